Background: an optimization exercise with open tools, aiming at small area. Do not read the settings as production practice.
At most, simulation tests tie the RTL to the original design; equivalence was not proved.
Order is by start time. A run may have started before the one above it ended, and the first run may already hold edits.
Not every run is shown, and edits may drop behaviour that the tests do not exercise.
Only the layout flow was run in run 1; the RTL was not checked for function there.
Power figures rest on the tool's default switching activity, not on a simulated workload.

### flow/config.mk
export PLATFORM = sky130hd
export DESIGN_NAME = sync_fifo
export DESIGN_NICKNAME = sync_fifo
export VERILOG_FILES = /design/flow/design.v
export SDC_FILE = /design/flow/constraint.sdc
export NUM_CORES = 4
export LEC_CHECK = 0
export CAP_MARGIN = 20
export CORE_MARGIN = 2
export CORE_UTILIZATION = 40
export SLEW_MARGIN = 20
### flow/constraint.sdc
create_clock -name core_clock -period 5.0 [get_ports {clock}]
set_input_delay 1.0000 -clock core_clock [delete_from_list [all_inputs] [get_ports {clock}]]
set_output_delay 1.0000 -clock core_clock [all_outputs]
set_load 0.01 [all_outputs]
### flow/design.v
`timescale 1ns / 10ps
module sync_fifo
  #
  (
   parameter WIDTH = 32,
   parameter DEPTH = 8,
   parameter DLOG2 = 3,
   parameter AFULL = 3
   )
  (
   input  [WIDTH-1:0]     data,
   input                  wrreq,
   input                  rdreq,
   input                  clock,
   input                  aclr,
   output reg [WIDTH-1:0] q,
   output                 full,
   output                 empty,
   output reg [DLOG2-1:0] usedw,
   output                 almost_full
   );
  reg [WIDTH-1:0]         ram[DEPTH-1:0];
  reg [DLOG2-1:0]         wr_addr;
  reg [DLOG2-1:0]         rd_addr;
  always @(posedge clock, posedge aclr)
    if (aclr) begin
      usedw   <= 'b0;
      wr_addr <= 'b0;
      rd_addr <= 'b0;
      q       <= 'b0;
    end else begin
      case ({wrreq, rdreq})
        2'b10: usedw <= usedw + 8'h1;
        2'b01: usedw <= usedw - 8'h1;
      endcase  
      if (wrreq) ram[wr_addr] <= data;
      if (wrreq) wr_addr <= wr_addr + 8'h1;
      if (rdreq) begin
        rd_addr <= rd_addr + 8'h1;
        q       <= ram[rd_addr];
      end
    end  
  assign full = &usedw;
  assign empty = ~|usedw;
  assign almost_full = usedw > AFULL;
endmodule  
### flow/run.sh
#!/bin/bash
# synth_recipe.tcl (not shown) runs the flow's synth.tcl, then flattens the netlist and writes it again
# the make line also repeats each setting of config.mk as NAME=value (left out here)
make -C /OpenROAD-flow-scripts/flow DESIGN_CONFIG=/design/flow/config.mk WORK_HOME=/design/flow/orfs CLKGATE_MAP_FILE= SYNTH_SCRIPT=/design/flow/synth_recipe.tcl finish
==> results_dict.tcl, run 1 <==
set metrics [dict create \
    clk_latency_ns 0.55 \
    maxSlewViolCount 0 \
    cpPeakStageDelay_ns 0.61 \
    nFillCells 2455 \
    die_w_microns 174 \
    grt_max_degree 71 \
    antenna_found_initial 1 \
    grt_util_all_layers_pct 16.4 \
    first_pass_iters 5 \
    setup_viol 0 \
    cap_violations 0 \
    critical-path-top-delay-family "buffers and inverters" \
    max_slew_margin_pct 50.6 \
    rsz0062_at_grt "no" \
    powerDensity_nw_per_um2 570 \
    arrival_ns 3.43 \
    slowest_stage "ha_1" \
    path_cells "inv_1, ha_1, buf_4, nor4_2, nand2_2, buf_4, o211a_1, o22ai_1" \
    worst_pin_slew_ns 0.740 \
    ys_types 32 \
    clock_sinks 297 \
    synth_area_per_cell_sq_um 17.6 \
    final_common_cell "edfxtp_1" \
    rows 62 \
    worst_ep_required_time_ns 5.40 \
    hold_buffers 0 \
    syn-num-nets 706 \
    vias 6103 \
    grt.busiest_layer "met2" \
    met3_usage_pct 2.60 \
    fin_util_pct 47.8 \
    io_pins 74 \
    grt_pass1_wl_mm 38.2 \
    startpoint_type "flip-flop" \
    seqCellArea_sq_um 8710 \
    synth_seq_cells 297 \
    synthCells 656 \
    cts_buffers 30 \
    path_clk_slew_ns 0.06 \
    place_hpwl_mm 13.5 \
    cts_buffer_depth 3 \
    area_growth_pct 18.1 \
    cpMostUsedCell "buf_4" \
    min_period_over_period_pct 60.5 \
    async_reset_ff_share_pct 13.8 \
    fmax_mhz 330 \
    drt_iter0_drc 490 \
    placement.io_buffers 73 \
    period_needed_ns 3.03 \
    finish.net_count 784 \
    start_util_pct 40.5 \
    skew_ns 0.0219 \
    multi_input_area_sq_um 2470 \
    first_global_vias 6546 \
    worst-path-buf-inv 3 \
    hold_class "reg -> reg" \
    use_met2_pct 28.3 \
    final_cell_mix "256 x edfxtp_1, 72 x clkdlybuf4s50_1, 42 x inv_1" \
    worstSetupEndpointType "flip-flop" \
    hold_viol 0 \
    critPathKind "reg -> reg" \
    cts-resized-gates 0 \
    via_per_inst 5.34 \
    leakage_nw 4.90 \
    post_drt_wl_per_cell_microns 21.6 \
    cts_tree "done" \
    drive_gt1_share_pct 16.8 \
    irDropWorstVdd_mv 0.370 \
    ys_seq_area_share_pct 75.4 \
    grt_overflow 0 \
    path_max_fanout 36 \
    totalWireLength_mm 24.7 \
    place.gp.congestion 0.744 \
    h-tree-depth 1 \
    post_cts_buffers 0 \
    cts-root-buf "clkbuf_16" \
    syn_area_sq_um 11600 \
    drc 0 \
    status "finished clean" \
    fin_tns_setup_ns 0 \
    core_sq_um 28500 \
    die_h_microns 174 \
    grt.met1_usage_pct 21.4 \
    design.die.area_sq_um 30300 \
    synth_enable_flop_cells 256 \
    ys.flop_type "edfxtp_1" \
    yosys_warnings 2 \
    final_antenna_net_count 0 \
]
where the power goes:
group | internal [mW] | switching, mW
clock | 1.27 | 0.887
sequential | 3.03 | 0.191
combinational | 1.10 | 1.31
total | 5.39 | 2.39
worst paths after layout:
| kind | from | endpoint | slack, ns | cells after the start |
|---|---|---|---|---|
| worst max register to register | rd_addr[0]$_DFFE_PP0P_ | q[1]$_DFFE_PP0P_ | 1.97 | 8 |
| max in group asynchronous | aclr | rd_addr[2]$_DFFE_PP0P_ | 3.51 | 3 |
| worst max-delay path | rd_addr[0]$_DFFE_PP0P_ | q[1]$_DFFE_PP0P_ | 1.97 | 8 |
| worst min-delay path | ram[0][25]$_DFFE_PP_ | q[25]$_DFFE_PP0P_ | 0.52 | 2 |
| worst min register to register | ram[0][25]$_DFFE_PP_ | q[25]$_DFFE_PP0P_ | 0.52 | 2 |
| min in group asynchronous | aclr | usedw[0]$_DFFE_PP0P_ | 1.00 | 3 |
sequential cells by signal, summed over array words and instances (netlist names):
name / count
wr_addr: 3
usedw: 3
rd_addr: 3
ram: 256
q: 32
worst min-delay path, stage by stage, from the launching register on:
cell,delay [ns]
edfxtp_1,0.31
o21ai_0,0.08
o22ai_1,0.10
cell families (layout without fill, tap and decap cells):
| family | count (synthesis) | in the layout | synth area share (%) |
|---|---|---|---|
| AO/OA/AOI/OAI | 197 | 197 | 14.4 |
| XOR/XNOR | 5 | 5 | 0.379 |
| adder cells (fa/ha/maj) | 14 | 14 | 1.58 |
| buffers and inverters | 89 | 191 | 3.36 |
| flip-flops | 297 | 297 | 75.4 |
| multiplexers | 31 | 31 | 3.83 |
| other | 0 | 1 | 0 |
| AND/OR/NAND/NOR | 23 | 23 | 1.06 |
metal layers:
metal / up-vias / part of all wire, % / wire [microns]
met2: 172 / 50 / 12200
met4: 0 / 2.7 / 663
met3: 48 / 4.5 / 1120
met1: 3097 / 43 / 10700
met5: - / 0 / 0
li1: 2786 / - / -
cells in the mapped netlist (5+ instances only):
| master | count | area share, % |
|---|---|---|
| mux2_4 | 25 | 3.2 |
| edfxtp_1 | 256 | 67 |
| buf_2 | 9 | 0.39 |
| o22ai_1 | 32 | 1.7 |
| ha_1 | 13 | 1.4 |
| a22o_1 | 31 | 2.3 |
| inv_1 | 43 | 1.4 |
| clkbuf_1 | 29 | 0.94 |
| nand2_1 | 5 | 0.16 |
| and3_1 | 7 | 0.38 |
| a221oi_2 | 25 | 3.2 |
| nor2_1 | 6 | 0.19 |
| mux2_2 | 6 | 0.58 |
| o211a_1 | 31 | 2.7 |
| o21ai_0 | 32 | 1.4 |
| a221oi_1 | 8 | 0.61 |
| dfrtp_1 | 41 | 8.9 |
| a22oi_1 | 32 | 2.1 |
through the flow:
step / hold WS, ns / total power, mW / cell area [sq um] / setup WS, ns / std cells
2_1_floorplan: 0.491 / 4.83 / 11600 / 1.66 / 656
3_3_place_gp: 0.511 / 5.61 / 12700 / 2.02 / 1086
3_5_place_dp: 0.518 / 5.70 / 12700 / 1.96 / 1086
4_1_cts: 0.523 / 7.86 / 13600 / 1.97 / 1142
5_1_grt: 0.556 / 8.16 / 13700 / 1.76 / 1143
6_report: 0.522 / 7.78 / 13700 / 1.97 / 1143
final cells by class:
cell class	instances	area share, %
clock buffer	42	6.13
timing repair buffer	92	6.36
multi-input combinational	270	18.1
antenna	1	0.0183
sequential	297	63.8
tap	384	3.52
inverter	43	1.18
clock inverter	14	0.871
==> run 2, diff against run 1 <==
==> flow/design.v (replaced) <==
`timescale 1ns / 10ps
module sync_fifo
  #
  (
   parameter WIDTH = 32,
   parameter DEPTH = 8,
   parameter DLOG2 = 3,
   parameter AFULL = 3
   )
  (
   input  [WIDTH-1:0]     data,
   input                  wrreq,
   input                  rdreq,
   input                  clock,
   input                  aclr,
   output [WIDTH-1:0]     q,
   output                 full,
   output                 empty,
   output reg [DLOG2-1:0] usedw,
   output                 almost_full
   );
  reg [WIDTH-1:0]         mem [DEPTH-1:0];
  reg                     q_vld;
  integer                 k;
  always @(posedge clock)
    if (wrreq) begin
      mem[0] <= data;
      for (k = 1; k < DEPTH; k = k + 1)
        mem[k] <= mem[k-1];
    end
  always @(posedge clock, posedge aclr)
    if (aclr) begin
      usedw <= 'b0;
      q_vld <= 1'b0;
    end else begin
      case ({wrreq, rdreq})
        2'b10: usedw <= usedw + 1'b1;
        2'b01: usedw <= usedw - 1'b1;
        default: ;
      endcase
      if (rdreq) q_vld <= 1'b1;
    end
  reg [WIDTH-1:0] q_r;
  always @* begin
    q_r = {WIDTH{1'b0}};
    for (k = 0; k < DEPTH; k = k + 1)
      q_r = q_r | (mem[k] & {WIDTH{q_vld && (usedw == k)}});
  end
  assign q = q_r;
  assign full = &usedw;
  assign empty = ~|usedw;
  assign almost_full = usedw > AFULL;
endmodule  
==> run 2 against run 1 <==
First-iteration DRC count rose by 32%. Die area fell by 14%. Clock-buffer cell count fell by 8. Register-to-register slack improved by 1.3 ns. Still clean. Critical endpoint is now q[8]. Global-route usage fell by 1.0 points. Utilization rose by 0.98 points. Sequential share of layout area rose by 1.8 points. Largest power group unchanged.
==> results_dict.tcl, run 2 <==
set metrics [dict create \
    min_period_over_period_pct 87.6 \
    worst-path-buf-inv 3 \
    design.die.area_sq_um 26000 \
    synth_enable_flop_cells 256 \
    via_per_inst 5.64 \
    fmax_mhz 228 \
    rsz0062_at_grt "no" \
    fin_cells 935 \
    die_w_microns 161 \
    core_sq_um 24300 \
    post_drt_wl_per_cell_microns 21.7 \
    worst_ep_required_time_ns 4.00 \
    path_cells "inv_1, ha_2, buf_4, a222oi_1, a21boi_0, clkdlybuf4s50_1" \
    critical-path-top-delay-family "buffers and inverters" \
    worstSetupEndpointType "output pin" \
    clk_latency_ns 0.53 \
    max_slew_margin_pct 48.7 \
    final_common_cell "edfxtp_1" \
    first_global_vias 5415 \
    drt_iter0_drc 645 \
    power.net_switching_mw 2.00 \
    met2_length_mm 9.76 \
    synth_most_common_cell "edfxtp_1" \
    path_max_fanout 33 \
    io_pins 74 \
    startpoint_type "flip-flop" \
    seq_power_share_pct 39.2 \
    syn-num-nets 560 \
    finish.net_count 637 \
    ys_types 26 \
    leakage_nw 4.03 \
    final_antenna_net_count 0 \
    cts-resized-gates 0 \
    seqCellArea_sq_um 7790 \
    cts_tree "done" \
    synth.top_cell.area_share_pct 77.8 \
    syn_area_sq_um 9890 \
    powerDensity_nw_per_um2 580 \
    status "finished clean" \
    critPathKind "reg -> out" \
    grt_overflow 0 \
    slowest_stage "dfrtp_4" \
    wl_met3_mm 1.37 \
    grt_pass1_wl_mm 31.4 \
    met1_length_mm 8.68 \
    path_clk_slew_ns 0.06 \
    hold_buffers 0 \
    cts_buffer_depth 3 \
    fin_tns_setup_ns 0 \
    ys_seq_area_share_pct 78.8 \
    largest_reg_flops 256 \
    cap_violations 0 \
    drive_gt1_share_pct 15.2 \
    yosys_warnings 2 \
    swShare_pct 29.1 \
    nFillCells 2022 \
    maxSlewViolCount 0 \
    vias 5275 \
    place.gp.congestion 0.718 \
    ys.flop_type "edfxtp_1" \
    hold_class "reg -> reg" \
    final_cell_mix "256 x edfxtp_1, 72 x clkdlybuf4s50_1, 32 x a222oi_1" \
    grt_max_degree 121 \
    rows 57 \
    cts_buffers 28 \
    arrival_ns 3.38 \
    first_pass_iters 7 \
    async_reset_ff_share_pct 1.54 \
    antenna_found_initial 0 \
    start_util_pct 40.7 \
    skew_ns 0.00620 \
    drc 0 \
    place_hpwl_mm 11.2 \
    antennaDiodeCount 0 \
    multi_input_area_sq_um 1890 \
    synth_area_per_cell_sq_um 19.2 \
    area_growth_pct 20.0 \
    period_needed_ns 4.38 \
    cpPeakStageDelay_ns 0.66 \
    top_regs "mem: 256 flops, usedw: 3 flops, q_vld: 1 flops" \
    post_cts_buffers 0 \
    cts-root-buf "clkbuf_16" \
    setup_viol 0 \
    dpl.cell_count 887 \
    die_h_microns 161 \
    ys_top_cells_by_count "256 x edfxtp_1, 32 x a222oi_1, 31 x mux2_2, 31 x o21ai_0" \
    placement.io_buffers 73 \
    synth.area.top_cells "edfxtp_1 78%, mux2_2 3.5%, a222oi_1 3.2%, a221o_1 3.0%, a22o_1 2.7%" \
    h-tree-depth 1 \
    comb_power_share_pct 30.8 \
    clock_sinks 260 \
    grt_util_all_layers_pct 15.4 \
    power.internal_mw 4.88 \
    worst_pin_slew_ns 0.769 \
    irDropWorstVdd_mv 0.307 \
    power.share.clock_pct 29.9 \
    synth_largest_area_cell "edfxtp_1" \
    routed.top_layer "met4" \
    totalWireLength_mm 20.3 \
    hold_viol 0 \
    synth_seq_cells 260 \
    largest-register "mem" \
    synthCells 516 \
]
==> run 2: area by class of cell <==
class | count | area share (%)
timing repair buffer | 85 | 7.06
clock buffer | 34 | 6.27
sequential | 260 | 65.7
inverter | 6 | 0.190
clock inverter | 14 | 1.44
tap | 324 | 3.42
multi-input combinational | 212 | 16.0
==> run 2: cell families (layout without fill, tap and decap cells) <==
kind of cell,Yosys count,after routing,share of synthesized area (%)
xor gates and xnor gates,2,2,0.177
buffers and inverters,44,139,2.20
muxes,36,36,4.29
and+or+nand+nor,5,5,0.241
adders and majority gates,8,8,1.01
DFF,260,260,78.8
AOI/OAI and AO/OA,161,161,13.3
==> run 2: metrics by stage <==
stage	power [mW]	util [%]	cell area (sq um)	setup slack (ns)	hold WS (ns)
finish	6.88	48.8	11900	0.618	0.442
floorplan	3.88	-	9890	2.01	0.420
CTS	6.97	48.8	11900	0.569	0.442
global placement	4.86	45.0	11000	1.19	0.424
detailed placement	4.88	45.0	11000	1.16	0.430
global route	7.20	48.8	11900	0.455	0.447
==> run 2: path summary, 6_finish.rpt <==
kind	from	end	slack, ns	cells past startpoint
min	mem[1][5]$_DFFE_PP_	mem[2][5]$_DFFE_PP_	0.44	0
min in group asynchronous	aclr	usedw[1]$_DFFE_PP0P_	0.65	2
max in group asynchronous	aclr	usedw[2]$_DFFE_PP0P_	4.17	2
min reg2reg	mem[1][5]$_DFFE_PP_	mem[2][5]$_DFFE_PP_	0.44	0
max	usedw[2]$_DFFE_PP0P_	q[8]	0.62	6
max reg2reg	usedw[2]$_DFFE_PP0P_	usedw[2]$_DFFE_PP0P_	3.31	4
==> run 2: power groups by stage <==
stage / sequential [mW] / clock, mW / combinational (mW)
floorplan: 2.67 / 0 / 1.21
global placement: 2.73 / 0 / 2.12
detailed placement: 2.74 / 0 / 2.14
CTS: 2.70 / 2.12 / 2.15
global route: 2.72 / 2.20 / 2.28
finish: 2.70 / 2.06 / 2.12
==> run 2: per-layer routing <==
metal  up-vias  global-route usage (%)
li1       2335                       -
met4         0                    4.79
met2       214                    24.8
met5         -                       0
met3        41                    3.08
met1      2685                    21.1
==> run 3, diff against run 2 <==
--- a/flow/design.v
+++ b/flow/design.v
@@ -29,4 +29,12 @@
         mem[k] <= mem[k-1];
     end
+  wire            cnt_en = wrreq ^ rdreq;
+  wire            cnt_dn = rdreq;
+  wire [DLOG2-1:0] tgl;
+  genvar g;
+  assign tgl[0] = cnt_en;
+  generate for (g = 1; g < DLOG2; g = g + 1) begin : g_tgl
+    assign tgl[g] = tgl[g-1] & (usedw[g-1] ^ cnt_dn);
+  end endgenerate
   always @(posedge clock, posedge aclr)
     if (aclr) begin
@@ -34,18 +42,15 @@
       q_vld <= 1'b0;
     end else begin
-      case ({wrreq, rdreq})
-        2'b10: usedw <= usedw + 1'b1;
-        2'b01: usedw <= usedw - 1'b1;
-        default: ;
-      endcase
+      usedw <= usedw ^ tgl;
       if (rdreq) q_vld <= 1'b1;
     end
-  reg [WIDTH-1:0] q_r;
-  always @* begin
-    q_r = {WIDTH{1'b0}};
-    for (k = 0; k < DEPTH; k = k + 1)
-      q_r = q_r | (mem[k] & {WIDTH{q_vld && (usedw == k)}});
-  end
-  assign q = q_r;
+  wire [DEPTH-1:0] sel;
+  generate for (g = 0; g < DEPTH; g = g + 1) begin : g_sel
+    assign sel[g] = q_vld & (usedw == g);
+  end endgenerate
+  wire [WIDTH-1:0] t0 = ~((mem[0] & {WIDTH{sel[0]}}) | (mem[1] & {WIDTH{sel[1]}}) | (mem[2] & {WIDTH{sel[2]}}));
+  wire [WIDTH-1:0] t1 = ~((mem[3] & {WIDTH{sel[3]}}) | (mem[4] & {WIDTH{sel[4]}}) | (mem[5] & {WIDTH{sel[5]}}));
+  wire [WIDTH-1:0] t2 = ~((mem[6] & {WIDTH{sel[6]}}) | (mem[7] & {WIDTH{sel[7]}}));
+  assign q = ~(t0 & t1 & t2);
   assign full = &usedw;
   assign empty = ~|usedw;
==> flow/flow/run.sh (new file) <==
#!/bin/bash
# Layout flow: the standard ORFS layout (standard.sh) with these changes:
#  - synthesis maps the combinational logic with an area-only ABC script
#    (flow/abc_area.script, via flow/synth_area.tcl); registers are mapped
#    by the standard synthesis steps, before ABC, so they are unchanged;
#  - ports are buffered with the smallest buffer (buf_1);
#  - the clock tree is built from clkbuf_4/clkbuf_8 without dummy loads.
# Each make run writes its output to a log of its own here; ORFS keeps its
# per-step logs under orfs/logs.
set -euo pipefail
work=$(pwd)
export FLOW_ABC_SCRIPT=$work/flow/abc_area.script
export FLOW_STD_SYNTH=$work/synth_recipe.tcl
vars=(
  "SYNTH_SCRIPT=$work/flow/synth_area.tcl"
  "BUFFER_PORTS_ARGS=-buffer_cell sky130_fd_sc_hd__buf_1"
  "CTS_ARGS=-sink_clustering_enable -repair_clock_nets -dont_use_dummy_load -buf_list {sky130_fd_sc_hd__clkbuf_4 sky130_fd_sc_hd__clkbuf_8} -sink_clustering_size 16 -sink_clustering_max_diameter 50"
)
bash standard.sh "${vars[@]}" synth > "$work/synth.log" 2>&1
bash standard.sh "${vars[@]}" finish > "$work/layout.log" 2>&1
==> flow/flow/abc_area.script (new file) <==
&get -n
&st
&synch2
&nf -a
&put
==> flow/flow/synth_area.tcl (new file) <==
# The standard flow's synthesis (synth_recipe.tcl) with one change: the ABC call that maps
# the combinational logic uses an area-only script (flow/abc_area.script)
# instead of ORFS's delay-driven one. Registers are mapped before ABC runs,
# so they come out as in the standard synthesis.
proc abc {args} {
  set i [lsearch -exact $args -script]
  if { $i >= 0 && ![string match *retime* [lindex $args [expr {$i + 1}]]] } {
    lset args [expr {$i + 1}] $::env(FLOW_ABC_SCRIPT)
  }
  foreach opt {-D -constr} {
    set j [lsearch -exact $args $opt]
    if { $j >= 0 } { set args [lreplace $args $j [expr {$j + 1}]] }
  }
  yosys abc {*}$args
}
source $::env(FLOW_STD_SYNTH)
==> flow/standard.sh (new file) <==
#!/bin/bash
# synth_recipe.tcl (not shown) runs the flow's synth.tcl, then flattens the netlist and writes it again
# the make line also repeats each setting of config.mk as NAME=value (left out here)
make -C /OpenROAD-flow-scripts/flow DESIGN_CONFIG=/design/flow/config.mk WORK_HOME=/design/flow/orfs CLKGATE_MAP_FILE= SYNTH_SCRIPT=/design/flow/synth_recipe.tcl "${@:-finish}"
removed: flow/run.sh
==> run 3 against run 2 <==
Still clean on timing, DRC and antenna. Cell count down 15%. Synthesized area down 9.0%. Utilization is 2.9 points lower. Clock-buffer cell count is 10 lower. Global-route usage fell by 0.15 points. Power decreased by 26%. Routed wire length shrank 12%. Synthesized cell count decreased by 21%. Clock power shrank 48%. Maximum frequency rose by 17%. Die area is 8.8% lower. Hold slack got worse by 0.16 ns. Critical path type unchanged. Critical endpoint is now q[0].
==> results_dict.tcl, run 3 <==
set metrics [dict create \
    grt_util_all_layers_pct 15.2 \
    maxSlewViolCount 0 \
    place.gp.congestion 0.713 \
    arrival_ns 2.74 \
    io_pins 74 \
    final_common_cell "edfxtp_1" \
    finish.net_count 551 \
    worst-path-buf-inv 1 \
    hold_viol 0 \
    irDropWorstVdd_mv 0.266 \
    synth_most_common_cell "edfxtp_1" \
    worst_slack_ns 1.26 \
    worst_r2r_endpoint "usedw[2]$_DFF_PP0_" \
    drive_gt1_share_pct 7.99 \
    ys_types 17 \
    synth.area.top_cells "edfxtp_1 85%, a222oi_1 7.1%, a22oi_1 2.7%, nand3_1 1.8%, dfrtp_1 1.1%" \
    max_slew_margin_pct 39.3 \
    status "finished clean" \
    fmax_mhz 267 \
    synth_area_per_cell_sq_um 22.0 \
    leakage_nw 3.24 \
    grt_max_degree 83 \
    synth_largest_area_cell "edfxtp_1" \
    grt_pass1_wl_mm 28.4 \
    largest-register "mem" \
    core_sq_um 22000 \
    post_drt_wl_per_cell_microns 22.6 \
    clock_sinks 260 \
    first_global_vias 4866 \
    drc 0 \
    skew_ns 0.0483 \
    post-place-ws_ns 1.77 \
    synth_seq_cells 260 \
    rsz0062_at_grt "no" \
    cts-root-buf "clkbuf_8" \
    largest_reg_flops 256 \
    drt_iter0_drc 493 \
    rows 54 \
    worstSetupEndpointType "output pin" \
    async_reset_ff_share_pct 1.54 \
    grt_overflow 0 \
    syn_area_sq_um 8990 \
    syn-num-nets 445 \
    start_util_pct 41.0 \
    fin_tns_setup_ns 0 \
    yosys_warnings 2 \
    cts_tree "done" \
    hold_buffers 0 \
    path_clk_slew_ns 0.08 \
    die_w_microns 154 \
    fin_util_pct 45.9 \
    final_antenna_net_count 0 \
    hold_class "in -> async" \
    synthCells 409 \
    first_pass_iters 7 \
    fin_cells 793 \
    antenna_found_initial 0 \
    vias 4682 \
    cts-resized-gates 0 \
    ys_top_cells_by_count "256 x edfxtp_1, 64 x a222oi_1, 32 x a22oi_1, 32 x nand3_1" \
    cap_violations 0 \
    cts_buffers 24 \
    min_period_over_period_pct 74.8 \
    area_growth_pct 12.0 \
    critical-path-top-delay-family "simple AND/OR/NAND/NOR gates" \
    dpl.cell_count 769 \
    slowest_stage "and4b_2" \
    die_h_microns 154 \
    placement.io_buffers 73 \
    path_max_fanout 32 \
    synth_enable_flop_cells 256 \
    period_needed_ns 3.74 \
    synth.top_cell.area_share_pct 85.5 \
    path_cells "and4b_2, a222oi_1, nand3_1, buf_1" \
    clk_latency_ns 0.55 \
    cp.depth 4 \
    worst_ep_required_time_ns 4.00 \
    worst_pin_slew_ns 0.911 \
    reg2regPathDepth 3 \
    cpPeakStageDelay_ns 0.91 \
    powerDensity_nw_per_um2 508 \
    ys.flop_type "edfxtp_1" \
    ys_seq_area_share_pct 86.6 \
    r2r_setup_slack_ns 3.67 \
    startpoint_type "flip-flop" \
    place_hpwl_mm 9.56 \
    totalWireLength_mm 17.9 \
    cts_buffer_depth 3 \
    h-tree-depth 1 \
    design.die.area_sq_um 23700 \
    final_cell_mix "256 x edfxtp_1, 72 x buf_1, 64 x a222oi_1" \
    via_per_inst 5.90 \
    setup_viol 0 \
    critPathKind "reg -> out" \
    post_cts_buffers 0 \
    r2r_start "usedw[0]$_DFF_PP0_" \
    top_regs "mem: 256 flops, usedw: 3 flops, q_vld: 1 flops" \
    antennaDiodeCount 0 \
]
## run 3: metal layers
layer	track usage, %	share of wire [%]	up-vias
met5	0	0	-
met4	3.56	1.7	0
met3	3.18	6.7	19
met2	23.9	48	183
met1	22.0	43	2410
li1	-	-	2070
## run 3: cells by family (layout without fill, tap and decap cells)
family,count (synthesis),in the layout,synth area share [%]
and+or+nand+nor,45,45,2.94
buffers and inverters,2,106,0.0834
AOI/OAI and AO/OA,96,96,9.80
DFF,260,260,86.6
xor gates and xnor gates,6,6,0.584
## run 3: stage by stage
stage / power (mW) / cell area [sq um] / hold WS (ns)
after CTS: 5.21 / 10100 / 0.246
final: 5.12 / 10100 / 0.277
after global placement: 4.12 / 9750 / 0.428
after floorplan: 3.46 / 8990 / 0.425
after global routing: 5.40 / 10100 / 0.261
after detailed placement: 4.14 / 9750 / 0.433
## run 3: how the worst max path moves through the flow
stage | start | endpoint
after floorplan | usedw[0]$_DFF_PP0_ | q[0]
after global placement | usedw[0]$_DFF_PP0_ | q[14]
after detailed placement | usedw[0]$_DFF_PP0_ | q[14]
after CTS | usedw[0]$_DFF_PP0_ | q[14]
after global routing | usedw[0]$_DFF_PP0_ | q[14]
final | usedw[0]$_DFF_PP0_ | q[0]
## run 3: report_power, final
part	leakage (nW)	internal [mW]	total (mW)	switching, mW
logic	0.520	0.481	1.37	0.888
clock network	0.173	0.428	1.07	0.643
registers	2.55	2.56	2.68	0.121
## run 3: cell type report
type                            count  area, sq um
Sequential cell                   260         7790
Inverter                            1         3.75
Tap cell                          280          350
Timing Repair Buffer               81          350
Fill cell                        1843        11900
Clock buffer                       24          330
Multi-Input combinational cell    147         1250
==> run 4, diff against run 3 <==
--- a/flow/flow/run.sh
+++ b/flow/flow/run.sh
@@ -5,5 +5,5 @@
 #    by the standard synthesis steps, before ABC, so they are unchanged;
 #  - ports are buffered with the smallest buffer (buf_1);
-#  - the clock tree is built from clkbuf_4/clkbuf_8 without dummy loads.
+#  - the clock tree is built from clkbuf_4 without dummy loads.
 # Each make run writes its output to a log of its own here; ORFS keeps its
 # per-step logs under orfs/logs.
@@ -15,5 +15,5 @@
   "SYNTH_SCRIPT=$work/flow/synth_area.tcl"
   "BUFFER_PORTS_ARGS=-buffer_cell sky130_fd_sc_hd__buf_1"
-  "CTS_ARGS=-sink_clustering_enable -repair_clock_nets -dont_use_dummy_load -buf_list {sky130_fd_sc_hd__clkbuf_4 sky130_fd_sc_hd__clkbuf_8} -sink_clustering_size 16 -sink_clustering_max_diameter 50"
+  "CTS_ARGS=-sink_clustering_enable -repair_clock_nets -dont_use_dummy_load -buf_list {sky130_fd_sc_hd__clkbuf_4} -sink_clustering_size 10 -sink_clustering_max_diameter 40"
 )
 bash standard.sh "${vars[@]}" synth > "$work/synth.log" 2>&1
==> run 4 against run 3 <==
Cell area shrank 0.52%. Sequential share of layout area grew 0.40 points. Combinational power is essentially flat. Hold slack lost 0.030 ns. Synthesized area is the same. First-iteration DRC count grew 14%. Via count grew 1.2%. Clock skew grew 0.0066 ns. Power shrank 1.5%. Clock power shrank 7%. Routed wire length grew 1.3%. Cell count grew 1.6%. Critical path type unchanged. Largest cell class unchanged.
==> results_dict.tcl, run 4 <==
set metrics [dict create \
    status "finished clean" \
    worstSetupEndpointType "output pin" \
    final_common_cell "edfxtp_1" \
    synth_top_family_by_area "compound AO/OA/AOI/OAI gates" \
    h-tree-depth 2 \
    rsz0062_at_grt "no" \
    area_growth_pct 11.5 \
    cap_violations 0 \
    grt_overflow 0 \
    die_h_microns 154 \
    postPlaceCellArea_sq_um 9750 \
    grt_max_degree 83 \
    cts-root-buf "clkbuf_4" \
    cts-resized-gates 0 \
    startpoint_type "flip-flop" \
    io_pins 74 \
    hold_class "in -> async" \
    path_max_fanout 32 \
    largest_reg_flops 256 \
    antenna_found_initial 0 \
    placement.io_buffers 73 \
    largest-register "mem" \
    cts_buffers 37 \
    dpl.cell_count 769 \
    die_w_microns 154 \
    p_total_mw 5.04 \
    antennaDiodeCount 0 \
    syn_area_sq_um 8990 \
    yosys_warnings 2 \
    first_pass_iters 5 \
    place.gp.congestion 0.713 \
    nFillCells 1869 \
    synth_seq_cells 260 \
    muxShareOfSynthArea_pct 0 \
    fmax_mhz 266 \
    maxSlewViolCount 0 \
    core_sq_um 22000 \
    final_cell_mix "256 x edfxtp_1, 72 x buf_1, 64 x a222oi_1" \
    setup_viol 0 \
    finish.net_count 564 \
    synth_most_common_cell "edfxtp_1" \
    totalWireLength_mm 18.1 \
    worst_ep_required_time_ns 4.00 \
    critPathKind "reg -> out" \
    via_per_inst 5.88 \
    design.die.area_sq_um 23700 \
    synthSimpleGateAreaFrac_pct 2.94 \
    max_slew_margin_pct 39.8 \
    synth_area_per_cell_sq_um 22.0 \
    path_clk_slew_ns 0.06 \
    synthCells 409 \
    syn-num-nets 445 \
    grt_pass1_wl_mm 28.8 \
    leakage_nw 3.24 \
    irDropWorstVdd_mv 0.266 \
    synth_enable_flop_cells 256 \
    design_area_sq_um 10000 \
    start_util_pct 41.0 \
    hold_viol 0 \
    period_needed_ns 3.77 \
    skew_ns 0.0549 \
    holdWs_ns 0.246 \
    post_cts_buffers 0 \
    synth.area.top_cells "edfxtp_1 85%, a222oi_1 7.1%, a22oi_1 2.7%, nand3_1 1.8%, dfrtp_1 1.1%" \
    cts_tree "done" \
    min_period_over_period_pct 75.3 \
    final_antenna_net_count 0 \
    powerDensity_nw_per_um2 503 \
    synthAdderAreaFrac_pct 0 \
    worst_pin_slew_ns 0.903 \
    hold_buffers 0 \
    post_drt_wl_per_cell_microns 22.5 \
    place_hpwl_mm 9.56 \
    fin_tns_setup_ns 0 \
    fin_cells 806 \
    clock_sinks 260 \
    drt_iter0_drc 561 \
    synth.top_cell.area_share_pct 85.5 \
    drive_gt1_share_pct 10.3 \
    clk_latency_ns 0.63 \
    grt_util_all_layers_pct 15.5 \
    drc 0 \
    cts_buffer_depth 3 \
    synth_compound_area_share_pct 9.80 \
    ys_seq_area_share_pct 86.6 \
    ys_types 17 \
    rows 54 \
    ys.flop_type "edfxtp_1" \
    synthXorXnorAreaFrac_pct 0.584 \
    async_reset_ff_share_pct 1.54 \
    top_regs "mem: 256 flops, usedw: 3 flops, q_vld: 1 flops" \
    vias 4739 \
    synth_largest_area_cell "edfxtp_1" \
    arrival_ns 2.77 \
    first_global_vias 4985 \
    ys_top_cells_by_count "256 x edfxtp_1, 64 x a222oi_1, 32 x a22oi_1, 32 x nand3_1" \
]
==> run 4: cell counts after synthesis <==
No cell type changed its count.
==> run 4: cells by family after synthesis <==
kind of cell	Yosys count
DFF	260
AOI/OAI and AO/OA	96
and+or+nand+nor	45
xor gates and xnor gates	6
buffers and inverters	2
==> run 4: metrics by stage <==
step	setup WS (ns)	util, %
floorplan	0.431	-
global placement	1.82	44.4
detailed placement	1.77	44.4
CTS	1.14	45.6
global route	1.00	45.6
finish	1.23	45.6
==> run 4: cell type report <==
cell class	count	area [sq um]	share of cell area (%)
Clock buffer	37	278	2.77
Inverter	1	3.75	0.0374
Multi-Input combinational cell	147	1250	12.5
Sequential cell	260	7790	77.7
Tap cell	280	350	3.50
Timing Repair Buffer	81	350	3.50
==> run 4: final timing paths <==
| check | from | end | slack, ns | depth (start not counted) |
|---|---|---|---|---|
| min in group core_clock | mem[1][16]$_DFFE_PP_ | mem[2][16]$_DFFE_PP_ | 0.41 | 0 |
| hold / removal | aclr | usedw[0]$_DFF_PP0_ | 0.25 | 2 |
| hold reg to reg | mem[1][16]$_DFFE_PP_ | mem[2][16]$_DFFE_PP_ | 0.41 | 0 |
| max in group asynchronous | aclr | usedw[1]$_DFF_PP0_ | 4.61 | 2 |
| setup / recovery | usedw[1]$_DFF_PP0_ | q[2] | 1.23 | 4 |
| setup reg to reg | usedw[0]$_DFF_PP0_ | usedw[2]$_DFF_PP0_ | 3.66 | 3 |
==> run 4: critical path, cell delays in order, from the launching register on <==
cell and delay, ns:
dfrtp_1 0.68, and4_2 0.93, a22oi_1 0.24, nand3_1 0.16
buf_1 0.18
==> run 4: per-layer routing <==
layer,global-route usage [%],wire (microns)
met1,21.9,7770
met2,24.2,8690
met3,3.75,1340
met4,4.49,347
met5,0,0
==> run 4: where the power goes <==
| part | internal, mW | switching, mW |
|---|---|---|
| Sequential | 2.56 | 0.121 |
| Clock | 0.342 | 0.652 |
| Combinational | 0.481 | 0.886 |
==> run 5, diff against run 4 <==
==> flow/design.v (replaced) <==
`timescale 1ns / 10ps
module sync_fifo
  #
  (
   parameter WIDTH = 32,
   parameter DEPTH = 8,
   parameter DLOG2 = 3,
   parameter AFULL = 3
   )
  (
   input  [WIDTH-1:0]     data,
   input                  wrreq,
   input                  rdreq,
   input                  clock,
   input                  aclr,
   output reg [WIDTH-1:0] q,
   output                 full,
   output                 empty,
   output reg [DLOG2-1:0] usedw,
   output                 almost_full
   );
  localparam NWORDS = DEPTH - 1;
  reg [WIDTH-1:0]         mem [NWORDS-1:0];
  integer                 k;
  always @(posedge clock)
    if (wrreq) begin
      mem[0] <= data;
      for (k = 1; k < NWORDS; k = k + 1)
        mem[k] <= mem[k-1];
    end
  wire            cnt_en = wrreq ^ rdreq;
  wire            cnt_dn = rdreq;
  wire [DLOG2-1:0] tgl;
  genvar g;
  assign tgl[0] = cnt_en;
  generate for (g = 1; g < DLOG2; g = g + 1) begin : g_tgl
    assign tgl[g] = tgl[g-1] & (usedw[g-1] ^ cnt_dn);
  end endgenerate
  wire [NWORDS-1:0] sel;
  generate for (g = 0; g < NWORDS; g = g + 1) begin : g_sel
    assign sel[g] = rdreq & (usedw == g + 1);
  end endgenerate
  wire hold = ~rdreq;
  wire [WIDTH-1:0] t0 = ~((mem[0] & {WIDTH{sel[0]}}) | (mem[1] & {WIDTH{sel[1]}}) | (mem[2] & {WIDTH{sel[2]}}));
  wire [WIDTH-1:0] t1 = ~((mem[3] & {WIDTH{sel[3]}}) | (mem[4] & {WIDTH{sel[4]}}) | (mem[5] & {WIDTH{sel[5]}}));
  wire [WIDTH-1:0] t2 = ~((mem[6] & {WIDTH{sel[6]}}) | (q & {WIDTH{hold}}));
  wire [WIDTH-1:0] q_nxt = ~(t0 & t1 & t2);
  always @(posedge clock, posedge aclr)
    if (aclr) begin
      usedw <= 'b0;
      q     <= 'b0;
    end else begin
      usedw <= usedw ^ tgl;
      q     <= q_nxt;
    end
  assign full = &usedw;
  assign empty = ~|usedw;
  assign almost_full = usedw > AFULL;
endmodule  
--- a/flow/flow/run.sh
+++ b/flow/flow/run.sh
@@ -5,5 +5,5 @@
 #    by the standard synthesis steps, before ABC, so they are unchanged;
 #  - ports are buffered with the smallest buffer (buf_1);
-#  - the clock tree is built from clkbuf_4 without dummy loads.
+#  - the clock tree is built from clkbuf_4/clkbuf_8 without dummy loads.
 # Each make run writes its output to a log of its own here; ORFS keeps its
 # per-step logs under orfs/logs.
@@ -15,5 +15,5 @@
   "SYNTH_SCRIPT=$work/flow/synth_area.tcl"
   "BUFFER_PORTS_ARGS=-buffer_cell sky130_fd_sc_hd__buf_1"
-  "CTS_ARGS=-sink_clustering_enable -repair_clock_nets -dont_use_dummy_load -buf_list {sky130_fd_sc_hd__clkbuf_4} -sink_clustering_size 10 -sink_clustering_max_diameter 40"
+  "CTS_ARGS=-sink_clustering_enable -repair_clock_nets -dont_use_dummy_load -buf_list {sky130_fd_sc_hd__clkbuf_4 sky130_fd_sc_hd__clkbuf_8} -sink_clustering_size 16 -sink_clustering_max_diameter 50"
 )
 bash standard.sh "${vars[@]}" synth > "$work/synth.log" 2>&1
==> flow/flow/abc_area.script (replaced) <==
&get -n
&st
&dch
&nf -a
&put
==> run 5 against run 4 <==
Utilization fell by 0.15 points. Non-clock buffer count down 1. Clock-buffer cell count down 13. Synthesized cell count decreased by 0.49%. Synthesized area is 2.2% lower. Maximum frequency up 47%. First-iteration DRC count rose by 29%. Combinational power is 45% lower. Clock skew shrank 0.028 ns. Register-to-register slack got worse by 0.78 ns. Via count fell by 3.4%. Die area fell by 2.1%.
==> results_dict.tcl, run 5 <==
set metrics [dict create \
    cap_violations 0 \
    min_period_over_period_pct 51.1 \
    use_met2_pct 23.6 \
    grt.met1_usage_pct 22.1 \
    worst_pin_slew_ns 0.951 \
    synth_largest_area_cell "edfxtp_1" \
    design.die.area_sq_um 23200 \
    arrival_ns 2.96 \
    antennaDiodeCount 0 \
    largest_reg_flops 224 \
    rsz0062_at_grt "no" \
    area_growth_pct 12.2 \
    rows 54 \
    final_cell_mix "224 x edfxtp_1, 72 x buf_1, 64 x a222oi_1" \
    largest-register "mem" \
    seq_power_share_pct 60.8 \
    ys_top_cells_by_count "224 x edfxtp_1, 64 x a222oi_1, 35 x dfrtp_1" \
    grt_pass1_wl_mm 27.3 \
    die_h_microns 152 \
    grt_max_degree 75 \
    die_w_microns 152 \
    grt_overflow 0 \
    comb_power_share_pct 16.3 \
    synth_area_per_cell_sq_um 21.6 \
    cts_buffers 24 \
    power.share.clock_pct 22.8 \
    design_area_sq_um 9870 \
    holdWs_ns 0.428 \
    hold_buffers 0 \
    path_max_fanout 18 \
    status "finished clean" \
    cts_buffer_depth 3 \
    h-tree-depth 1 \
    synth_seq_cells 259 \
    first_pass_iters 6 \
    period_needed_ns 2.55 \
    totalWireLength_mm 17.8 \
    p_total_mw 4.64 \
    dpl.cell_count 766 \
    syn-num-nets 443 \
    synth_most_common_cell "edfxtp_1" \
    final_antenna_net_count 0 \
    fmax_mhz 392 \
    post_cts_buffers 0 \
    async_reset_ff_share_pct 13.5 \
    start_util_pct 40.6 \
    io_pins 74 \
    powerDensity_nw_per_um2 470 \
    final_common_cell "edfxtp_1" \
    place.gp.congestion 0.650 \
    ys_seq_area_share_pct 86.4 \
    max_slew_margin_pct 36.6 \
    power.internal_mw 3.35 \
    ys_types 16 \
    path_clk_slew_ns 0.09 \
    critPathKind "in -> reg" \
    worst_ep_required_time_ns 5.41 \
    hold_viol 0 \
    maxSlewViolCount 0 \
    core_sq_um 21700 \
    place_hpwl_mm 9.39 \
    power.net_switching_mw 1.28 \
    leakage_nw 3.29 \
    antenna_found_initial 0 \
    nFillCells 1814 \
    worst_slack_ns 2.45 \
    grt.busiest_layer "met2" \
    fin_util_pct 45.5 \
    multi_input_area_sq_um 1230 \
    synth.top_cell.area_share_pct 76.5 \
    synthCells 407 \
    clock_sinks 259 \
    postPlaceCellArea_sq_um 9540 \
    clk_latency_ns 0.53 \
    irDropWorstVdd_mv 0.176 \
    finish.net_count 548 \
    ys.flop_type "edfxtp_1" \
    vias 4577 \
    skew_ns 0.0265 \
    synth.area.top_cells "edfxtp_1 76%, dfrtp_1 10%, a222oi_1 7.3%, a22oi_1 2.7%, nand3_1 1.8%" \
    swShare_pct 27.7 \
    met3_usage_pct 2.62 \
    yosys_warnings 2 \
    startpoint_type "input pin" \
    via_per_inst 5.79 \
    cts-root-buf "clkbuf_8" \
    drive_gt1_share_pct 7.84 \
    fin_cells 790 \
    syn_area_sq_um 8800 \
    post-place-ws_ns 1.93 \
    synth_enable_flop_cells 224 \
    placement.io_buffers 73 \
    setup_viol 0 \
    hold_class "reg -> reg" \
    grt_util_all_layers_pct 14.9 \
    drt_iter0_drc 721 \
    worstSetupEndpointType "flip-flop" \
    first_global_vias 4617 \
    top_regs "mem: 224 flops, q: 32 flops, usedw: 3 flops" \
    cts_tree "done" \
    drc 0 \
    fin_tns_setup_ns 0 \
    cts-resized-gates 0 \
    post_drt_wl_per_cell_microns 22.5 \
    seqCellArea_sq_um 7600 \
]
-- run 5: layer usage --
metal / routed length [microns] / part of all wire [%]
met3: 1390 / 7.8
met5: 0 / 0
met4: 258 / 1.5
met1: 7600 / 43
met2: 8530 / 48
-- run 5: final cells by class --
| type | instances | area share (%) |
|---|---|---|
| flip-flops and latches | 259 | 77.0 |
| multi-input cells | 145 | 12.5 |
| well taps | 280 | 3.55 |
| repair buffers | 80 | 3.47 |
| clock buffers | 24 | 3.35 |
| inverters | 2 | 0.0761 |
-- run 5: final timing paths --
kind	from	to	cells past startpoint	slack [ns]
worst max-delay path	rdreq	q[22]$_DFF_PP0_	5	2.45
worst min-delay path	mem[3][10]$_DFFE_PP_	mem[4][10]$_DFFE_PP_	0	0.43
worst max register to register	usedw[0]$_DFF_PP0_	q[19]$_DFF_PP0_	3	2.88
worst min register to register	mem[3][10]$_DFFE_PP_	mem[4][10]$_DFFE_PP_	0	0.43
max in group asynchronous	aclr	q[19]$_DFF_PP0_	2	3.76
min in group asynchronous	aclr	q[20]$_DFF_PP0_	2	0.64
-- run 5: critical path, stage by stage --
cell      delay (ns)
buf_1           0.38
clkinv_1        0.65
buf_4           0.45
a222oi_1        0.36
nand3_1         0.11
-- run 5: kinds of logic after synthesis --
logic type                count (synthesis)  synth area share [%]
AOI/OAI and AO/OA                        96                  10.0
DFF                                     259                  86.4
buffers and inverters                     3                 0.128
and+or+nand+nor                          43                  2.84
xor gates and xnor gates                  6                 0.597
-- run 5: power by group through the flow --
stage / registers, mW / clock network, mW / logic [mW]
detailed placement: 2.87 / 0 / 0.770
CTS: 2.82 / 1.10 / 0.771
floorplan: 2.85 / 0 / 0.382
global route: 2.85 / 1.19 / 0.829
global placement: 2.85 / 0 / 0.740
finish: 2.82 / 1.06 / 0.757
==> run 6, diff against run 5 <==
--- a/flow/flow/run.sh
+++ b/flow/flow/run.sh
@@ -5,5 +5,5 @@
 #    by the standard synthesis steps, before ABC, so they are unchanged;
 #  - ports are buffered with the smallest buffer (buf_1);
-#  - the clock tree is built from clkbuf_4/clkbuf_8 without dummy loads.
+#  - the clock tree is built from clkbuf_4 without dummy loads.
 # Each make run writes its output to a log of its own here; ORFS keeps its
 # per-step logs under orfs/logs.
@@ -15,5 +15,5 @@
   "SYNTH_SCRIPT=$work/flow/synth_area.tcl"
   "BUFFER_PORTS_ARGS=-buffer_cell sky130_fd_sc_hd__buf_1"
-  "CTS_ARGS=-sink_clustering_enable -repair_clock_nets -dont_use_dummy_load -buf_list {sky130_fd_sc_hd__clkbuf_4 sky130_fd_sc_hd__clkbuf_8} -sink_clustering_size 16 -sink_clustering_max_diameter 50"
+  "CTS_ARGS=-sink_clustering_enable -repair_clock_nets -dont_use_dummy_load -buf_list {sky130_fd_sc_hd__clkbuf_4} -sink_clustering_size 10 -sink_clustering_max_diameter 40"
 )
 bash standard.sh "${vars[@]}" synth > "$work/synth.log" 2>&1
==> run 6 against run 5 <==
Still clean on timing, DRC and antenna. Power is 1.9% lower. Register-to-register slack worse by 0.03 ns. Global-route usage is 0.20 points higher. Hold slack worse by 0.029 ns. Synthesized area stayed put. Utilization is 0.28 points lower. Die area stayed put. Flip-flop and latch count stayed put. Maximum frequency is 3.0% lower. Setup slack worse by 0.079 ns. Sequential power hardly changed. Critical path type is now reg -> out. Critical endpoint is now full. Largest power group unchanged.
==> results_dict.tcl, run 6 <==
set metrics [dict create \
    status "finished clean" \
    min_period_over_period_pct 52.7 \
    final_cell_mix "224 x edfxtp_1, 72 x buf_1, 64 x a222oi_1" \
    synth_area_per_cell_sq_um 21.6 \
    synth.area.top_cells "edfxtp_1 76%, dfrtp_1 10%, a222oi_1 7.3%, a22oi_1 2.7%, nand3_1 1.8%" \
    totalWireLength_mm 18.0 \
    post_cts_buffers 0 \
    cts-root-buf "clkbuf_4" \
    clk_latency_ns 0.61 \
    rows 54 \
    grt.met1_usage_pct 21.7 \
    grt_overflow 0 \
    path_clk_slew_ns 0.11 \
    critPathKind "reg -> out" \
    largest-register "mem" \
    synth_seq_cells 259 \
    grt_pass1_wl_mm 27.4 \
    grt.busiest_layer "met2" \
    worst_ep_required_time_ns 4.00 \
    maxSlewViolCount 0 \
    die_h_microns 152 \
    place.gp.congestion 0.650 \
    fmax_mhz 380 \
    irDropWorstVdd_mv 0.169 \
    placement.io_buffers 73 \
    powerDensity_nw_per_um2 464 \
    design.die.area_sq_um 23200 \
    start_util_pct 40.6 \
    period_needed_ns 2.63 \
    max_slew_margin_pct 37.4 \
    die_w_microns 152 \
    grt_util_all_layers_pct 15.1 \
    fin_tns_setup_ns 0 \
    syn_area_sq_um 8800 \
    largest_reg_flops 224 \
    post-place-ws_ns 1.93 \
    ys_types 16 \
    syn-num-nets 443 \
    ys.flop_type "edfxtp_1" \
    area_growth_pct 11.5 \
    use_met2_pct 23.3 \
    leakage_nw 3.29 \
    hold_buffers 0 \
    drc 0 \
    path_max_fanout 12 \
    met3_usage_pct 3.64 \
    synth_most_common_cell "edfxtp_1" \
    h-tree-depth 2 \
    synth_enable_flop_cells 224 \
    drive_gt1_share_pct 9.96 \
    design_area_sq_um 9810 \
    fin_util_pct 45.2 \
    rsz0062_at_grt "no" \
    worst_pin_slew_ns 0.938 \
    grt_max_degree 75 \
    synth.top_cell.area_share_pct 76.5 \
    first_pass_iters 9 \
    via_per_inst 5.89 \
    yosys_warnings 2 \
    synthCells 407 \
    first_global_vias 4759 \
    arrival_ns 1.63 \
    cap_violations 0 \
    core_sq_um 21700 \
    hold_viol 0 \
    nFillCells 1829 \
    drt_iter0_drc 726 \
    ys_seq_area_share_pct 86.4 \
    cts-resized-gates 0 \
    synth_largest_area_cell "edfxtp_1" \
    ys_top_cells_by_count "224 x edfxtp_1, 64 x a222oi_1, 35 x dfrtp_1" \
    clock_sinks 259 \
    skew_ns 0.0491 \
    cts_tree "done" \
    worst_slack_ns 2.37 \
    async_reset_ff_share_pct 13.5 \
    worstSetupEndpointType "output pin" \
    place_hpwl_mm 9.39 \
    vias 4727 \
    p_total_mw 4.55 \
    cts_buffer_depth 3 \
    antenna_found_initial 0 \
    post_drt_wl_per_cell_microns 22.4 \
    setup_viol 0 \
    final_antenna_net_count 0 \
    hold_class "reg -> reg" \
    top_regs "mem: 224 flops, q: 32 flops, usedw: 3 flops" \
    antennaDiodeCount 0 \
    final_common_cell "edfxtp_1" \
    finish.net_count 560 \
    postPlaceCellArea_sq_um 9540 \
    startpoint_type "flip-flop" \
    cts_buffers 36 \
    io_pins 74 \
]
==> run 6: cell count changes in the layout (fill, tap and decap cells not counted) <==
cell / delta
clkbuf_4: +36
clkbuf_8: -24
==> run 6: worst paths after layout <==
| kind | start | to | slack [ns] | depth (start not counted) |
|---|---|---|---|---|
| max | usedw[0]$_DFF_PP0_ | full | 2.37 | 2 |
| min | mem[1][8]$_DFFE_PP_ | mem[2][8]$_DFFE_PP_ | 0.40 | 0 |
| max reg2reg | usedw[0]$_DFF_PP0_ | q[15]$_DFF_PP0_ | 2.85 | 3 |
| min reg2reg | mem[1][8]$_DFFE_PP_ | mem[2][8]$_DFFE_PP_ | 0.40 | 0 |
| max in group asynchronous | aclr | q[25]$_DFF_PP0_ | 3.84 | 2 |
| min in group asynchronous | aclr | q[20]$_DFF_PP0_ | 0.56 | 2 |
==> run 6: logic make-up (layout without fill, tap and decap cells) <==
logic type             Yosys count  in the layout  share of synthesized area, %
flip-flops                     259            259                          86.4
AND/OR/NAND/NOR                 43             43                          2.84
AO/OA/AOI/OAI                   96             96                          10.0
XOR/XNOR                         6              6                         0.597
buffers and inverters            3            118                         0.128
==> run 6: layout make-up <==
| cell class | instances | area, sq um | share of cell area, % |
|---|---|---|---|
| clock buffers | 36 | 270 | 2.76 |
| repair buffers | 80 | 343 | 3.50 |
| well taps | 280 | 350 | 3.57 |
| multi-input cells | 145 | 1230 | 12.6 |
| inverters | 2 | 7.51 | 0.0766 |
| flip-flops and latches | 259 | 7600 | 77.5 |
==> run 6: power by group <==
part,switching (mW),internal [mW]
Sequential,0.197,2.62
Combinational,0.457,0.301
Clock,0.636,0.333
==> run 6: routing by layer <==
metal  routed length [microns]  share of wire [%]
met4                       317                1.8
met1                      7670                 43
met5                         0                  0
met3                      1430                8.0
met2                      8570                 48
==> run 6: worst max-delay path, cell delays in order, from the launching register on <==
cell and delay [ns]:
dfrtp_1 0.65, and3_1 0.22, buf_1 0.14
==> run 6: through the flow <==
step                      hold WS (ns)  instances
final                            0.400        802
after global routing             0.400        802
after CTS                        0.396        802
after detailed placement         0.434        766
after global placement           0.432        766
after floorplan                  0.425        407
==> run 7, diff against run 6 <==
--- a/flow/flow/run.sh
+++ b/flow/flow/run.sh
@@ -16,4 +16,8 @@
   "BUFFER_PORTS_ARGS=-buffer_cell sky130_fd_sc_hd__buf_1"
   "CTS_ARGS=-sink_clustering_enable -repair_clock_nets -dont_use_dummy_load -buf_list {sky130_fd_sc_hd__clkbuf_4} -sink_clustering_size 10 -sink_clustering_max_diameter 40"
+  "CORE_UTILIZATION=60"
+  "PLACE_DENSITY=0.75"
+  "CAP_MARGIN=5"
+  "SLEW_MARGIN=5"
 )
 bash standard.sh "${vars[@]}" synth > "$work/synth.log" 2>&1
==> run 7 against run 6 <==
Combinational power about the same. Clock-buffer cell count down 6. Critical endpoint unchanged. Sequential share of layout area up 1.2 points. Die area shrank 33%. Highest routed layer unchanged.
==> results_dict.tcl, run 7 <==
set metrics [dict create \
    ys.flop_type "edfxtp_1" \
    synth_most_common_cell "edfxtp_1" \
    fin_tns_setup_ns 0 \
    clk_latency_ns 0.65 \
    skew_ns 0.0183 \
    drc 0 \
    arrival_ns 1.66 \
    r2r_setup_slack_ns 2.98 \
    io_pins 74 \
    placement.io_buffers 73 \
    worst_slack_ns 2.34 \
    fin_util_pct 66.9 \
    synth.top_cell.area_share_pct 76.5 \
    totalWireLength_mm 16.8 \
    cts_buffer_depth 3 \
    yosys_warnings 2 \
    ys_types 16 \
    worstHoldEndpoint "mem[6][15]$_DFFE_PP_" \
    reg2regPathDepth 3 \
    synthXorXnorAreaFrac_pct 0.597 \
    synthCells 407 \
    worst_pin_slew_ns 0.895 \
    place.gp.congestion 0.715 \
    grt_pass1_wl_mm 26.3 \
    post_drt_wl_per_cell_microns 24.0 \
    die_h_microns 125 \
    synth_enable_flop_cells 224 \
    hold_path_depth 0 \
    antenna_found_initial 0 \
    worstSetupEndpointType "output pin" \
    syn-num-nets 443 \
    largest-register "mem" \
    synth_largest_area_cell "edfxtp_1" \
    leakage_nw 3.26 \
    fmax_mhz 375 \
    hold_buffers 0 \
    multi_input_area_sq_um 1230 \
    ys_seq_area_share_pct 86.4 \
    r2r_start "usedw[0]$_DFF_PP0_" \
    synth_top_family_by_area "compound AO/OA/AOI/OAI gates" \
    final_common_cell "edfxtp_1" \
    top_regs "mem: 224 flops, q: 32 flops, usedw: 3 flops" \
    synth_compound_area_share_pct 10.0 \
    synthSimpleGateAreaFrac_pct 2.84 \
    cts_buffers 30 \
    cts-root-buf "clkbuf_4" \
    grt_max_degree 76 \
    nFillCells 972 \
    min_period_over_period_pct 53.3 \
    drt_iter0_drc 719 \
    place_hpwl_mm 9.15 \
    final_cell_mix "224 x edfxtp_1, 72 x buf_1, 64 x a222oi_1" \
    worst_ep_required_time_ns 4.00 \
    h-tree-depth 1 \
    area_growth_pct 9.74 \
    start_util_pct 61.0 \
    rsz0062_at_grt "no" \
    powerDensity_nw_per_um2 460 \
    grt.met1_usage_pct 30.3 \
    first_pass_iters 9 \
    grt.busiest_layer "met2" \
    maxSlewViolCount 0 \
    hold_start "mem[5][15]$_DFFE_PP_" \
    syn_area_sq_um 8800 \
    rows 44 \
    hold_viol 0 \
    cap_violations 0 \
    worst_r2r_endpoint "q[20]$_DFF_PP0_" \
    max_slew_margin_pct 40.3 \
    via_per_inst 6.75 \
    post-place-ws_ns 2.09 \
    seqCellArea_sq_um 7600 \
    critPathKind "reg -> out" \
    synth_seq_cells 259 \
    synthAdderAreaFrac_pct 0 \
    use_met2_pct 34.3 \
    path_max_fanout 12 \
    hold_class "reg -> reg" \
    finish.net_count 554 \
    cts-resized-gates 0 \
    post_cts_buffers 0 \
    irDropWorstVdd_mv 0.189 \
    grt_util_all_layers_pct 21.3 \
    status "finished clean" \
    final_antenna_net_count 0 \
    grt_overflow 0 \
    first_global_vias 4905 \
    ys_top_cells_by_count "224 x edfxtp_1, 64 x a222oi_1, 35 x dfrtp_1" \
    synth.area.top_cells "edfxtp_1 76%, dfrtp_1 10%, a222oi_1 7.3%, a22oi_1 2.7%, nand3_1 1.8%" \
    setup_viol 0 \
    antennaDiodeCount 0 \
    period_needed_ns 2.66 \
    cts_tree "done" \
    vias 4725 \
    die_w_microns 125 \
    drive_gt1_share_pct 8.91 \
    startpoint_type "flip-flop" \
    largest_reg_flops 224 \
    async_reset_ff_share_pct 13.5 \
    core_sq_um 14400 \
    met3_usage_pct 4.02 \
    design.die.area_sq_um 15600 \
    synth_area_per_cell_sq_um 21.6 \
    muxShareOfSynthArea_pct 0 \
    clock_sinks 259 \
    path_clk_slew_ns 0.10 \
]
run 7: cell types whose count changed in the layout (fill, tap and decap cells not counted):
cell      before  now
clkbuf_4      37   31
buf_12         1    2
buf_4          6    5
run 7: power breakdown:
group | internal, mW | total, mW | switching (mW) | leakage, nW
clock | 0.275 | 0.878 | 0.603 | 0.138
combinational | 0.302 | 0.757 | 0.455 | 0.496
sequential | 2.62 | 2.81 | 0.189 | 2.63
total | 3.20 | 4.44 | 1.25 | 3.26
run 7: metrics by stage:
step,total power [mW],area [sq um],cells,hold WS (ns)
after global placement,3.57,9430,670,0.431
after CTS,4.48,9650,700,0.448
after detailed placement,3.62,9430,670,0.431
after global routing,4.65,9650,700,0.446
after floorplan,3.23,8800,407,0.425
final,4.44,9650,700,0.447
run 7: area by class of cell:
cell class / instances / share of cell area [%]
inverters: 2 / 0.0778
multi-input cells: 145 / 12.8
repair buffers: 80 / 3.68
well taps: 184 / 2.38
clock buffers: 30 / 2.33
flip-flops and latches: 259 / 78.7
run 7: cells by family after synthesis:
group,Yosys count
buffers and inverters,3
DFF,259
AOI/OAI and AO/OA,96
xor gates and xnor gates,6
and+or+nand+nor,43
run 7: how the worst max path moves through the flow:
stage | from | endpoint | slack, ns | cells past startpoint
6_report | usedw[1]$_DFF_PP0_ | full | 2.34 | 2
5_1_grt | usedw[1]$_DFF_PP0_ | full | 2.22 | 2
4_1_cts | usedw[1]$_DFF_PP0_ | full | 2.30 | 2
3_3_place_gp | rdreq | q[8]$_DFF_PP0_ | 2.26 | 5
2_1_floorplan | rdreq | q[0]$_DFF_PP0_ | 1.04 | 3
3_5_place_dp | rdreq | q[0]$_DFF_PP0_ | 2.09 | 5
run 7: layer usage:
layer / part of all wire [%] / vias to the layer above
met1: 41 / 2420
met3: 7.9 / 33
met5: 0 / -
li1: - / 2050
met4: 2.1 / 0
met2: 49 / 222
run 7: critical path, cell delays in order, from the launching register on:
cell and delay [ns]:
dfrtp_1 0.65, and3_1 0.22, buf_1 0.15
==> run 8, diff against run 7 <==
--- a/flow/flow/run.sh
+++ b/flow/flow/run.sh
@@ -16,8 +16,6 @@
   "BUFFER_PORTS_ARGS=-buffer_cell sky130_fd_sc_hd__buf_1"
   "CTS_ARGS=-sink_clustering_enable -repair_clock_nets -dont_use_dummy_load -buf_list {sky130_fd_sc_hd__clkbuf_4} -sink_clustering_size 10 -sink_clustering_max_diameter 40"
-  "CORE_UTILIZATION=60"
-  "PLACE_DENSITY=0.75"
-  "CAP_MARGIN=5"
-  "SLEW_MARGIN=5"
+  "CORE_UTILIZATION=75"
+  "PLACE_DENSITY=0.88"
 )
 bash standard.sh "${vars[@]}" synth > "$work/synth.log" 2>&1
==> run 8 against run 7 <==
Largest cell class unchanged. Non-clock buffer count increased by 4. Still clean. Critical endpoint is now q[11]$_DFF_PP0_. Combinational power increased by 3.0%. Highest routed layer unchanged. Largest power group unchanged. Cell count decreased by 5.1%.
==> results_dict.tcl, run 8 <==
set metrics [dict create \
    totalWireLength_mm 16.8 \
    worst-path-buf-inv 2 \
    path_clk_slew_ns 0.10 \
    max_slew_margin_pct 22.4 \
    ys_top_cells_by_count "224 x edfxtp_1, 64 x a222oi_1, 35 x dfrtp_1" \
    antenna_found_initial 0 \
    dpl.cell_count 633 \
    setup_viol 0 \
    final_antenna_net_count 0 \
    io_pins 74 \
    critical-path-top-delay-family "simple AND/OR/NAND/NOR gates" \
    synth_area_per_cell_sq_um 21.6 \
    syn_area_sq_um 8800 \
    first_global_vias 4980 \
    worst_pin_slew_ns 1.16 \
    swShare_pct 28.0 \
    rsz0062_at_grt "no" \
    fin_tns_setup_ns 0 \
    ys.flop_type "edfxtp_1" \
    final_cell_mix "224 x edfxtp_1, 72 x buf_1, 64 x a222oi_1" \
    start_util_pct 77.0 \
    final_common_cell "edfxtp_1" \
    cts-resized-gates 0 \
    yosys_warnings 2 \
    hold_buffers 0 \
    clock_sinks 259 \
    cts_tree "done" \
    grt_util_all_layers_pct 26.7 \
    place.gp.congestion 0.752 \
    top_regs "mem: 224 flops, q: 32 flops, usedw: 3 flops" \
    period_needed_ns 2.74 \
    grt_max_degree 115 \
    core_sq_um 11400 \
    synth.top_cell.area_share_pct 76.5 \
    hold_viol 0 \
    r2r_setup_slack_ns 2.49 \
    clk_latency_ns 0.61 \
    fin_util_pct 84.4 \
    design.die.area_sq_um 12600 \
    powerDensity_nw_per_um2 464 \
    finish.net_count 559 \
    post_drt_wl_per_cell_microns 25.3 \
    critPathKind "in -> reg" \
    largest-register "mem" \
    drc 0 \
    arrival_ns 3.28 \
    place_hpwl_mm 10.2 \
    synth_largest_area_cell "edfxtp_1" \
    placement.io_buffers 73 \
    h-tree-depth 1 \
    power.share.clock_pct 19.5 \
    synth_seq_cells 259 \
    synth.area.top_cells "edfxtp_1 76%, dfrtp_1 10%, a222oi_1 7.3%, a22oi_1 2.7%, nand3_1 1.8%" \
    cts_buffers 31 \
    die_w_microns 112 \
    area_growth_pct 9.54 \
    path_max_fanout 18 \
    status "finished clean" \
    holdWs_ns 0.391 \
    power.net_switching_mw 1.25 \
    cts-root-buf "clkbuf_4" \
    first_pass_iters 9 \
    leakage_nw 3.29 \
    drive_gt1_share_pct 9.40 \
    grt_overflow 0 \
    synthCells 407 \
    cts_buffer_depth 3 \
    syn-num-nets 443 \
    ys_seq_area_share_pct 86.4 \
    maxSlewViolCount 0 \
    synth_enable_flop_cells 224 \
    async_reset_ff_share_pct 13.5 \
    drt_iter0_drc 773 \
    fmax_mhz 365 \
    ys_types 16 \
    synth_most_common_cell "edfxtp_1" \
    comb_power_share_pct 17.4 \
    power.internal_mw 3.22 \
    grt_pass1_wl_mm 26.0 \
    largest_reg_flops 224 \
    rows 39 \
    min_period_over_period_pct 54.9 \
    vias 4875 \
    via_per_inst 7.34 \
    worstSetupEndpointType "flip-flop" \
    fin_cells 664 \
    path_cells "buf_1, nor4bb_4, buf_4, a22oi_1, nand3_1" \
    worst_ep_required_time_ns 5.54 \
    slowest_stage "nor4bb_4" \
    cpPeakStageDelay_ns 1.11 \
    die_h_microns 112 \
    hold_class "reg -> reg" \
    antennaDiodeCount 0 \
    skew_ns 0.0595 \
    seq_power_share_pct 63.1 \
    irDropWorstVdd_mv 0.349 \
    startpoint_type "input pin" \
    cap_violations 0 \
    post_cts_buffers 0 \
]
==> run 8: cell count changes in the layout (fill, tap and decap cells not counted) <==
cell,delta
inv_2,+1
and4b_1,+2
and4_1,+1
clkbuf_4,+1
and4_2,-1
buf_4,+4
clkinv_1,-1
and4b_2,-2
==> run 8: kinds of logic (layout without fill, tap and decap cells) <==
| group | after synthesis | in the layout | share of synthesized area (%) |
|---|---|---|---|
| xor+xnor | 6 | 6 | 0.597 |
| flops | 259 | 259 | 86.4 |
| compound gates | 96 | 96 | 10.0 |
| buf+inv | 3 | 117 | 0.128 |
| simple gates | 43 | 43 | 2.84 |
==> run 8: worst reg2reg max path, delay by kind of cell, from the launching register on <==
family / cells / cell delay (ns)
compound gates: 1 / 0.16
buf+inv: 1 / 0.45
flops: 1 / 0.65
simple gates: 2 / 1.17
==> run 8: final timing paths <==
check | start | end | cells after the start
max | rdreq | q[11]$_DFF_PP0_ | 5
min | mem[0][7]$_DFFE_PP_ | mem[1][7]$_DFFE_PP_ | 0
max reg2reg | usedw[2]$_DFF_PP0_ | q[11]$_DFF_PP0_ | 4
min reg2reg | mem[0][7]$_DFFE_PP_ | mem[1][7]$_DFFE_PP_ | 0
max in group asynchronous | aclr | q[10]$_DFF_PP0_ | 2
min in group asynchronous | aclr | q[17]$_DFF_PP0_ | 2
==> run 8: cell type report <==
| cell class | count | area [sq um] |
|---|---|---|
| Clock buffer | 31 | 233 |
| Tap cell | 143 | 179 |
| Fill cell | 520 | 1780 |
| Multi-Input combinational cell | 145 | 1230 |
| Sequential cell | 259 | 7600 |
| Inverter | 2 | 7.51 |
| Timing Repair Buffer | 84 | 385 |
==> run 8: stage by stage <==
step	area [sq um]	power, mW	setup WS [ns]
2_1_floorplan	8800	3.23	1.04
3_3_place_gp	9400	3.56	1.78
3_5_place_dp	9400	3.64	1.59
4_1_cts	9640	4.48	2.25
5_1_grt	9640	4.64	2.22
6_report	9640	4.47	2.26
==> run 8: power groups by stage <==
stage | logic, mW | registers [mW] | clock network (mW)
2_1_floorplan | 0.382 | 2.85 | 0
3_3_place_gp | 0.730 | 2.83 | 0
3_5_place_dp | 0.777 | 2.86 | 0
4_1_cts | 0.778 | 2.82 | 0.884
5_1_grt | 0.840 | 2.84 | 0.957
6_report | 0.780 | 2.82 | 0.870
==> run 8: metal layers <==
layer	vias to the layer above	global-route usage (%)	part of all wire, %
met5	-	0	0
met4	0	9.76	1.8
met3	28	5.13	11
met2	333	42.3	50
met1	2456	38.8	37
li1	2058	-	-
==> run 9, diff against run 8 <==
--- a/flow/flow/run.sh
+++ b/flow/flow/run.sh
@@ -16,6 +16,7 @@
   "BUFFER_PORTS_ARGS=-buffer_cell sky130_fd_sc_hd__buf_1"
   "CTS_ARGS=-sink_clustering_enable -repair_clock_nets -dont_use_dummy_load -buf_list {sky130_fd_sc_hd__clkbuf_4} -sink_clustering_size 10 -sink_clustering_max_diameter 40"
-  "CORE_UTILIZATION=75"
-  "PLACE_DENSITY=0.88"
+  "CORE_UTILIZATION=60"
+  "PLACE_DENSITY=0.75"
+  "GPL_TIMING_DRIVEN=0"
 )
 bash standard.sh "${vars[@]}" synth > "$work/synth.log" 2>&1
==> run 9 against run 8 <==
Hold slack got worse by 0.15 ns. Largest power group unchanged. Cell count rose by 7.7%. Sequential power barely moved. Critical path type is now reg -> out. Clock-buffer cell count fell by 1. Power rose by 0.49%. Via count fell by 3.0%. Register-to-register slack improved by 0.24 ns. Combinational power rose by 4.9%. Critical path depth fell by 3. Clock skew fell by 0.026 ns.
==> results_dict.tcl, run 9 <==
set metrics [dict create \
    powerDensity_nw_per_um2 454 \
    cts-resized-gates 0 \
    cts_buffers 30 \
    place_hpwl_mm 9.96 \
    cts_tree "done" \
    power.share.clock_pct 19.4 \
    via_per_inst 6.62 \
    place.gp.congestion 0.705 \
    cpPeakStageDelay_ns 0.68 \
    fmax_mhz 374 \
    post_drt_wl_per_cell_microns 23.1 \
    drt_iter0_drc 681 \
    yosys_warnings 2 \
    seqCellArea_sq_um 7600 \
    worst_ep_required_time_ns 4.00 \
    vias 4730 \
    hold_class "in -> async" \
    worstSetupEndpointType "output pin" \
    syn-num-nets 443 \
    synth_top_family_by_area "compound AO/OA/AOI/OAI gates" \
    synth_area_per_cell_sq_um 21.6 \
    rsz0062_at_grt "no" \
    hold_buffers 0 \
    skew_ns 0.0334 \
    grt_util_all_layers_pct 21.3 \
    clk_latency_ns 0.62 \
    die_h_microns 125 \
    area_growth_pct 12.5 \
    startpoint_type "flip-flop" \
    power.net_switching_mw 1.24 \
    irDropWorstVdd_mv 0.235 \
    finish.net_count 568 \
    leakage_nw 3.38 \
    synthSimpleGateAreaFrac_pct 2.84 \
    top_regs "mem: 224 flops, q: 32 flops, usedw: 3 flops" \
    cap_violations 0 \
    ys_types 16 \
    first_pass_iters 8 \
    slowest_stage "dfrtp_1" \
    core_sq_um 14400 \
    largest-register "mem" \
    grt_overflow 0 \
    maxSlewViolCount 0 \
    synth_largest_area_cell "edfxtp_1" \
    dpl.cell_count 684 \
    muxShareOfSynthArea_pct 0 \
    post_cts_buffers 0 \
    path_clk_slew_ns 0.10 \
    power.internal_mw 3.25 \
    drc 0 \
    synthAdderAreaFrac_pct 0 \
    nFillCells 917 \
    async_reset_ff_share_pct 13.5 \
    final_common_cell "edfxtp_1" \
    fin_cells 715 \
    largest_reg_flops 224 \
    synth_most_common_cell "edfxtp_1" \
    grt_pass1_wl_mm 26.4 \
    synthCells 407 \
    synth_seq_cells 259 \
    ys_top_cells_by_count "224 x edfxtp_1, 64 x a222oi_1, 35 x dfrtp_1" \
    holdWs_ns 0.245 \
    cts-root-buf "clkbuf_4" \
    h-tree-depth 1 \
    drive_gt1_share_pct 11.3 \
    first_global_vias 4938 \
    rows 44 \
    critPathKind "reg -> out" \
    syn_area_sq_um 8800 \
    ys.flop_type "edfxtp_1" \
    grt_max_degree 39 \
    cts_buffer_depth 3 \
    design.die.area_sq_um 15600 \
    multi_input_area_sq_um 1230 \
    comb_power_share_pct 18.2 \
    final_cell_mix "224 x edfxtp_1, 73 x buf_1, 64 x a222oi_1" \
    hold_viol 0 \
    io_pins 74 \
    setup_viol 0 \
    seq_power_share_pct 62.3 \
    status "finished clean" \
    synth_enable_flop_cells 224 \
    final_antenna_net_count 0 \
    period_needed_ns 2.67 \
    synth.area.top_cells "edfxtp_1 76%, dfrtp_1 10%, a222oi_1 7.3%, a22oi_1 2.7%, nand3_1 1.8%" \
    path_max_fanout 12 \
    synth.top_cell.area_share_pct 76.5 \
    synth_compound_area_share_pct 10.0 \
    clock_sinks 259 \
    min_period_over_period_pct 53.4 \
    totalWireLength_mm 16.5 \
    antenna_found_initial 1 \
    swShare_pct 27.7 \
    die_w_microns 125 \
    ys_seq_area_share_pct 86.4 \
    start_util_pct 61.0 \
    synthXorXnorAreaFrac_pct 0.597 \
    worst_pin_slew_ns 0.790 \
    arrival_ns 1.67 \
    placement.io_buffers 73 \
    max_slew_margin_pct 47.3 \
    path_cells "and3_1, buf_1" \
]
-- run 9: logic make-up (layout without fill, tap and decap cells) --
kind of cell / count (synthesis) / count (layout)
AO/OA/AOI/OAI: 96 / 96
XOR/XNOR: 6 / 6
buffers and inverters: 3 / 126
flip-flops: 259 / 259
other: 0 / 1
AND/OR/NAND/NOR: 43 / 43
-- run 9: worst paths after layout --
| kind | startpoint | end | slack, ns | cells after the start |
|---|---|---|---|---|
| worst min register to register | mem[2][7]$_DFFE_PP_ | mem[3][7]$_DFFE_PP_ | 0.41 | 0 |
| worst max-delay path | usedw[0]$_DFF_PP0_ | full | 2.33 | 2 |
| worst max register to register | usedw[2]$_DFF_PP0_ | q[21]$_DFF_PP0_ | 2.73 | 6 |
| max in group asynchronous | aclr | q[22]$_DFF_PP0_ | 4.31 | 3 |
| min in group core_clock | mem[2][7]$_DFFE_PP_ | mem[3][7]$_DFFE_PP_ | 0.41 | 0 |
| worst min-delay path | aclr | q[19]$_DFF_PP0_ | 0.25 | 2 |
-- run 9: final cells by class --
cell class	count	area share, %
Sequential cell	259	76.8
Multi-Input combinational cell	145	12.5
Timing Repair Buffer	93	5.99
Tap cell	184	2.33
Clock buffer	30	2.27
Inverter	2	0.101
Buffer	1	0.0379
Antenna cell	1	0.0253
-- run 9: critical path, delay by kind of cell, from the launching register on --
| kind | cells | cell delay [ns] |
|---|---|---|
| flip-flops | 1 | 0.68 |
| AND/OR/NAND/NOR | 1 | 0.23 |
| buffers and inverters | 1 | 0.15 |
-- run 9: stage by stage --
| stage | worst slack [ns] | utilization (%) | area [sq um] | TNS, ns | total power [mW] |
|---|---|---|---|---|---|
| after floorplan | 1.04 | - | 8800 | 0 | 3.23 |
| after global placement | -5.28 | 64.5 | 9300 | -1042.36 | 3.56 |
| after detailed placement | 1.77 | 67.1 | 9670 | 0 | 3.67 |
| after CTS | 2.28 | 68.6 | 9900 | 0 | 4.53 |
| after global routing | 2.19 | 68.6 | 9900 | 0 | 4.72 |
| final | 2.33 | 68.6 | 9900 | 0 | 4.49 |
-- run 9: layer usage --
metal | wire length (microns) | track usage [%]
met2 | 8480 | 35.8
met5 | 0 | 0
met4 | 326 | 7.45
met1 | 6470 | 29.0
met3 | 1250 | 3.59
-- run 9: power by group through the flow --
stage	Sequential [mW]	Combinational, mW	Clock, mW
CTS	2.80	0.826	0.902
finish	2.80	0.818	0.873
global route	2.83	0.893	0.990
detailed placement	2.85	0.822	0
floorplan	2.85	0.382	0
global placement	2.83	0.726	0
==> run 10, diff against run 9 <==
--- a/flow/flow/run.sh
+++ b/flow/flow/run.sh
@@ -18,5 +18,4 @@
   "CORE_UTILIZATION=60"
   "PLACE_DENSITY=0.75"
-  "GPL_TIMING_DRIVEN=0"
 )
 bash standard.sh "${vars[@]}" synth > "$work/synth.log" 2>&1
==> run 10 against run 9 <==
Critical path type unchanged. Register-to-register slack gained 0.25 ns. Routed wire length increased by 1.9%. Sequential power hardly changed. Via count is 0.11% lower. Highest routed layer unchanged. Cell area decreased by 2.5%. Power shrank 1.0%. Synthesized cell count did not move. Sequential share of layout area increased by 2.0 points.
==> results_dict.tcl, run 10 <==
set metrics [dict create \
    min_period_over_period_pct 53.3 \
    syn_area_sq_um 8800 \
    h-tree-depth 1 \
    worst_pin_slew_ns 0.895 \
    largest_reg_flops 224 \
    drt_iter0_drc 719 \
    path_max_fanout 12 \
    syn-num-nets 443 \
    totalWireLength_mm 16.8 \
    largest-register "mem" \
    hold_class "reg -> reg" \
    post-place-ws_ns 2.09 \
    drive_gt1_share_pct 8.91 \
    clock_sinks 259 \
    max_slew_margin_pct 40.3 \
    place.gp.congestion 0.715 \
    irDropWorstVdd_mv 0.189 \
    design.die.area_sq_um 15600 \
    ys_types 16 \
    grt_overflow 0 \
    ys_seq_area_share_pct 86.4 \
    hold_viol 0 \
    fmax_mhz 375 \
    p_total_mw 4.44 \
    start_util_pct 61.0 \
    grt_max_degree 76 \
    startpoint_type "flip-flop" \
    cap_violations 0 \
    period_needed_ns 2.66 \
    first_global_vias 4905 \
    antenna_found_initial 0 \
    synthCells 407 \
    cts-resized-gates 0 \
    place_hpwl_mm 9.15 \
    status "finished clean" \
    finish.net_count 554 \
    synth_enable_flop_cells 224 \
    synth_area_per_cell_sq_um 21.6 \
    grt_util_all_layers_pct 21.3 \
    ys_top_cells_by_count "224 x edfxtp_1, 64 x a222oi_1, 35 x dfrtp_1" \
    via_per_inst 6.75 \
    post_cts_buffers 0 \
    setup_viol 0 \
    synth_largest_area_cell "edfxtp_1" \
    arrival_ns 1.66 \
    clk_latency_ns 0.65 \
    path_clk_slew_ns 0.10 \
    synth.top_cell.area_share_pct 76.5 \
    maxSlewViolCount 0 \
    critPathKind "reg -> out" \
    rows 44 \
    final_common_cell "edfxtp_1" \
    worstSetupEndpointType "output pin" \
    cts-root-buf "clkbuf_4" \
    powerDensity_nw_per_um2 460 \
    cts_tree "done" \
    cts_buffers 30 \
    core_sq_um 14400 \
    area_growth_pct 9.74 \
    antennaDiodeCount 0 \
    io_pins 74 \
    worst_ep_required_time_ns 4.00 \
    worst_slack_ns 2.34 \
    fin_tns_setup_ns 0 \
    synth_seq_cells 259 \
    final_cell_mix "224 x edfxtp_1, 72 x buf_1, 64 x a222oi_1" \
    skew_ns 0.0183 \
    async_reset_ff_share_pct 13.5 \
    ys.flop_type "edfxtp_1" \
    synth_most_common_cell "edfxtp_1" \
    leakage_nw 3.26 \
    die_h_microns 125 \
    grt_pass1_wl_mm 26.3 \
    first_pass_iters 9 \
    hold_buffers 0 \
    synth.area.top_cells "edfxtp_1 76%, dfrtp_1 10%, a222oi_1 7.3%, a22oi_1 2.7%, nand3_1 1.8%" \
    cts_buffer_depth 3 \
    yosys_warnings 2 \
    rsz0062_at_grt "no" \
    top_regs "mem: 224 flops, q: 32 flops, usedw: 3 flops" \
    final_antenna_net_count 0 \
    placement.io_buffers 73 \
    post_drt_wl_per_cell_microns 24.0 \
    vias 4725 \
    die_w_microns 125 \
    drc 0 \
]
[run 10: metal layers]
metal  wire [microns]  vias up  GRT usage [%]
met2             8290      222           34.3
met5                0        -              0
met4              352        0           7.12
li1                 -     2050              -
met3             1330       33           4.02
met1             6860     2420           30.3
[run 10: final cells by class]
class	instances	area, sq um
Sequential cell	259	7600
Fill cell	972	4770
Multi-Input combinational cell	145	1230
Timing Repair Buffer	80	355
Tap cell	184	230
Clock buffer	30	225
Inverter	2	7.51
[run 10: kinds of logic after synthesis]
group / synth area share (%)
AO/OA/AOI/OAI: 10.0
XOR/XNOR: 0.597
AND/OR/NAND/NOR: 2.84
flip-flops: 86.4
buffers and inverters: 0.128
[run 10: worst paths after layout]
check | start | to | slack [ns] | cells after the start
setup / recovery | usedw[1]$_DFF_PP0_ | full | 2.34 | 2
hold / removal | mem[5][15]$_DFFE_PP_ | mem[6][15]$_DFFE_PP_ | 0.45 | 0
setup reg to reg | usedw[0]$_DFF_PP0_ | q[20]$_DFF_PP0_ | 2.98 | 3
hold reg to reg | mem[5][15]$_DFFE_PP_ | mem[6][15]$_DFFE_PP_ | 0.45 | 0
max in group asynchronous | aclr | q[29]$_DFF_PP0_ | 3.92 | 2
min in group asynchronous | aclr | q[13]$_DFF_PP0_ | 0.49 | 2
[run 10: metrics by stage]
step	instance area (sq um)	hold WS (ns)	std cells	util [%]
2_1_floorplan	8800	0.425	407	-
3_3_place_gp	9430	0.431	670	65.4
3_5_place_dp	9430	0.431	670	65.4
4_1_cts	9650	0.448	700	66.9
5_1_grt	9650	0.446	700	66.9
6_report	9650	0.447	700	66.9
[run 10: worst max-delay path: stages (launching register included)]
cell and delay, ns:
dfrtp_1 0.65, and3_1 0.22, buf_1 0.15
[run 10: power breakdown]
| part | switching [mW] | internal (mW) |
|---|---|---|
| registers | 0.189 | 2.62 |
| clock network | 0.603 | 0.275 |
| logic | 0.455 | 0.302 |
==> run 11, diff against run 10 <==
--- a/flow/flow/run.sh
+++ b/flow/flow/run.sh
@@ -16,6 +16,6 @@
   "BUFFER_PORTS_ARGS=-buffer_cell sky130_fd_sc_hd__buf_1"
   "CTS_ARGS=-sink_clustering_enable -repair_clock_nets -dont_use_dummy_load -buf_list {sky130_fd_sc_hd__clkbuf_4} -sink_clustering_size 10 -sink_clustering_max_diameter 40"
-  "CORE_UTILIZATION=60"
-  "PLACE_DENSITY=0.75"
+  "CORE_UTILIZATION=50"
+  "PLACE_DENSITY=0.65"
 )
 bash standard.sh "${vars[@]}" synth > "$work/synth.log" 2>&1
==> run 11 against run 10 <==
Flip-flop and latch count unchanged. Cell area up 0.79%. First-iteration DRC count up 7.0%. Critical path depth unchanged. Die area up 19%.
==> results_dict.tcl, run 11 <==
set metrics [dict create \
    swShare_pct 28.1 \
    grt_pass1_wl_mm 26.5 \
    period_needed_ns 2.59 \
    synthCells 407 \
    final_antenna_net_count 0 \
    slowest_stage "dfrtp_1" \
    cts_tree "done" \
    synth_seq_cells 259 \
    syn_area_sq_um 8800 \
    hold_class "reg -> reg" \
    synth_area_per_cell_sq_um 21.6 \
    final_common_cell "edfxtp_1" \
    design.die.area_sq_um 18700 \
    core_sq_um 17200 \
    post_cts_buffers 0 \
    synth_enable_flop_cells 224 \
    synth_most_common_cell "edfxtp_1" \
    start_util_pct 51.0 \
    rsz0062_at_grt "no" \
    drive_gt1_share_pct 9.79 \
    largest_reg_flops 224 \
    maxSlewViolCount 0 \
    final_cell_mix "224 x edfxtp_1, 72 x buf_1, 64 x a222oi_1" \
    fmax_mhz 386 \
    synth.top_cell.area_share_pct 76.5 \
    ys_types 16 \
    startpoint_type "flip-flop" \
    arrival_ns 1.59 \
    status "finished clean" \
    cap_violations 0 \
    fin_tns_setup_ns 0 \
    drt_iter0_drc 769 \
    comb_power_share_pct 16.7 \
    async_reset_ff_share_pct 13.5 \
    holdWs_ns 0.416 \
    skew_ns 0.0704 \
    post-place-ws_ns 1.94 \
    leakage_nw 3.28 \
    ys.flop_type "edfxtp_1" \
    first_global_vias 4669 \
    setup_viol 0 \
    place_hpwl_mm 8.93 \
    syn-num-nets 443 \
    worstSetupEndpointType "output pin" \
    drc 0 \
    die_h_microns 137 \
    power.internal_mw 3.25 \
    seq_power_share_pct 62.2 \
    placement.io_buffers 73 \
    vias 4707 \
    design_area_sq_um 9730 \
    path_clk_slew_ns 0.10 \
    totalWireLength_mm 17.1 \
    yosys_warnings 2 \
    grt_overflow 0 \
    worst-path-buf-inv 1 \
    postPlaceCellArea_sq_um 9470 \
    antenna_found_initial 0 \
    max_slew_margin_pct 38.8 \
    cts-root-buf "clkbuf_4" \
    irDropWorstVdd_mv 0.284 \
    grt_max_degree 143 \
    die_w_microns 137 \
    ys_top_cells_by_count "224 x edfxtp_1, 64 x a222oi_1, 35 x dfrtp_1" \
    post_drt_wl_per_cell_microns 22.9 \
    min_period_over_period_pct 51.9 \
    io_pins 74 \
    path_max_fanout 12 \
    worst_pin_slew_ns 0.916 \
    hold_viol 0 \
    antennaDiodeCount 0 \
    r2r_setup_slack_ns 2.80 \
    top_regs "mem: 224 flops, q: 32 flops, usedw: 3 flops" \
    powerDensity_nw_per_um2 464 \
    cts_buffer_depth 3 \
    place.gp.congestion 0.734 \
    power.net_switching_mw 1.27 \
    synth_largest_area_cell "edfxtp_1" \
    grt_util_all_layers_pct 18.9 \
    path_cells "and3_1, buf_1" \
    worst_ep_required_time_ns 4.00 \
    hold_buffers 0 \
    synth.area.top_cells "edfxtp_1 76%, dfrtp_1 10%, a222oi_1 7.3%, a22oi_1 2.7%, nand3_1 1.8%" \
    fin_util_pct 56.5 \
    rows 48 \
    cts-resized-gates 0 \
    fin_cells 746 \
    first_pass_iters 7 \
    p_total_mw 4.52 \
    cpPeakStageDelay_ns 0.65 \
    largest-register "mem" \
    clock_sinks 259 \
    power.share.clock_pct 21.1 \
    h-tree-depth 2 \
    cts_buffers 35 \
    clk_latency_ns 0.63 \
    dpl.cell_count 711 \
    area_growth_pct 10.6 \
    critical-path-top-delay-family "flip-flops" \
    finish.net_count 559 \
    worst_slack_ns 2.41 \
    ys_seq_area_share_pct 86.4 \
    critPathKind "reg -> out" \
    via_per_inst 6.31 \
]
-- run 11: final cells by class --
class	count	area, sq um
clock buffers	35	263
well taps	225	282
inverters	2	7.51
repair buffers	80	343
flip-flops and latches	259	7600
multi-input cells	145	1230
fillers	1318	7510
-- run 11: kinds of logic (layout without fill, tap and decap cells) --
kind of cell,count (synthesis),after routing,synth area share (%)
and+or+nand+nor,43,43,2.84
AOI/OAI and AO/OA,96,96,10.0
buffers and inverters,3,117,0.128
xor gates and xnor gates,6,6,0.597
DFF,259,259,86.4
-- run 11: worst paths after layout --
kind / start / cells after the start / end
hold reg to reg: mem[1][12]$_DFFE_PP_ / 0 / mem[2][12]$_DFFE_PP_
setup / recovery: usedw[0]$_DFF_PP0_ / 2 / full
max in group asynchronous: aclr / 2 / usedw[2]$_DFF_PP0_
hold / removal: mem[1][12]$_DFFE_PP_ / 0 / mem[2][12]$_DFFE_PP_
min in group asynchronous: aclr / 2 / q[12]$_DFF_PP0_
setup reg to reg: usedw[1]$_DFF_PP0_ / 4 / q[20]$_DFF_PP0_
-- run 11: layer usage --
metal,GRT usage (%),wire (microns),vias up
li1,-,-,2063
met1,27.6,7200,2405
met2,28.5,8010,211
met3,4.81,1600,28
met4,5.61,276,0
met5,0,0,-
-- run 11: power groups by stage --
stage / sequential (mW) / combinational [mW] / clock [mW]
finish: 2.81 / 0.755 / 0.955
global route: 2.84 / 0.832 / 1.08
CTS: 2.81 / 0.768 / 0.990
detailed placement: 2.86 / 0.765 / 0
global placement: 2.84 / 0.743 / 0
floorplan: 2.85 / 0.382 / 0
==> run 12, diff against run 11 <==
--- a/flow/flow/run.sh
+++ b/flow/flow/run.sh
@@ -15,7 +15,7 @@
   "SYNTH_SCRIPT=$work/flow/synth_area.tcl"
   "BUFFER_PORTS_ARGS=-buffer_cell sky130_fd_sc_hd__buf_1"
-  "CTS_ARGS=-sink_clustering_enable -repair_clock_nets -dont_use_dummy_load -buf_list {sky130_fd_sc_hd__clkbuf_4} -sink_clustering_size 10 -sink_clustering_max_diameter 40"
-  "CORE_UTILIZATION=50"
-  "PLACE_DENSITY=0.65"
+  "CTS_ARGS=-sink_clustering_enable -repair_clock_nets -dont_use_dummy_load -buf_list {sky130_fd_sc_hd__clkbuf_4} -sink_clustering_size 11 -sink_clustering_max_diameter 45"
+  "CORE_UTILIZATION=60"
+  "PLACE_DENSITY=0.75"
 )
 bash standard.sh "${vars[@]}" synth > "$work/synth.log" 2>&1
==> run 12 against run 11 <==
Die area decreased by 16%. Synthesized area unchanged. Routed wire length shrank 1.7%. Maximum frequency down 1.9%. Critical endpoint unchanged. Setup slack worse by 0.051 ns. Via count up 0.30%. Global-route usage increased by 2.3 points.
==> results_dict.tcl, run 12 <==
set metrics [dict create \
    status "finished clean" \
    path_clk_slew_ns 0.11 \
    skew_ns 0.0357 \
    hold_viol 0 \
    synth_most_common_cell "edfxtp_1" \
    final_cell_mix "224 x edfxtp_1, 72 x buf_1, 64 x a222oi_1" \
    hold_class "reg -> reg" \
    grt_util_all_layers_pct 21.2 \
    grt_overflow 0 \
    worst_pin_slew_ns 0.891 \
    totalWireLength_mm 16.8 \
    die_w_microns 125 \
    top_regs "mem: 224 flops, q: 32 flops, usedw: 3 flops" \
    ys_seq_area_share_pct 86.4 \
    cap_violations 0 \
    critPathKind "reg -> out" \
    hold_path_depth 0 \
    first_global_vias 4885 \
    ys.flop_type "edfxtp_1" \
    start_util_pct 61.0 \
    place.gp.congestion 0.715 \
    synthCells 407 \
    max_slew_margin_pct 40.5 \
    cts-root-buf "clkbuf_4" \
    finish.net_count 552 \
    synth_area_per_cell_sq_um 21.6 \
    postPlaceCellArea_sq_um 9430 \
    drc 0 \
    worst_r2r_endpoint "q[12]$_DFF_PP0_" \
    post_drt_wl_per_cell_microns 24.0 \
    area_growth_pct 9.60 \
    swShare_pct 28.0 \
    period_needed_ns 2.64 \
    placement.io_buffers 73 \
    synth_largest_area_cell "edfxtp_1" \
    synth.top_cell.area_share_pct 76.5 \
    yosys_warnings 2 \
    clock_sinks 259 \
    r2r_setup_slack_ns 2.99 \
    arrival_ns 1.64 \
    power.share.clock_pct 19.3 \
    fin_tns_setup_ns 0 \
    drive_gt1_share_pct 8.56 \
    final_antenna_net_count 0 \
    cts_buffers 28 \
    seq_power_share_pct 63.6 \
    min_period_over_period_pct 52.9 \
    power.net_switching_mw 1.24 \
    holdWs_ns 0.420 \
    irDropWorstVdd_mv 0.217 \
    cts-resized-gates 0 \
    h-tree-depth 1 \
    post_cts_buffers 0 \
    comb_power_share_pct 17.1 \
    die_h_microns 125 \
    first_pass_iters 6 \
    hold_buffers 0 \
    antenna_found_initial 1 \
    rows 44 \
    via_per_inst 6.75 \
    worstHoldEndpoint "mem[5][9]$_DFFE_PP_" \
    synth.area.top_cells "edfxtp_1 76%, dfrtp_1 10%, a222oi_1 7.3%, a22oi_1 2.7%, nand3_1 1.8%" \
    power.internal_mw 3.18 \
    startpoint_type "flip-flop" \
    grt_pass1_wl_mm 26.2 \
    core_sq_um 14400 \
    design_area_sq_um 9640 \
    worst_ep_required_time_ns 4.00 \
    rsz0062_at_grt "no" \
    largest_reg_flops 224 \
    clk_latency_ns 0.65 \
    reg2regPathDepth 3 \
    powerDensity_nw_per_um2 458 \
    ys_top_cells_by_count "224 x edfxtp_1, 64 x a222oi_1, 35 x dfrtp_1" \
    leakage_nw 3.25 \
    cts_buffer_depth 3 \
    fmax_mhz 378 \
    drt_iter0_drc 793 \
    cts_tree "done" \
    setup_viol 0 \
    p_total_mw 4.42 \
    async_reset_ff_share_pct 13.5 \
    final_common_cell "edfxtp_1" \
    r2r_start "usedw[0]$_DFF_PP0_" \
    ys_types 16 \
    path_max_fanout 12 \
    largest-register "mem" \
    syn_area_sq_um 8800 \
    grt_max_degree 76 \
    synth_seq_cells 259 \
    vias 4721 \
    place_hpwl_mm 9.15 \
    synth_enable_flop_cells 224 \
    worstSetupEndpointType "output pin" \
    syn-num-nets 443 \
    design.die.area_sq_um 15600 \
    maxSlewViolCount 0 \
    hold_start "mem[4][9]$_DFFE_PP_" \
    io_pins 74 \
]
-- run 12: cell counts after synthesis --
No cell type changed its count.
-- run 12: how the worst max path moves through the flow --
| stage | from | cells after the start | slack [ns] | endpoint |
|---|---|---|---|---|
| 2_1_floorplan | rdreq | 3 | 1.04 | q[0]$_DFF_PP0_ |
| 3_3_place_gp | rdreq | 5 | 2.26 | q[8]$_DFF_PP0_ |
| 3_5_place_dp | rdreq | 5 | 2.09 | q[0]$_DFF_PP0_ |
| 4_1_cts | usedw[1]$_DFF_PP0_ | 2 | 2.31 | full |
| 5_1_grt | usedw[1]$_DFF_PP0_ | 2 | 2.24 | full |
| 6_report | usedw[1]$_DFF_PP0_ | 2 | 2.36 | full |
-- run 12: area by class of cell --
| type | instances | area (sq um) |
|---|---|---|
| Multi-Input combinational cell | 145 | 1230 |
| Inverter | 2 | 7.51 |
| Fill cell | 974 | 4780 |
| Sequential cell | 259 | 7600 |
| Tap cell | 184 | 230 |
| Antenna cell | 1 | 2.50 |
| Timing Repair Buffer | 80 | 355 |
| Clock buffer | 28 | 210 |
-- run 12: stage by stage --
step,instances,setup WS [ns],utilization (%)
floorplan,407,1.04,-
global placement,670,2.26,65.4
detailed placement,670,2.09,65.4
CTS,698,2.31,66.8
global route,699,2.24,66.8
finish,699,2.36,66.8
-- run 12: kinds of logic after synthesis --
family	synth area share, %
flops	86.4
compound gates	10.0
simple gates	2.84
xor+xnor	0.597
buf+inv	0.128
-- run 12: critical path, stage by stage (launching register included) --
cell	delay, ns
dfrtp_1	0.65
and3_1	0.22
buf_1	0.15
-- run 12: power by group through the flow --
stage	combinational [mW]	clock (mW)	sequential, mW
after global routing	0.827	0.946	2.84
after CTS	0.766	0.878	2.81
final	0.757	0.853	2.81
after floorplan	0.382	0	2.85
after global placement	0.733	0	2.84
after detailed placement	0.764	0	2.86
-- run 12: layer usage --
layer | wire length (microns) | vias to the layer above | GRT usage [%]
met3 | 1390 | 27 | 3.77
met4 | 290 | 0 | 6.73
met2 | 8410 | 247 | 34.1
met5 | 0 | - | 0
li1 | - | 2051 | -
met1 | 6700 | 2396 | 30.3

## separate check: timing with driven ports
Ports are ideal in the flow. The routed layouts listed here were re-timed in OpenROAD. Step 1 (the two cells are an assumption about what drives the block):
set clk [get_ports {clock}]
set_driving_cell -lib_cell sky130_fd_sc_hd__clkbuf_16 $clk
set_driving_cell -lib_cell sky130_fd_sc_hd__buf_2 [delete_from_list [all_inputs] $clk]
Step 2 adds t to the input delays and takes it off the output delays; t is the mean of the earliest and latest rising clock arrival at the registers after step 1. Input paths then give back, and output paths get back, about the clock's delay inside the block. Slacks: ideal ports / drivers / drivers and shift; pairs: ideal ports / drivers.
run	t (ns)	setup slack, ns	worst setup path after step 2	clock arrival spread, ns	pins driven straight from the clock port
run 1	0.589	1.974 / 1.974 / 1.950	input to register	0.024 / 0.023	1
run 2	0.571	0.618 / 0.575 / 1.145	register to output	0.010 / 0.011	1
run 3	0.562	1.258 / 1.218 / 1.780	register to output	0.069 / 0.070	1
run 4	0.629	1.234 / 1.201 / 1.831	register to output	0.073 / 0.073	1
run 5	0.555	2.446 / 2.434 / 1.892	input to register	0.032 / 0.031	1
run 6	0.621	2.367 / 2.335 / 1.913	input to register	0.050 / 0.049	1
run 7	0.680	2.335 / 2.298 / 2.120	input to register	0.018 / 0.018	1
run 8	0.625	2.257 / 2.268 / 1.642	input to register	0.087 / 0.087	1
run 9	0.641	2.329 / 2.294 / 1.791	input to register	0.041 / 0.041	1
run 10	0.680	2.335 / 2.298 / 2.120	input to register	0.018 / 0.018	1
run 11	0.627	2.407 / 2.373 / 1.920	input to register	0.073 / 0.073	1
run 12	0.665	2.356 / 2.321 / 2.078	input to register	0.045 / 0.045	1
After both steps every run listed still meets setup and hold. The setup slack of run 8, which loses most, moves by +0.011 ns with the drivers and by -0.615 ns with both steps.
